Context: an optimization exercise on an open-source flow, tuned for small area, a short achievable clock period and few clock cycles. The choices shown serve that exercise and are no tape-out recipe.
The RTL was checked by simulation tests, not by an equivalence proof against the original design.
Runs are listed by start time; runs that overlapped did not see each other's results, and the first one shown may already differ from the original design.
The series may have gaps, and a smaller design here may also do less where the tests do not look.

### flow/run.sh
#!/bin/bash
# synth_recipe.tcl (not shown) runs the flow's synth.tcl, then flattens the netlist and writes it again
# the make line also repeats each setting of config.mk as NAME=value (left out here)
make -C /OpenROAD-flow-scripts/flow DESIGN_CONFIG=/design/flow/config.mk WORK_HOME=/design/flow/orfs CLKGATE_MAP_FILE= SYNTH_SCRIPT=/design/flow/synth_recipe.tcl finish
### flow/config.mk
export PLATFORM = sky130hd
export DESIGN_NAME = matrix_calculator
export DESIGN_NICKNAME = matrix_calculator
export VERILOG_FILES = /design/flow/design.v
export SDC_FILE = /design/flow/constraint.sdc
export NUM_CORES = 4
export LEC_CHECK = 0
export CAP_MARGIN = 20
export CORE_MARGIN = 2
export CORE_UTILIZATION = 40
export SLEW_MARGIN = 20
### flow/constraint.sdc
create_clock -name core_clock -period 12.0 [get_ports {clk}]
set_input_delay 2.4000 -clock core_clock [delete_from_list [all_inputs] [get_ports {clk}]]
set_output_delay 2.4000 -clock core_clock [all_outputs]
set_load 0.01 [all_outputs]
### flow/design.v
`timescale 1ns / 1ps
module matrix_calculator (
    input           clk,           
    input           rst_n, 
    input           start,   
    input  [3:0]    operation_type, 
    input  [5:0]    matrix_a_dim,  
    input  [5:0]    matrix_b_dim,
    input  [7:0]    scalar_value, 
    input  [199:0]  matrix_a_data,
    input  [199:0]  matrix_b_data, 
    output reg [399:0] result_data, 
    output reg [5:0]   result_dim, 
    output reg         done,    
    output reg         error      
);
localparam IDLE        = 3'd0;  
localparam LOAD_DATA   = 3'd1;  
localparam CALCULATE   = 3'd2;  
localparam OUTPUT_RES  = 3'd3;  
reg [7:0]  mat_a [0:24];  
reg [7:0]  mat_b [0:24];  
reg [15:0] res_mat [0:24];
reg [2:0]  current_state;
reg [4:0]  row_cnt;       
reg [4:0]  col_cnt;       
reg [4:0]  k_cnt;         
reg [4:0]  idx;           
reg [15:0] mul_acc;       
wire [2:0] a_rows = matrix_a_dim[5:3];
wire [2:0] a_cols = matrix_a_dim[2:0];
wire [2:0] b_rows = matrix_b_dim[5:3];
wire [2:0] b_cols = matrix_b_dim[2:0];
wire [4:0] a_size = a_rows * a_cols;  
wire [4:0] b_size = b_rows * b_cols;  
integer i;
always @(posedge clk or negedge rst_n) begin
    if (!rst_n) begin
        current_state <= IDLE;
        done <= 1'b0;
        error <= 1'b0;
        row_cnt <= 5'd0;
        col_cnt <= 5'd0;
        k_cnt <= 5'd0;
        idx <= 5'd0;
        mul_acc <= 16'd0;
        result_dim <= 6'd0;
        result_data <= 400'd0;
        for (i = 0; i < 25; i = i + 1) begin
            mat_a[i] <= 8'd0;
            mat_b[i] <= 8'd0;
            res_mat[i] <= 16'd0;
        end
    end else begin
        case (current_state)
            IDLE: begin
                done <= 1'b0;
                error <= 1'b0;
                idx <= 5'd0;
                row_cnt <= 5'd0;
                col_cnt <= 5'd0;
                if (start) begin
                    if (operation_type > 3'd3) begin
                        error <= 1'b1;
                        done <= 1'b1;   
                        current_state <= IDLE;
                    end else begin
                        if (a_rows == 0 || a_cols == 0) begin
                            error <= 1'b1;
                            done <= 1'b1;   
                            current_state <= IDLE;
                        end else begin
                            current_state <= LOAD_DATA;
                        end
                    end
                end
            end
            LOAD_DATA: begin
                for (i = 0; i < 25; i = i + 1) begin
                    mat_a[i] <= matrix_a_data[i*8 +: 8];
                    mat_b[i] <= matrix_b_data[i*8 +: 8];
                end
                case (operation_type)
                    3'd0: begin
                        current_state <= CALCULATE;
                    end
                    3'd1: begin
                        if (matrix_a_dim != matrix_b_dim || b_rows == 0 || b_cols == 0) begin
                            error <= 1'b1;
                            done <= 1'b1;   
                            current_state <= IDLE;
                        end else begin
                            current_state <= CALCULATE;
                        end
                    end
                    3'd2: begin
                        current_state <= CALCULATE;
                    end
                    3'd3: begin
                        if (a_cols != b_rows || b_rows == 0 || b_cols == 0) begin
                            error <= 1'b1;
                            done <= 1'b1;   
                            current_state <= IDLE;
                        end else begin
                            current_state <= CALCULATE;
                        end
                    end
                endcase
            end
            CALCULATE: begin
                case (operation_type)
                    3'd0: begin
                        if (row_cnt < a_rows) begin
                            if (col_cnt < a_cols) begin
                                res_mat[col_cnt * a_rows + row_cnt] <= {8'd0, mat_a[row_cnt * a_cols + col_cnt]};
                                col_cnt <= col_cnt + 1'b1;
                            end else begin
                                col_cnt <= 5'd0;
                                row_cnt <= row_cnt + 1'b1;
                            end
                        end else begin
                            result_dim <= {a_cols, a_rows};
                            current_state <= OUTPUT_RES;
                        end
                    end
                    3'd1: begin
                        if (idx < a_size) begin
                            res_mat[idx] <= {8'd0, mat_a[idx]} + {8'd0, mat_b[idx]};
                            idx <= idx + 1'b1;
                        end else begin
                            result_dim <= matrix_a_dim;
                            current_state <= OUTPUT_RES;
                        end
                    end
                    3'd2: begin
                        if (idx < a_size) begin
                            res_mat[idx] <= mat_a[idx] * scalar_value;
                            idx <= idx + 1'b1;
                        end else begin
                            result_dim <= matrix_a_dim;
                            current_state <= OUTPUT_RES;
                        end
                    end
                    3'd3: begin
                        if (row_cnt < a_rows) begin
                            if (col_cnt < b_cols) begin
                                if (k_cnt < a_cols) begin
                                    mul_acc <= mul_acc + mat_a[row_cnt * a_cols + k_cnt] * mat_b[k_cnt * b_cols + col_cnt];
                                    k_cnt <= k_cnt + 1'b1;
                                end else begin
                                    res_mat[row_cnt * b_cols + col_cnt] <= mul_acc;
                                    mul_acc <= 16'd0;
                                    k_cnt <= 5'd0;
                                    col_cnt <= col_cnt + 1'b1;
                                end
                            end else begin
                                col_cnt <= 5'd0;
                                row_cnt <= row_cnt + 1'b1;
                            end
                        end else begin
                            result_dim <= {a_rows, b_cols};
                            current_state <= OUTPUT_RES;
                        end
                    end
                endcase
            end
            OUTPUT_RES: begin
                for (i = 0; i < 25; i = i + 1) begin
                    result_data[i*16 +: 16] <= res_mat[i];
                end
                done <= 1'b1;  
                current_state <= IDLE; 
            end
            default: current_state <= IDLE;
        endcase
    end
end
endmodule
==> impl_metrics.csv, run 1 <==
group,metric,value,unit
setup_path,cp_data_required_time,12670,ps
logic_synthesis,synthAdderAreaFrac,6.11,%
cts,cts_resized,0,
sta,hold_violations,0,
cts,cts-root-buf,"clkbuf_16",
grt,antenna_found_initial,31,
cts,htreeDepth,4,
logic_synthesis,synth_flop_cell,"dfrtp_1",
grt,grt_max_degree,166,
place,hpwl,211000,um
cts,cts_inserted_buffers,138,
drt,wl_met2,127000,um
logic_synthesis,synthSimpleGateAreaFrac,9.55,%
finish,layout_common_cells,"dfrtp_1 (1246), mux2_2 (931), clkdlybuf4s50_1 (833), nand2_1 (473), o21ai_0 (277)",
logic_synthesis,async_reset_ff_share,100,%
floorplanning,start_util,40.2,%
worst_hold_path,min_path_cells,2,
grt,overflow,0,
place,port-buffer-count,834,
logic_synthesis,synth.avg_cell_area,11.6,sq um
sta,worst_slew_pin_slew,1150,ps
cts,clk_pin_slew,60,ps
cts,ctsHoldBuffers,0,
grt,grt_pass1_vias,49750,
logic_synthesis,synth.distinct_cells,94,
logic_synthesis,syn_nets,6074,
worst_hold_path,worst_hold_path_type,"register to register",
sta,fin_tns_setup,0,ps
cts,postCtsSetupBuffers,0,
sta,setup_viol_count_final,0,
floorplanning,die_h,400,um
drt,wl_met3,22300,um
setup_path,regToRegStartpoint,"k_cnt[2]$_DFFE_PN0P_",
floorplanning,io_pins,835,
floorplanning,die_area,160000,sq um
setup_path,cp-start-kind,"input pin",
logic_synthesis,ys_seq_elements,1246,
drt,viasPerCell,5.96,
setup_path,crit_slowest_cell,"a2111oi_0",
grt,grt_pass1_wl,387000,um
sta,slew_headroom,23.4,%
drt,remaining_drc_errors,0,
setup_path,critPathMaxFanout,18,
drt,top_layer,"met5",
drt,routedWlPerCell,32.9,um
drt,vias,49972,
cts,insertion_delay,810,ps
sta,fin_crit_sh,91.0,%
place,gp_congestion,0.995,
run,maxCapViolations,0,
drt,ant_nets,0,
sta,hold_ws,471,ps
worst_hold_path,worstHoldStart,"res_mat[5][0]$_DFFE_PN0P_",
drt,dr.pass1.iters,7,
logic_synthesis,synth.area.mux_share,18.0,%
logic_synthesis,synth_compound_area_share,11.4,%
worst_hold_path,hold_end,"res_mat[5][0]$_DFFE_PN0P_",
logic_synthesis,synth_edf_count,0,
finish,final_nets,6877,
setup_path,r2r_end,"mul_acc[15]$_DFFE_PN0P_",
setup_path,path_class,"input pin to register",
finish,syn_to_final_growth,25.7,%
logic_synthesis,synth_top_cell_area_share,49.7,%
floorplanning,coreArea,156000,sq um
floorplanning,die_w,400,um
sta,fin_crit,10920,ps
finish,drive_gt1_share,23.3,%
logic_synthesis,synth_largest_area_cell,"dfrtp_1",
logic_synthesis,synth_xor_xnor_area_share,1.45,%
logic_synthesis,postSynthCellCount,5406,
grt,track_usage,34.2,%
sta,slew_viol_final,0,
logic_synthesis,synth_area,62700,sq um
sta,max_freq,91.6,MHz
setup_path,r2r_slack,2450,ps
outcome,status,"timing/DRC/antenna clean",
setup_path,ff2ff_path_depth,33,
drt,first_iter_violations,5282,
drt,wl_met1,112000,um
logic_synthesis,ys_warn_count,4,
drt,wl,276000,um
logic_synthesis,ys_seq_area_share,49.7,%
cts,clockBufferDepth,3,
cts,tritoncts,"built",
logic_synthesis,synthTopCellsByArea,"dfrtp_1 (50%), mux2_2 (17%), fa_1 (3.5%), nand2_1 (2.8%), ha_1 (2.6%)",
sta,rsz0062_at_grt,"false",
floorplanning,rows,145,
setup_path,crit_path_end_kind,"register",
sta,finClkSkew,64.5,ps
logic_synthesis,synth_top_family_by_area,"multiplexers",
cts,clock-sinks,1246,
finish,layout_commonest_cell,"dfrtp_1",
setup_path,worst_ep_arrival_time,11600,ps
setup_path,cpPeakStageDelay,820,ps
## worst max-delay path by stage
stage,from,endpoint,slack (ps),cells past startpoint
final,matrix_a_dim[1],mul_acc[15]$_DFFE_PN0P_,1080,35
after global routing,matrix_a_dim[1],mul_acc[15]$_DFFE_PN0P_,510,34
after CTS,matrix_a_dim[1],mul_acc[15]$_DFFE_PN0P_,1140,35
after detailed placement,matrix_a_dim[1],mul_acc[15]$_DFFE_PN0P_,310,35
after global placement,matrix_a_dim[1],mul_acc[15]$_DFFE_PN0P_,310,35
after floorplan,matrix_a_dim[1],mul_acc[15]$_DFFE_PN0P_,1760,37
## registers in the layout, indices dropped and copies added, names as in the netlist
signal         count
mat_a            200
error              1
row_cnt            5
mul_acc           16
res_mat          400
col_cnt            5
result_data      400
current_state      2
result_dim         6
mat_b            200
done               1
k_cnt              5
idx                5
## synthesized netlist by cell type (9+ instances only)
library cell	n
nand4_1	42
xor2_1	27
a31oi_1	37
mux2i_1	58
a22oi_1	126
o22a_1	9
a22o_1	66
or3_1	13
o31ai_1	31
and3_1	36
or4_1	28
clkbuf_1	294
ha_1	132
xnor2_1	37
nor3b_1	10
o21ai_1	38
dfrtp_1	1246
o21bai_1	10
nand2b_1	26
and2_1	93
nand4b_1	10
nand3_1	118
mux4_2	11
nor3_1	58
nand3b_1	11
mux2_2	931
nand2_1	474
a21oi_1	167
a21o_1	22
nor2_1	178
o21ai_0	279
buf_2	46
fa_1	109
nor4_2	17
inv_1	224
o22ai_1	11
o211ai_1	27
buf_1	12
a211oi_1	10
nor2b_1	26
a222oi_1	45
nor4_1	26
a221oi_1	67
## routing by layer
layer | vias up | global-route usage [%]
met2 | 2381 | 54.4
met4 | 32 | 14.9
met5 | - | 0
met1 | 25720 | 44.5
met3 | 660 | 8.18
li1 | 21179 | -
## per-stage QoR
step | instance area (sq um) | cells | setup WS (ps) | utilization, %
after global placement | 74000 | 8126 | 314 | 47.4
after CTS | 78800 | 8377 | 1140 | 50.5
after global routing | 78800 | 8378 | 511 | 50.5
after detailed placement | 74000 | 8126 | 310 | 47.4
final | 78800 | 8385 | 1080 | 50.5
after floorplan | 62700 | 5406 | 1760 | -
## worst max-delay path, delay by kind of cell
family          cells  cell delay (ps)
buf+inv             9             1440
mux                 1              250
simple gates        3              220
compound gates     10             2530
fa+ha+maj           9             3860
xor+xnor            3              900
## cells by family (layout without fill, tap and decap cells)
| logic type | count (synthesis) | after routing |
|---|---|---|
| other | 0 | 7 |
| adders and majority gates | 241 | 241 |
| xor gates and xnor gates | 79 | 79 |
| buffers and inverters | 586 | 1500 |
| muxes | 1000 | 1000 |
| AOI/OAI and AO/OA | 1053 | 1053 |
| DFF | 1246 | 1246 |
| and+or+nand+nor | 1201 | 1201 |
## cell type report
class                      instances  area [sq um]
clock inverter                    53           742
antenna                            7          17.5
fill                           13989         77200
tap                             2058          2570
clock buffer                     198          4020
multi-input combinational       3574         29600
sequential                      1246         31200
timing repair buffer            1025          9870
inverter                         224           841
Testbench counts, summed over its fixed seeds: cycles 85,737.
Power of run 1 is not shown: the default activity estimate is doubtful for this run.
==> run 2: changes to the inputs <==
==> flow/design.v (replaced) <==
module matrix_calculator (
    input           clk,
    input           rst_n,
    input           start,
    input  [3:0]    operation_type,
    input  [5:0]    matrix_a_dim,
    input  [5:0]    matrix_b_dim,
    input  [7:0]    scalar_value,
    input  [199:0]  matrix_a_data,
    input  [199:0]  matrix_b_data,
    output reg [399:0] result_data,
    output reg [5:0]   result_dim,
    output reg         done,
    output reg         error
);
wire [2:0] R  = matrix_a_dim[5:3];
wire [2:0] C  = matrix_a_dim[2:0];
wire [2:0] Rb = matrix_b_dim[5:3];
wire [2:0] Cb = matrix_b_dim[2:0];
wire [3:0] op = operation_type;
wire err = (op > 4'd3) || (R == 3'd0) || (C == 3'd0) ||
           ((op == 4'd1) && (matrix_b_dim != matrix_a_dim)) ||
           ((op == 4'd3) && ((Rb != C) || (Cb == 3'd0)));
wire is_mm = (op[1:0] == 2'd3);
wire is_sc = (op[1:0] == 2'd2);
wire c1    = (C == 3'd1);
wire dot   = is_mm & ~c1;          
wire m5    = is_mm & c1;           
reg        busy;
reg  [2:0] ri, ci;
reg        l1, l2;
reg  [2:0] btop;                   
always @* begin
    case ({is_mm, R, is_mm ? Cb : C})
        {1'b0, 3'd1, 3'd1}: btop = 3'd0;
        {1'b0, 3'd1, 3'd2}: btop = 3'd0;
        {1'b0, 3'd1, 3'd3}: btop = 3'd0;
        {1'b0, 3'd1, 3'd4}: btop = 3'd0;
        {1'b0, 3'd1, 3'd5}: btop = 3'd0;
        {1'b0, 3'd2, 3'd1}: btop = 3'd0;
        {1'b0, 3'd2, 3'd2}: btop = 3'd0;
        {1'b0, 3'd2, 3'd3}: btop = 3'd1;
        {1'b0, 3'd2, 3'd4}: btop = 3'd1;
        {1'b0, 3'd2, 3'd5}: btop = 3'd1;
        {1'b0, 3'd3, 3'd1}: btop = 3'd0;
        {1'b0, 3'd3, 3'd2}: btop = 3'd1;
        {1'b0, 3'd3, 3'd3}: btop = 3'd1;
        {1'b0, 3'd3, 3'd4}: btop = 3'd2;
        {1'b0, 3'd3, 3'd5}: btop = 3'd2;
        {1'b0, 3'd4, 3'd1}: btop = 3'd0;
        {1'b0, 3'd4, 3'd2}: btop = 3'd1;
        {1'b0, 3'd4, 3'd3}: btop = 3'd2;
        {1'b0, 3'd4, 3'd4}: btop = 3'd3;
        {1'b0, 3'd4, 3'd5}: btop = 3'd3;
        {1'b0, 3'd5, 3'd1}: btop = 3'd0;
        {1'b0, 3'd5, 3'd2}: btop = 3'd1;
        {1'b0, 3'd5, 3'd3}: btop = 3'd2;
        {1'b0, 3'd5, 3'd4}: btop = 3'd3;
        {1'b0, 3'd5, 3'd5}: btop = 3'd4;
        {1'b1, 3'd1, 3'd1}: btop = 3'd0;
        {1'b1, 3'd1, 3'd2}: btop = 3'd0;
        {1'b1, 3'd1, 3'd3}: btop = 3'd0;
        {1'b1, 3'd1, 3'd4}: btop = 3'd0;
        {1'b1, 3'd1, 3'd5}: btop = 3'd0;
        {1'b1, 3'd2, 3'd1}: btop = 3'd0;
        {1'b1, 3'd2, 3'd2}: btop = 3'd0;
        {1'b1, 3'd2, 3'd3}: btop = 3'd1;
        {1'b1, 3'd2, 3'd4}: btop = 3'd1;
        {1'b1, 3'd2, 3'd5}: btop = 3'd1;
        {1'b1, 3'd3, 3'd1}: btop = 3'd0;
        {1'b1, 3'd3, 3'd2}: btop = 3'd1;
        {1'b1, 3'd3, 3'd3}: btop = 3'd1;
        {1'b1, 3'd3, 3'd4}: btop = 3'd2;
        {1'b1, 3'd3, 3'd5}: btop = 3'd2;
        {1'b1, 3'd4, 3'd1}: btop = 3'd0;
        {1'b1, 3'd4, 3'd2}: btop = 3'd1;
        {1'b1, 3'd4, 3'd3}: btop = 3'd2;
        {1'b1, 3'd4, 3'd4}: btop = 3'd3;
        {1'b1, 3'd4, 3'd5}: btop = 3'd3;
        {1'b1, 3'd5, 3'd1}: btop = 3'd0;
        {1'b1, 3'd5, 3'd2}: btop = 3'd1;
        {1'b1, 3'd5, 3'd3}: btop = 3'd2;
        {1'b1, 3'd5, 3'd4}: btop = 3'd3;
        {1'b1, 3'd5, 3'd5}: btop = 3'd4;
        default: btop = 3'd0;
    endcase
end
wire row_end  = (ci == Cb - 3'd1);
wire last_sel = dot ? (row_end && ri == R - 3'd1) : (ri == btop);
wire feed = busy | (start & ~err & op[1]);
always @(posedge clk or negedge rst_n) begin
    if (!rst_n) begin
        busy  <= 1'b0;
        ri    <= 3'd0;
        ci    <= 3'd0;
        l1    <= 1'b0;
        l2    <= 1'b0;
        done  <= 1'b0;
        error <= 1'b0;
    end else begin
        error <= start & err;
        l1    <= feed & last_sel;
        l2    <= l1;
        done  <= l2 | (start & (err | ~op[1]));
        if (feed & ~last_sel) begin
            busy <= 1'b1;
            if (dot & ~row_end) begin
                ci <= ci + 3'd1;
            end else begin
                ci <= 3'd0;
                ri <= ri + 3'd1;
            end
        end else begin
            busy <= 1'b0;
            ri   <= 3'd0;
            ci   <= 3'd0;
        end
    end
end
always @(posedge clk) begin
    if (start) begin
        case (op[1:0])
            2'd0:    result_dim <= {C, R};
            2'd3:    result_dim <= {R, Cb};
            default: result_dim <= matrix_a_dim;
        endcase
    end
end
wire [7:0] A [0:24];
wire [7:0] B [0:24];
genvar g;
generate for (g = 0; g < 25; g = g + 1) begin : unpack
    assign A[g] = matrix_a_data[8*g +: 8];
    assign B[g] = matrix_b_data[8*g +: 8];
end endgenerate
wire [7:0] xs [0:4];
wire [7:0] ys [0:4];
assign xs[0] = ({8{(dot && R == 3'd1 && ri == 3'd0 && C == 3'd2) || (dot && R == 3'd1 && ri == 3'd0 && C == 3'd3) || (dot && R == 3'd1 && ri == 3'd0 && C == 3'd4) || (dot && R == 3'd1 && ri == 3'd0 && C == 3'd5) || (dot && R == 3'd2 && ri == 3'd1 && C == 3'd2) || (dot && R == 3'd2 && ri == 3'd1 && C == 3'd3) || (dot && R == 3'd2 && ri == 3'd1 && C == 3'd4) || (dot && R == 3'd2 && ri == 3'd1 && C == 3'd5) || (dot && R == 3'd3 && ri == 3'd2 && C == 3'd2) || (dot && R == 3'd3 && ri == 3'd2 && C == 3'd3) || (dot && R == 3'd3 && ri == 3'd2 && C == 3'd4) || (dot && R == 3'd3 && ri == 3'd2 && C == 3'd5) || (dot && R == 3'd4 && ri == 3'd3 && C == 3'd2) || (dot && R == 3'd4 && ri == 3'd3 && C == 3'd3) || (dot && R == 3'd4 && ri == 3'd3 && C == 3'd4) || (dot && R == 3'd4 && ri == 3'd3 && C == 3'd5) || (dot && R == 3'd5 && ri == 3'd4 && C == 3'd2) || (dot && R == 3'd5 && ri == 3'd4 && C == 3'd3) || (dot && R == 3'd5 && ri == 3'd4 && C == 3'd4) || (dot && R == 3'd5 && ri == 3'd4 && C == 3'd5) || (is_sc && R == 3'd1 && C == 3'd1 && ri == 3'd0) || (m5 && R == 3'd1 && Cb == 3'd1 && ri == 3'd0) || (is_sc && R == 3'd1 && C == 3'd2 && ri == 3'd0) || (m5 && R == 3'd1 && Cb == 3'd2 && ri == 3'd0) || (is_sc && R == 3'd1 && C == 3'd3 && ri == 3'd0) || (m5 && R == 3'd1 && Cb == 3'd3 && ri == 3'd0) || (is_sc && R == 3'd1 && C == 3'd4 && ri == 3'd0) || (m5 && R == 3'd1 && Cb == 3'd4 && ri == 3'd0) || (is_sc && R == 3'd1 && C == 3'd5 && ri == 3'd0) || (m5 && R == 3'd1 && Cb == 3'd5 && ri == 3'd0) || (is_sc && R == 3'd2 && C == 3'd1 && ri == 3'd0) || (m5 && R == 3'd2 && Cb == 3'd1 && ri == 3'd0) || (is_sc && R == 3'd2 && C == 3'd2 && ri == 3'd0) || (m5 && R == 3'd2 && Cb == 3'd2 && ri == 3'd0) || (is_sc && R == 3'd2 && C == 3'd3 && ri == 3'd1) || (m5 && R == 3'd2 && Cb == 3'd3 && ri == 3'd1) || (is_sc && R == 3'd2 && C == 3'd4 && ri == 3'd1) || (m5 && R == 3'd2 && Cb == 3'd4 && ri == 3'd1) || (is_sc && R == 3'd2 && C == 3'd5 && ri == 3'd1) || (m5 && R == 3'd2 && Cb == 3'd5 && ri == 3'd1) || (is_sc && R == 3'd3 && C == 3'd1 && ri == 3'd0) || (m5 && R == 3'd3 && Cb == 3'd1 && ri == 3'd0) || (is_sc && R == 3'd3 && C == 3'd2 && ri == 3'd1) || (m5 && R == 3'd3 && Cb == 3'd2 && ri == 3'd1) || (is_sc && R == 3'd3 && C == 3'd3 && ri == 3'd1) || (m5 && R == 3'd3 && Cb == 3'd3 && ri == 3'd1) || (is_sc && R == 3'd3 && C == 3'd4 && ri == 3'd2) || (m5 && R == 3'd3 && Cb == 3'd4 && ri == 3'd2) || (is_sc && R == 3'd3 && C == 3'd5 && ri == 3'd2) || (m5 && R == 3'd3 && Cb == 3'd5 && ri == 3'd2) || (is_sc && R == 3'd4 && C == 3'd1 && ri == 3'd0) || (m5 && R == 3'd4 && Cb == 3'd1 && ri == 3'd0) || (is_sc && R == 3'd4 && C == 3'd2 && ri == 3'd1) || (m5 && R == 3'd4 && Cb == 3'd2 && ri == 3'd1) || (is_sc && R == 3'd4 && C == 3'd3 && ri == 3'd2) || (m5 && R == 3'd4 && Cb == 3'd3 && ri == 3'd2) || (is_sc && R == 3'd4 && C == 3'd4 && ri == 3'd3) || (m5 && R == 3'd4 && Cb == 3'd4 && ri == 3'd3) || (is_sc && R == 3'd4 && C == 3'd5 && ri == 3'd3) || (m5 && R == 3'd4 && Cb == 3'd5 && ri == 3'd3) || (is_sc && R == 3'd5 && C == 3'd1 && ri == 3'd0) || (m5 && R == 3'd5 && Cb == 3'd1 && ri == 3'd0) || (is_sc && R == 3'd5 && C == 3'd2 && ri == 3'd1) || (m5 && R == 3'd5 && Cb == 3'd2 && ri == 3'd1) || (is_sc && R == 3'd5 && C == 3'd3 && ri == 3'd2) || (m5 && R == 3'd5 && Cb == 3'd3 && ri == 3'd2) || (is_sc && R == 3'd5 && C == 3'd4 && ri == 3'd3) || (m5 && R == 3'd5 && Cb == 3'd4 && ri == 3'd3) || (is_sc && R == 3'd5 && C == 3'd5 && ri == 3'd4) || (m5 && R == 3'd5 && Cb == 3'd5 && ri == 3'd4)}} & A[0]) |
    ({8{(m5 && R == 3'd2 && Cb == 3'd3 && ri == 3'd0) || (m5 && R == 3'd2 && Cb == 3'd4 && ri == 3'd0) || (m5 && R == 3'd2 && Cb == 3'd5 && ri == 3'd0) || (m5 && R == 3'd3 && Cb == 3'd3 && ri == 3'd0) || (m5 && R == 3'd3 && Cb == 3'd4 && ri == 3'd1) || (m5 && R == 3'd3 && Cb == 3'd5 && ri == 3'd1) || (m5 && R == 3'd4 && Cb == 3'd3 && ri == 3'd1) || (m5 && R == 3'd4 && Cb == 3'd4 && ri == 3'd2) || (m5 && R == 3'd4 && Cb == 3'd5 && ri == 3'd2) || (m5 && R == 3'd5 && Cb == 3'd3 && ri == 3'd1) || (m5 && R == 3'd5 && Cb == 3'd4 && ri == 3'd2) || (m5 && R == 3'd5 && Cb == 3'd5 && ri == 3'd3)}} & A[1]) |
    ({8{(dot && R == 3'd2 && ri == 3'd0 && C == 3'd2) || (dot && R == 3'd3 && ri == 3'd1 && C == 3'd2) || (dot && R == 3'd4 && ri == 3'd2 && C == 3'd2) || (dot && R == 3'd5 && ri == 3'd3 && C == 3'd2) || (m5 && R == 3'd3 && Cb == 3'd2 && ri == 3'd0) || (m5 && R == 3'd3 && Cb == 3'd4 && ri == 3'd0) || (m5 && R == 3'd3 && Cb == 3'd5 && ri == 3'd0) || (m5 && R == 3'd4 && Cb == 3'd2 && ri == 3'd0) || (m5 && R == 3'd4 && Cb == 3'd4 && ri == 3'd1) || (m5 && R == 3'd4 && Cb == 3'd5 && ri == 3'd1) || (m5 && R == 3'd5 && Cb == 3'd2 && ri == 3'd0) || (m5 && R == 3'd5 && Cb == 3'd4 && ri == 3'd1) || (m5 && R == 3'd5 && Cb == 3'd5 && ri == 3'd2)}} & A[2]) |
    ({8{(dot && R == 3'd2 && ri == 3'd0 && C == 3'd3) || (dot && R == 3'd3 && ri == 3'd1 && C == 3'd3) || (dot && R == 3'd4 && ri == 3'd2 && C == 3'd3) || (dot && R == 3'd5 && ri == 3'd3 && C == 3'd3) || (m5 && R == 3'd4 && Cb == 3'd3 && ri == 3'd0) || (m5 && R == 3'd4 && Cb == 3'd4 && ri == 3'd0) || (m5 && R == 3'd4 && Cb == 3'd5 && ri == 3'd0) || (m5 && R == 3'd5 && Cb == 3'd3 && ri == 3'd0) || (m5 && R == 3'd5 && Cb == 3'd4 && ri == 3'd0) || (m5 && R == 3'd5 && Cb == 3'd5 && ri == 3'd1)}} & A[3]) |
    ({8{(dot && R == 3'd2 && ri == 3'd0 && C == 3'd4) || (dot && R == 3'd3 && ri == 3'd1 && C == 3'd4) || (dot && R == 3'd3 && ri == 3'd0 && C == 3'd2) || (dot && R == 3'd4 && ri == 3'd2 && C == 3'd4) || (dot && R == 3'd4 && ri == 3'd1 && C == 3'd2) || (dot && R == 3'd5 && ri == 3'd3 && C == 3'd4) || (dot && R == 3'd5 && ri == 3'd2 && C == 3'd2) || (m5 && R == 3'd5 && Cb == 3'd5 && ri == 3'd0)}} & A[4]) |
    ({8{(dot && R == 3'd2 && ri == 3'd0 && C == 3'd5) || (dot && R == 3'd3 && ri == 3'd1 && C == 3'd5) || (dot && R == 3'd4 && ri == 3'd2 && C == 3'd5) || (dot && R == 3'd5 && ri == 3'd3 && C == 3'd5) || (is_sc && R == 3'd2 && C == 3'd3 && ri == 3'd0) || (is_sc && R == 3'd2 && C == 3'd4 && ri == 3'd0) || (is_sc && R == 3'd2 && C == 3'd5 && ri == 3'd0) || (is_sc && R == 3'd3 && C == 3'd2 && ri == 3'd0) || (is_sc && R == 3'd3 && C == 3'd3 && ri == 3'd0) || (is_sc && R == 3'd3 && C == 3'd4 && ri == 3'd1) || (is_sc && R == 3'd3 && C == 3'd5 && ri == 3'd1) || (is_sc && R == 3'd4 && C == 3'd2 && ri == 3'd0) || (is_sc && R == 3'd4 && C == 3'd3 && ri == 3'd1) || (is_sc && R == 3'd4 && C == 3'd4 && ri == 3'd2) || (is_sc && R == 3'd4 && C == 3'd5 && ri == 3'd2) || (is_sc && R == 3'd5 && C == 3'd2 && ri == 3'd0) || (is_sc && R == 3'd5 && C == 3'd3 && ri == 3'd1) || (is_sc && R == 3'd5 && C == 3'd4 && ri == 3'd2) || (is_sc && R == 3'd5 && C == 3'd5 && ri == 3'd3)}} & A[5]) |
    ({8{(dot && R == 3'd3 && ri == 3'd0 && C == 3'd3) || (dot && R == 3'd4 && ri == 3'd1 && C == 3'd3) || (dot && R == 3'd4 && ri == 3'd0 && C == 3'd2) || (dot && R == 3'd5 && ri == 3'd2 && C == 3'd3) || (dot && R == 3'd5 && ri == 3'd1 && C == 3'd2)}} & A[6]) |
    ({8{(dot && R == 3'd3 && ri == 3'd0 && C == 3'd4) || (dot && R == 3'd4 && ri == 3'd1 && C == 3'd4) || (dot && R == 3'd5 && ri == 3'd2 && C == 3'd4) || (dot && R == 3'd5 && ri == 3'd0 && C == 3'd2)}} & A[8]) |
    ({8{(dot && R == 3'd4 && ri == 3'd0 && C == 3'd3) || (dot && R == 3'd5 && ri == 3'd1 && C == 3'd3)}} & A[9]) |
    ({8{(dot && R == 3'd3 && ri == 3'd0 && C == 3'd5) || (dot && R == 3'd4 && ri == 3'd1 && C == 3'd5) || (dot && R == 3'd5 && ri == 3'd2 && C == 3'd5) || (is_sc && R == 3'd3 && C == 3'd4 && ri == 3'd0) || (is_sc && R == 3'd3 && C == 3'd5 && ri == 3'd0) || (is_sc && R == 3'd4 && C == 3'd3 && ri == 3'd0) || (is_sc && R == 3'd4 && C == 3'd4 && ri == 3'd1) || (is_sc && R == 3'd4 && C == 3'd5 && ri == 3'd1) || (is_sc && R == 3'd5 && C == 3'd3 && ri == 3'd0) || (is_sc && R == 3'd5 && C == 3'd4 && ri == 3'd1) || (is_sc && R == 3'd5 && C == 3'd5 && ri == 3'd2)}} & A[10]) |
    ({8{(dot && R == 3'd4 && ri == 3'd0 && C == 3'd4) || (dot && R == 3'd5 && ri == 3'd1 && C == 3'd4) || (dot && R == 3'd5 && ri == 3'd0 && C == 3'd3)}} & A[12]) |
    ({8{(dot && R == 3'd4 && ri == 3'd0 && C == 3'd5) || (dot && R == 3'd5 && ri == 3'd1 && C == 3'd5) || (is_sc && R == 3'd4 && C == 3'd4 && ri == 3'd0) || (is_sc && R == 3'd4 && C == 3'd5 && ri == 3'd0) || (is_sc && R == 3'd5 && C == 3'd4 && ri == 3'd0) || (is_sc && R == 3'd5 && C == 3'd5 && ri == 3'd1)}} & A[15]) |
    ({8{(dot && R == 3'd5 && ri == 3'd0 && C == 3'd4)}} & A[16]) |
    ({8{(dot && R == 3'd5 && ri == 3'd0 && C == 3'd5) || (is_sc && R == 3'd5 && C == 3'd5 && ri == 3'd0)}} & A[20]);
assign ys[0] = ({8{is_sc}} & scalar_value) |
    ({8{(dot && Cb == 3'd1 && ci == 3'd0) || (dot && Cb == 3'd2 && ci == 3'd1) || (dot && Cb == 3'd3 && ci == 3'd2) || (dot && Cb == 3'd4 && ci == 3'd3) || (dot && Cb == 3'd5 && ci == 3'd4) || (m5 && R == 3'd1 && Cb == 3'd1 && ri == 3'd0) || (m5 && R == 3'd1 && Cb == 3'd2 && ri == 3'd0) || (m5 && R == 3'd1 && Cb == 3'd3 && ri == 3'd0) || (m5 && R == 3'd1 && Cb == 3'd4 && ri == 3'd0) || (m5 && R == 3'd1 && Cb == 3'd5 && ri == 3'd0) || (m5 && R == 3'd2 && Cb == 3'd1 && ri == 3'd0) || (m5 && R == 3'd2 && Cb == 3'd2 && ri == 3'd0) || (m5 && R == 3'd2 && Cb == 3'd3 && ri == 3'd1) || (m5 && R == 3'd2 && Cb == 3'd4 && ri == 3'd1) || (m5 && R == 3'd2 && Cb == 3'd5 && ri == 3'd1) || (m5 && R == 3'd2 && Cb == 3'd5 && ri == 3'd0) || (m5 && R == 3'd3 && Cb == 3'd1 && ri == 3'd0) || (m5 && R == 3'd3 && Cb == 3'd2 && ri == 3'd1) || (m5 && R == 3'd3 && Cb == 3'd3 && ri == 3'd1) || (m5 && R == 3'd3 && Cb == 3'd4 && ri == 3'd2) || (m5 && R == 3'd3 && Cb == 3'd5 && ri == 3'd2) || (m5 && R == 3'd3 && Cb == 3'd5 && ri == 3'd1) || (m5 && R == 3'd3 && Cb == 3'd5 && ri == 3'd0) || (m5 && R == 3'd4 && Cb == 3'd1 && ri == 3'd0) || (m5 && R == 3'd4 && Cb == 3'd2 && ri == 3'd1) || (m5 && R == 3'd4 && Cb == 3'd3 && ri == 3'd2) || (m5 && R == 3'd4 && Cb == 3'd4 && ri == 3'd3) || (m5 && R == 3'd4 && Cb == 3'd5 && ri == 3'd3) || (m5 && R == 3'd4 && Cb == 3'd5 && ri == 3'd2) || (m5 && R == 3'd4 && Cb == 3'd5 && ri == 3'd1) || (m5 && R == 3'd4 && Cb == 3'd5 && ri == 3'd0) || (m5 && R == 3'd5 && Cb == 3'd1 && ri == 3'd0) || (m5 && R == 3'd5 && Cb == 3'd2 && ri == 3'd1) || (m5 && R == 3'd5 && Cb == 3'd3 && ri == 3'd2) || (m5 && R == 3'd5 && Cb == 3'd4 && ri == 3'd3) || (m5 && R == 3'd5 && Cb == 3'd5 && ri == 3'd4) || (m5 && R == 3'd5 && Cb == 3'd5 && ri == 3'd3) || (m5 && R == 3'd5 && Cb == 3'd5 && ri == 3'd2) || (m5 && R == 3'd5 && Cb == 3'd5 && ri == 3'd1) || (m5 && R == 3'd5 && Cb == 3'd5 && ri == 3'd0)}} & B[0]) |
    ({8{(dot && Cb == 3'd2 && ci == 3'd0) || (dot && Cb == 3'd3 && ci == 3'd1) || (dot && Cb == 3'd4 && ci == 3'd2) || (dot && Cb == 3'd5 && ci == 3'd3) || (m5 && R == 3'd2 && Cb == 3'd4 && ri == 3'd0) || (m5 && R == 3'd3 && Cb == 3'd2 && ri == 3'd0) || (m5 && R == 3'd3 && Cb == 3'd4 && ri == 3'd1) || (m5 && R == 3'd4 && Cb == 3'd2 && ri == 3'd0) || (m5 && R == 3'd4 && Cb == 3'd3 && ri == 3'd0) || (m5 && R == 3'd4 && Cb == 3'd4 && ri == 3'd2) || (m5 && R == 3'd5 && Cb == 3'd2 && ri == 3'd0) || (m5 && R == 3'd5 && Cb == 3'd3 && ri == 3'd0) || (m5 && R == 3'd5 && Cb == 3'd4 && ri == 3'd2)}} & B[1]) |
    ({8{(dot && Cb == 3'd3 && ci == 3'd0) || (dot && Cb == 3'd4 && ci == 3'd1) || (dot && Cb == 3'd5 && ci == 3'd2) || (m5 && R == 3'd2 && Cb == 3'd3 && ri == 3'd0) || (m5 && R == 3'd3 && Cb == 3'd3 && ri == 3'd0) || (m5 && R == 3'd3 && Cb == 3'd4 && ri == 3'd0) || (m5 && R == 3'd4 && Cb == 3'd3 && ri == 3'd1) || (m5 && R == 3'd4 && Cb == 3'd4 && ri == 3'd1) || (m5 && R == 3'd5 && Cb == 3'd3 && ri == 3'd1) || (m5 && R == 3'd5 && Cb == 3'd4 && ri == 3'd1)}} & B[2]) |
    ({8{(dot && Cb == 3'd4 && ci == 3'd0) || (dot && Cb == 3'd5 && ci == 3'd1) || (m5 && R == 3'd4 && Cb == 3'd4 && ri == 3'd0) || (m5 && R == 3'd5 && Cb == 3'd4 && ri == 3'd0)}} & B[3]) |
    ({8{(dot && Cb == 3'd5 && ci == 3'd0)}} & B[4]);
assign xs[1] = ({8{(m5 && R == 3'd1 && Cb == 3'd2 && ri == 3'd0) || (m5 && R == 3'd1 && Cb == 3'd3 && ri == 3'd0) || (m5 && R == 3'd1 && Cb == 3'd4 && ri == 3'd0) || (m5 && R == 3'd1 && Cb == 3'd5 && ri == 3'd0) || (m5 && R == 3'd2 && Cb == 3'd2 && ri == 3'd0) || (m5 && R == 3'd2 && Cb == 3'd3 && ri == 3'd1) || (m5 && R == 3'd2 && Cb == 3'd4 && ri == 3'd1) || (m5 && R == 3'd2 && Cb == 3'd5 && ri == 3'd1) || (m5 && R == 3'd3 && Cb == 3'd2 && ri == 3'd1) || (m5 && R == 3'd3 && Cb == 3'd3 && ri == 3'd1) || (m5 && R == 3'd3 && Cb == 3'd4 && ri == 3'd2) || (m5 && R == 3'd3 && Cb == 3'd5 && ri == 3'd2) || (m5 && R == 3'd4 && Cb == 3'd2 && ri == 3'd1) || (m5 && R == 3'd4 && Cb == 3'd3 && ri == 3'd2) || (m5 && R == 3'd4 && Cb == 3'd4 && ri == 3'd3) || (m5 && R == 3'd4 && Cb == 3'd5 && ri == 3'd3) || (m5 && R == 3'd5 && Cb == 3'd2 && ri == 3'd1) || (m5 && R == 3'd5 && Cb == 3'd3 && ri == 3'd2) || (m5 && R == 3'd5 && Cb == 3'd4 && ri == 3'd3) || (m5 && R == 3'd5 && Cb == 3'd5 && ri == 3'd4)}} & A[0]) |
    ({8{(dot && R == 3'd1 && ri == 3'd0 && C == 3'd2) || (dot && R == 3'd1 && ri == 3'd0 && C == 3'd3) || (dot && R == 3'd1 && ri == 3'd0 && C == 3'd4) || (dot && R == 3'd1 && ri == 3'd0 && C == 3'd5) || (dot && R == 3'd2 && ri == 3'd1 && C == 3'd2) || (dot && R == 3'd2 && ri == 3'd1 && C == 3'd3) || (dot && R == 3'd2 && ri == 3'd1 && C == 3'd4) || (dot && R == 3'd2 && ri == 3'd1 && C == 3'd5) || (dot && R == 3'd3 && ri == 3'd2 && C == 3'd2) || (dot && R == 3'd3 && ri == 3'd2 && C == 3'd3) || (dot && R == 3'd3 && ri == 3'd2 && C == 3'd4) || (dot && R == 3'd3 && ri == 3'd2 && C == 3'd5) || (dot && R == 3'd4 && ri == 3'd3 && C == 3'd2) || (dot && R == 3'd4 && ri == 3'd3 && C == 3'd3) || (dot && R == 3'd4 && ri == 3'd3 && C == 3'd4) || (dot && R == 3'd4 && ri == 3'd3 && C == 3'd5) || (dot && R == 3'd5 && ri == 3'd4 && C == 3'd2) || (dot && R == 3'd5 && ri == 3'd4 && C == 3'd3) || (dot && R == 3'd5 && ri == 3'd4 && C == 3'd4) || (dot && R == 3'd5 && ri == 3'd4 && C == 3'd5) || (is_sc && R == 3'd1 && C == 3'd2 && ri == 3'd0) || (is_sc && R == 3'd1 && C == 3'd3 && ri == 3'd0) || (is_sc && R == 3'd1 && C == 3'd4 && ri == 3'd0) || (is_sc && R == 3'd1 && C == 3'd5 && ri == 3'd0) || (is_sc && R == 3'd2 && C == 3'd1 && ri == 3'd0) || (m5 && R == 3'd2 && Cb == 3'd1 && ri == 3'd0) || (is_sc && R == 3'd2 && C == 3'd2 && ri == 3'd0) || (is_sc && R == 3'd2 && C == 3'd3 && ri == 3'd1) || (is_sc && R == 3'd2 && C == 3'd4 && ri == 3'd1) || (m5 && R == 3'd2 && Cb == 3'd4 && ri == 3'd0) || (is_sc && R == 3'd2 && C == 3'd5 && ri == 3'd1) || (m5 && R == 3'd2 && Cb == 3'd5 && ri == 3'd0) || (is_sc && R == 3'd3 && C == 3'd1 && ri == 3'd0) || (m5 && R == 3'd3 && Cb == 3'd1 && ri == 3'd0) || (is_sc && R == 3'd3 && C == 3'd2 && ri == 3'd1) || (is_sc && R == 3'd3 && C == 3'd3 && ri == 3'd1) || (is_sc && R == 3'd3 && C == 3'd4 && ri == 3'd2) || (m5 && R == 3'd3 && Cb == 3'd4 && ri == 3'd1) || (is_sc && R == 3'd3 && C == 3'd5 && ri == 3'd2) || (m5 && R == 3'd3 && Cb == 3'd5 && ri == 3'd1) || (is_sc && R == 3'd4 && C == 3'd1 && ri == 3'd0) || (m5 && R == 3'd4 && Cb == 3'd1 && ri == 3'd0) || (is_sc && R == 3'd4 && C == 3'd2 && ri == 3'd1) || (is_sc && R == 3'd4 && C == 3'd3 && ri == 3'd2) || (is_sc && R == 3'd4 && C == 3'd4 && ri == 3'd3) || (m5 && R == 3'd4 && Cb == 3'd4 && ri == 3'd2) || (is_sc && R == 3'd4 && C == 3'd5 && ri == 3'd3) || (m5 && R == 3'd4 && Cb == 3'd5 && ri == 3'd2) || (is_sc && R == 3'd5 && C == 3'd1 && ri == 3'd0) || (m5 && R == 3'd5 && Cb == 3'd1 && ri == 3'd0) || (is_sc && R == 3'd5 && C == 3'd2 && ri == 3'd1) || (is_sc && R == 3'd5 && C == 3'd3 && ri == 3'd2) || (is_sc && R == 3'd5 && C == 3'd4 && ri == 3'd3) || (m5 && R == 3'd5 && Cb == 3'd4 && ri == 3'd2) || (is_sc && R == 3'd5 && C == 3'd5 && ri == 3'd4) || (m5 && R == 3'd5 && Cb == 3'd5 && ri == 3'd3)}} & A[1]) |
    ({8{(m5 && R == 3'd3 && Cb == 3'd3 && ri == 3'd0) || (m5 && R == 3'd3 && Cb == 3'd4 && ri == 3'd0) || (m5 && R == 3'd3 && Cb == 3'd5 && ri == 3'd0) || (m5 && R == 3'd4 && Cb == 3'd3 && ri == 3'd1) || (m5 && R == 3'd4 && Cb == 3'd4 && ri == 3'd1) || (m5 && R == 3'd4 && Cb == 3'd5 && ri == 3'd1) || (m5 && R == 3'd5 && Cb == 3'd3 && ri == 3'd1) || (m5 && R == 3'd5 && Cb == 3'd4 && ri == 3'd1) || (m5 && R == 3'd5 && Cb == 3'd5 && ri == 3'd2)}} & A[2]) |
    ({8{(dot && R == 3'd2 && ri == 3'd0 && C == 3'd2) || (dot && R == 3'd3 && ri == 3'd1 && C == 3'd2) || (dot && R == 3'd4 && ri == 3'd2 && C == 3'd2) || (dot && R == 3'd5 && ri == 3'd3 && C == 3'd2) || (m5 && R == 3'd4 && Cb == 3'd2 && ri == 3'd0) || (m5 && R == 3'd4 && Cb == 3'd3 && ri == 3'd0) || (m5 && R == 3'd4 && Cb == 3'd5 && ri == 3'd0) || (m5 && R == 3'd5 && Cb == 3'd2 && ri == 3'd0) || (m5 && R == 3'd5 && Cb == 3'd3 && ri == 3'd0) || (m5 && R == 3'd5 && Cb == 3'd5 && ri == 3'd1)}} & A[3]) |
    ({8{(dot && R == 3'd2 && ri == 3'd0 && C == 3'd3) || (dot && R == 3'd3 && ri == 3'd1 && C == 3'd3) || (dot && R == 3'd4 && ri == 3'd2 && C == 3'd3) || (dot && R == 3'd5 && ri == 3'd3 && C == 3'd3) || (m5 && R == 3'd5 && Cb == 3'd4 && ri == 3'd0) || (m5 && R == 3'd5 && Cb == 3'd5 && ri == 3'd0)}} & A[4]) |
    ({8{(dot && R == 3'd2 && ri == 3'd0 && C == 3'd4) || (dot && R == 3'd3 && ri == 3'd1 && C == 3'd4) || (dot && R == 3'd3 && ri == 3'd0 && C == 3'd2) || (dot && R == 3'd4 && ri == 3'd2 && C == 3'd4) || (dot && R == 3'd4 && ri == 3'd1 && C == 3'd2) || (dot && R == 3'd5 && ri == 3'd3 && C == 3'd4) || (dot && R == 3'd5 && ri == 3'd2 && C == 3'd2)}} & A[5]) |
    ({8{(dot && R == 3'd2 && ri == 3'd0 && C == 3'd5) || (dot && R == 3'd3 && ri == 3'd1 && C == 3'd5) || (dot && R == 3'd4 && ri == 3'd2 && C == 3'd5) || (dot && R == 3'd5 && ri == 3'd3 && C == 3'd5) || (is_sc && R == 3'd2 && C == 3'd4 && ri == 3'd0) || (is_sc && R == 3'd2 && C == 3'd5 && ri == 3'd0) || (is_sc && R == 3'd3 && C == 3'd3 && ri == 3'd0) || (is_sc && R == 3'd3 && C == 3'd4 && ri == 3'd1) || (is_sc && R == 3'd3 && C == 3'd5 && ri == 3'd1) || (is_sc && R == 3'd4 && C == 3'd2 && ri == 3'd0) || (is_sc && R == 3'd4 && C == 3'd3 && ri == 3'd1) || (is_sc && R == 3'd4 && C == 3'd4 && ri == 3'd2) || (is_sc && R == 3'd4 && C == 3'd5 && ri == 3'd2) || (is_sc && R == 3'd5 && C == 3'd2 && ri == 3'd0) || (is_sc && R == 3'd5 && C == 3'd3 && ri == 3'd1) || (is_sc && R == 3'd5 && C == 3'd4 && ri == 3'd2) || (is_sc && R == 3'd5 && C == 3'd5 && ri == 3'd3)}} & A[6]) |
    ({8{(dot && R == 3'd3 && ri == 3'd0 && C == 3'd3) || (dot && R == 3'd4 && ri == 3'd1 && C == 3'd3) || (dot && R == 3'd4 && ri == 3'd0 && C == 3'd2) || (dot && R == 3'd5 && ri == 3'd2 && C == 3'd3) || (dot && R == 3'd5 && ri == 3'd1 && C == 3'd2)}} & A[7]) |
    ({8{(dot && R == 3'd3 && ri == 3'd0 && C == 3'd4) || (dot && R == 3'd4 && ri == 3'd1 && C == 3'd4) || (dot && R == 3'd5 && ri == 3'd2 && C == 3'd4) || (dot && R == 3'd5 && ri == 3'd0 && C == 3'd2)}} & A[9]) |
    ({8{(dot && R == 3'd4 && ri == 3'd0 && C == 3'd3) || (dot && R == 3'd5 && ri == 3'd1 && C == 3'd3)}} & A[10]) |
    ({8{(dot && R == 3'd3 && ri == 3'd0 && C == 3'd5) || (dot && R == 3'd4 && ri == 3'd1 && C == 3'd5) || (dot && R == 3'd5 && ri == 3'd2 && C == 3'd5) || (is_sc && R == 3'd3 && C == 3'd4 && ri == 3'd0) || (is_sc && R == 3'd3 && C == 3'd5 && ri == 3'd0) || (is_sc && R == 3'd4 && C == 3'd3 && ri == 3'd0) || (is_sc && R == 3'd4 && C == 3'd4 && ri == 3'd1) || (is_sc && R == 3'd4 && C == 3'd5 && ri == 3'd1) || (is_sc && R == 3'd5 && C == 3'd3 && ri == 3'd0) || (is_sc && R == 3'd5 && C == 3'd4 && ri == 3'd1) || (is_sc && R == 3'd5 && C == 3'd5 && ri == 3'd2)}} & A[11]) |
    ({8{(dot && R == 3'd4 && ri == 3'd0 && C == 3'd4) || (dot && R == 3'd5 && ri == 3'd1 && C == 3'd4) || (dot && R == 3'd5 && ri == 3'd0 && C == 3'd3)}} & A[13]) |
    ({8{(dot && R == 3'd4 && ri == 3'd0 && C == 3'd5) || (dot && R == 3'd5 && ri == 3'd1 && C == 3'd5) || (is_sc && R == 3'd4 && C == 3'd5 && ri == 3'd0) || (is_sc && R == 3'd5 && C == 3'd4 && ri == 3'd0) || (is_sc && R == 3'd5 && C == 3'd5 && ri == 3'd1)}} & A[16]) |
    ({8{(dot && R == 3'd5 && ri == 3'd0 && C == 3'd4)}} & A[17]) |
    ({8{(dot && R == 3'd5 && ri == 3'd0 && C == 3'd5) || (is_sc && R == 3'd5 && C == 3'd5 && ri == 3'd0)}} & A[21]);
assign ys[1] = ({8{is_sc}} & scalar_value) |
    ({8{(m5 && R == 3'd2 && Cb == 3'd1 && ri == 3'd0) || (m5 && R == 3'd3 && Cb == 3'd1 && ri == 3'd0) || (m5 && R == 3'd3 && Cb == 3'd3 && ri == 3'd0) || (m5 && R == 3'd4 && Cb == 3'd1 && ri == 3'd0) || (m5 && R == 3'd4 && Cb == 3'd2 && ri == 3'd0) || (m5 && R == 3'd4 && Cb == 3'd3 && ri == 3'd1) || (m5 && R == 3'd5 && Cb == 3'd1 && ri == 3'd0) || (m5 && R == 3'd5 && Cb == 3'd2 && ri == 3'd0) || (m5 && R == 3'd5 && Cb == 3'd3 && ri == 3'd1) || (m5 && R == 3'd5 && Cb == 3'd4 && ri == 3'd0)}} & B[0]) |
    ({8{(dot && Cb == 3'd1 && ci == 3'd0) || (m5 && R == 3'd1 && Cb == 3'd2 && ri == 3'd0) || (m5 && R == 3'd1 && Cb == 3'd3 && ri == 3'd0) || (m5 && R == 3'd1 && Cb == 3'd4 && ri == 3'd0) || (m5 && R == 3'd1 && Cb == 3'd5 && ri == 3'd0) || (m5 && R == 3'd2 && Cb == 3'd2 && ri == 3'd0) || (m5 && R == 3'd2 && Cb == 3'd3 && ri == 3'd1) || (m5 && R == 3'd2 && Cb == 3'd4 && ri == 3'd1) || (m5 && R == 3'd2 && Cb == 3'd5 && ri == 3'd1) || (m5 && R == 3'd2 && Cb == 3'd5 && ri == 3'd0) || (m5 && R == 3'd3 && Cb == 3'd2 && ri == 3'd1) || (m5 && R == 3'd3 && Cb == 3'd3 && ri == 3'd1) || (m5 && R == 3'd3 && Cb == 3'd4 && ri == 3'd2) || (m5 && R == 3'd3 && Cb == 3'd5 && ri == 3'd2) || (m5 && R == 3'd3 && Cb == 3'd5 && ri == 3'd1) || (m5 && R == 3'd3 && Cb == 3'd5 && ri == 3'd0) || (m5 && R == 3'd4 && Cb == 3'd2 && ri == 3'd1) || (m5 && R == 3'd4 && Cb == 3'd3 && ri == 3'd2) || (m5 && R == 3'd4 && Cb == 3'd4 && ri == 3'd3) || (m5 && R == 3'd4 && Cb == 3'd5 && ri == 3'd3) || (m5 && R == 3'd4 && Cb == 3'd5 && ri == 3'd2) || (m5 && R == 3'd4 && Cb == 3'd5 && ri == 3'd1) || (m5 && R == 3'd4 && Cb == 3'd5 && ri == 3'd0) || (m5 && R == 3'd5 && Cb == 3'd2 && ri == 3'd1) || (m5 && R == 3'd5 && Cb == 3'd3 && ri == 3'd2) || (m5 && R == 3'd5 && Cb == 3'd4 && ri == 3'd3) || (m5 && R == 3'd5 && Cb == 3'd5 && ri == 3'd4) || (m5 && R == 3'd5 && Cb == 3'd5 && ri == 3'd3) || (m5 && R == 3'd5 && Cb == 3'd5 && ri == 3'd2) || (m5 && R == 3'd5 && Cb == 3'd5 && ri == 3'd1) || (m5 && R == 3'd5 && Cb == 3'd5 && ri == 3'd0)}} & B[1]) |
    ({8{(dot && Cb == 3'd2 && ci == 3'd1) || (m5 && R == 3'd2 && Cb == 3'd4 && ri == 3'd0) || (m5 && R == 3'd3 && Cb == 3'd4 && ri == 3'd1) || (m5 && R == 3'd4 && Cb == 3'd3 && ri == 3'd0) || (m5 && R == 3'd4 && Cb == 3'd4 && ri == 3'd2) || (m5 && R == 3'd5 && Cb == 3'd3 && ri == 3'd0) || (m5 && R == 3'd5 && Cb == 3'd4 && ri == 3'd2)}} & B[2]) |
    ({8{(dot && Cb == 3'd2 && ci == 3'd0) || (dot && Cb == 3'd3 && ci == 3'd2) || (m5 && R == 3'd3 && Cb == 3'd4 && ri == 3'd0) || (m5 && R == 3'd4 && Cb == 3'd4 && ri == 3'd1) || (m5 && R == 3'd5 && Cb == 3'd4 && ri == 3'd1)}} & B[3]) |
    ({8{(dot && Cb == 3'd3 && ci == 3'd1) || (dot && Cb == 3'd4 && ci == 3'd3)}} & B[4]) |
    ({8{(dot && Cb == 3'd3 && ci == 3'd0) || (dot && Cb == 3'd4 && ci == 3'd2) || (dot && Cb == 3'd5 && ci == 3'd4)}} & B[5]) |
    ({8{(dot && Cb == 3'd4 && ci == 3'd1) || (dot && Cb == 3'd5 && ci == 3'd3)}} & B[6]) |
    ({8{(dot && Cb == 3'd4 && ci == 3'd0) || (dot && Cb == 3'd5 && ci == 3'd2)}} & B[7]) |
    ({8{(dot && Cb == 3'd5 && ci == 3'd1)}} & B[8]) |
    ({8{(dot && Cb == 3'd5 && ci == 3'd0)}} & B[9]);
assign xs[2] = ({8{(m5 && R == 3'd1 && Cb == 3'd3 && ri == 3'd0) || (m5 && R == 3'd1 && Cb == 3'd4 && ri == 3'd0) || (m5 && R == 3'd1 && Cb == 3'd5 && ri == 3'd0) || (m5 && R == 3'd2 && Cb == 3'd3 && ri == 3'd1) || (m5 && R == 3'd2 && Cb == 3'd4 && ri == 3'd1) || (m5 && R == 3'd2 && Cb == 3'd5 && ri == 3'd1) || (m5 && R == 3'd3 && Cb == 3'd3 && ri == 3'd1) || (m5 && R == 3'd3 && Cb == 3'd4 && ri == 3'd2) || (m5 && R == 3'd3 && Cb == 3'd5 && ri == 3'd2) || (m5 && R == 3'd4 && Cb == 3'd3 && ri == 3'd2) || (m5 && R == 3'd4 && Cb == 3'd4 && ri == 3'd3) || (m5 && R == 3'd4 && Cb == 3'd5 && ri == 3'd3) || (m5 && R == 3'd5 && Cb == 3'd3 && ri == 3'd2) || (m5 && R == 3'd5 && Cb == 3'd4 && ri == 3'd3) || (m5 && R == 3'd5 && Cb == 3'd5 && ri == 3'd4)}} & A[0]) |
    ({8{(m5 && R == 3'd2 && Cb == 3'd2 && ri == 3'd0) || (m5 && R == 3'd2 && Cb == 3'd4 && ri == 3'd0) || (m5 && R == 3'd2 && Cb == 3'd5 && ri == 3'd0) || (m5 && R == 3'd3 && Cb == 3'd2 && ri == 3'd1) || (m5 && R == 3'd3 && Cb == 3'd4 && ri == 3'd1) || (m5 && R == 3'd3 && Cb == 3'd5 && ri == 3'd1) || (m5 && R == 3'd4 && Cb == 3'd2 && ri == 3'd1) || (m5 && R == 3'd4 && Cb == 3'd4 && ri == 3'd2) || (m5 && R == 3'd4 && Cb == 3'd5 && ri == 3'd2) || (m5 && R == 3'd5 && Cb == 3'd2 && ri == 3'd1) || (m5 && R == 3'd5 && Cb == 3'd4 && ri == 3'd2) || (m5 && R == 3'd5 && Cb == 3'd5 && ri == 3'd3)}} & A[1]) |
    ({8{(dot && R == 3'd1 && ri == 3'd0 && C == 3'd3) || (dot && R == 3'd1 && ri == 3'd0 && C == 3'd4) || (dot && R == 3'd1 && ri == 3'd0 && C == 3'd5) || (dot && R == 3'd2 && ri == 3'd1 && C == 3'd3) || (dot && R == 3'd2 && ri == 3'd1 && C == 3'd4) || (dot && R == 3'd2 && ri == 3'd1 && C == 3'd5) || (dot && R == 3'd3 && ri == 3'd2 && C == 3'd3) || (dot && R == 3'd3 && ri == 3'd2 && C == 3'd4) || (dot && R == 3'd3 && ri == 3'd2 && C == 3'd5) || (dot && R == 3'd4 && ri == 3'd3 && C == 3'd3) || (dot && R == 3'd4 && ri == 3'd3 && C == 3'd4) || (dot && R == 3'd4 && ri == 3'd3 && C == 3'd5) || (dot && R == 3'd5 && ri == 3'd4 && C == 3'd3) || (dot && R == 3'd5 && ri == 3'd4 && C == 3'd4) || (dot && R == 3'd5 && ri == 3'd4 && C == 3'd5) || (is_sc && R == 3'd1 && C == 3'd3 && ri == 3'd0) || (is_sc && R == 3'd1 && C == 3'd4 && ri == 3'd0) || (is_sc && R == 3'd1 && C == 3'd5 && ri == 3'd0) || (is_sc && R == 3'd2 && C == 3'd2 && ri == 3'd0) || (is_sc && R == 3'd2 && C == 3'd3 && ri == 3'd1) || (is_sc && R == 3'd2 && C == 3'd4 && ri == 3'd1) || (is_sc && R == 3'd2 && C == 3'd5 && ri == 3'd1) || (is_sc && R == 3'd3 && C == 3'd1 && ri == 3'd0) || (m5 && R == 3'd3 && Cb == 3'd1 && ri == 3'd0) || (is_sc && R == 3'd3 && C == 3'd2 && ri == 3'd1) || (is_sc && R == 3'd3 && C == 3'd3 && ri == 3'd1) || (m5 && R == 3'd3 && Cb == 3'd3 && ri == 3'd0) || (is_sc && R == 3'd3 && C == 3'd4 && ri == 3'd2) || (is_sc && R == 3'd3 && C == 3'd5 && ri == 3'd2) || (m5 && R == 3'd3 && Cb == 3'd5 && ri == 3'd0) || (is_sc && R == 3'd4 && C == 3'd1 && ri == 3'd0) || (m5 && R == 3'd4 && Cb == 3'd1 && ri == 3'd0) || (is_sc && R == 3'd4 && C == 3'd2 && ri == 3'd1) || (is_sc && R == 3'd4 && C == 3'd3 && ri == 3'd2) || (m5 && R == 3'd4 && Cb == 3'd3 && ri == 3'd1) || (is_sc && R == 3'd4 && C == 3'd4 && ri == 3'd3) || (is_sc && R == 3'd4 && C == 3'd5 && ri == 3'd3) || (m5 && R == 3'd4 && Cb == 3'd5 && ri == 3'd1) || (is_sc && R == 3'd5 && C == 3'd1 && ri == 3'd0) || (m5 && R == 3'd5 && Cb == 3'd1 && ri == 3'd0) || (is_sc && R == 3'd5 && C == 3'd2 && ri == 3'd1) || (is_sc && R == 3'd5 && C == 3'd3 && ri == 3'd2) || (m5 && R == 3'd5 && Cb == 3'd3 && ri == 3'd1) || (is_sc && R == 3'd5 && C == 3'd4 && ri == 3'd3) || (is_sc && R == 3'd5 && C == 3'd5 && ri == 3'd4) || (m5 && R == 3'd5 && Cb == 3'd5 && ri == 3'd2)}} & A[2]) |
    ({8{(m5 && R == 3'd4 && Cb == 3'd2 && ri == 3'd0) || (m5 && R == 3'd4 && Cb == 3'd4 && ri == 3'd1) || (m5 && R == 3'd4 && Cb == 3'd5 && ri == 3'd0) || (m5 && R == 3'd5 && Cb == 3'd2 && ri == 3'd0) || (m5 && R == 3'd5 && Cb == 3'd4 && ri == 3'd1) || (m5 && R == 3'd5 && Cb == 3'd5 && ri == 3'd1)}} & A[3]) |
    ({8{(m5 && R == 3'd5 && Cb == 3'd3 && ri == 3'd0) || (m5 && R == 3'd5 && Cb == 3'd4 && ri == 3'd0) || (m5 && R == 3'd5 && Cb == 3'd5 && ri == 3'd0)}} & A[4]) |
    ({8{(dot && R == 3'd2 && ri == 3'd0 && C == 3'd3) || (dot && R == 3'd3 && ri == 3'd1 && C == 3'd3) || (dot && R == 3'd4 && ri == 3'd2 && C == 3'd3) || (dot && R == 3'd5 && ri == 3'd3 && C == 3'd3)}} & A[5]) |
    ({8{(dot && R == 3'd2 && ri == 3'd0 && C == 3'd4) || (dot && R == 3'd3 && ri == 3'd1 && C == 3'd4) || (dot && R == 3'd4 && ri == 3'd2 && C == 3'd4) || (dot && R == 3'd5 && ri == 3'd3 && C == 3'd4)}} & A[6]) |
    ({8{(dot && R == 3'd2 && ri == 3'd0 && C == 3'd5) || (dot && R == 3'd3 && ri == 3'd1 && C == 3'd5) || (dot && R == 3'd4 && ri == 3'd2 && C == 3'd5) || (dot && R == 3'd5 && ri == 3'd3 && C == 3'd5) || (is_sc && R == 3'd2 && C == 3'd4 && ri == 3'd0) || (is_sc && R == 3'd2 && C == 3'd5 && ri == 3'd0) || (is_sc && R == 3'd3 && C == 3'd3 && ri == 3'd0) || (is_sc && R == 3'd3 && C == 3'd4 && ri == 3'd1) || (is_sc && R == 3'd3 && C == 3'd5 && ri == 3'd1) || (is_sc && R == 3'd4 && C == 3'd2 && ri == 3'd0) || (is_sc && R == 3'd4 && C == 3'd3 && ri == 3'd1) || (is_sc && R == 3'd4 && C == 3'd4 && ri == 3'd2) || (is_sc && R == 3'd4 && C == 3'd5 && ri == 3'd2) || (is_sc && R == 3'd5 && C == 3'd2 && ri == 3'd0) || (is_sc && R == 3'd5 && C == 3'd3 && ri == 3'd1) || (is_sc && R == 3'd5 && C == 3'd4 && ri == 3'd2) || (is_sc && R == 3'd5 && C == 3'd5 && ri == 3'd3)}} & A[7]) |
    ({8{(dot && R == 3'd3 && ri == 3'd0 && C == 3'd3) || (dot && R == 3'd4 && ri == 3'd1 && C == 3'd3) || (dot && R == 3'd5 && ri == 3'd2 && C == 3'd3)}} & A[8]) |
    ({8{(dot && R == 3'd3 && ri == 3'd0 && C == 3'd4) || (dot && R == 3'd4 && ri == 3'd1 && C == 3'd4) || (dot && R == 3'd5 && ri == 3'd2 && C == 3'd4)}} & A[10]) |
    ({8{(dot && R == 3'd4 && ri == 3'd0 && C == 3'd3) || (dot && R == 3'd5 && ri == 3'd1 && C == 3'd3)}} & A[11]) |
    ({8{(dot && R == 3'd3 && ri == 3'd0 && C == 3'd5) || (dot && R == 3'd4 && ri == 3'd1 && C == 3'd5) || (dot && R == 3'd5 && ri == 3'd2 && C == 3'd5) || (is_sc && R == 3'd3 && C == 3'd5 && ri == 3'd0) || (is_sc && R == 3'd4 && C == 3'd4 && ri == 3'd1) || (is_sc && R == 3'd4 && C == 3'd5 && ri == 3'd1) || (is_sc && R == 3'd5 && C == 3'd3 && ri == 3'd0) || (is_sc && R == 3'd5 && C == 3'd4 && ri == 3'd1) || (is_sc && R == 3'd5 && C == 3'd5 && ri == 3'd2)}} & A[12]) |
    ({8{(dot && R == 3'd4 && ri == 3'd0 && C == 3'd4) || (dot && R == 3'd5 && ri == 3'd1 && C == 3'd4) || (dot && R == 3'd5 && ri == 3'd0 && C == 3'd3)}} & A[14]) |
    ({8{(dot && R == 3'd4 && ri == 3'd0 && C == 3'd5) || (dot && R == 3'd5 && ri == 3'd1 && C == 3'd5) || (is_sc && R == 3'd4 && C == 3'd5 && ri == 3'd0) || (is_sc && R == 3'd5 && C == 3'd4 && ri == 3'd0) || (is_sc && R == 3'd5 && C == 3'd5 && ri == 3'd1)}} & A[17]) |
    ({8{(dot && R == 3'd5 && ri == 3'd0 && C == 3'd4)}} & A[18]) |
    ({8{(dot && R == 3'd5 && ri == 3'd0 && C == 3'd5) || (is_sc && R == 3'd5 && C == 3'd5 && ri == 3'd0)}} & A[22]);
assign ys[2] = ({8{is_sc}} & scalar_value) |
    ({8{(m5 && R == 3'd2 && Cb == 3'd2 && ri == 3'd0) || (m5 && R == 3'd3 && Cb == 3'd1 && ri == 3'd0) || (m5 && R == 3'd3 && Cb == 3'd2 && ri == 3'd1) || (m5 && R == 3'd4 && Cb == 3'd1 && ri == 3'd0) || (m5 && R == 3'd4 && Cb == 3'd2 && ri == 3'd1) || (m5 && R == 3'd4 && Cb == 3'd4 && ri == 3'd1) || (m5 && R == 3'd5 && Cb == 3'd1 && ri == 3'd0) || (m5 && R == 3'd5 && Cb == 3'd2 && ri == 3'd1) || (m5 && R == 3'd5 && Cb == 3'd3 && ri == 3'd0) || (m5 && R == 3'd5 && Cb == 3'd4 && ri == 3'd1)}} & B[0]) |
    ({8{(m5 && R == 3'd3 && Cb == 3'd3 && ri == 3'd0) || (m5 && R == 3'd4 && Cb == 3'd2 && ri == 3'd0) || (m5 && R == 3'd4 && Cb == 3'd3 && ri == 3'd1) || (m5 && R == 3'd5 && Cb == 3'd2 && ri == 3'd0) || (m5 && R == 3'd5 && Cb == 3'd3 && ri == 3'd1) || (m5 && R == 3'd5 && Cb == 3'd4 && ri == 3'd0)}} & B[1]) |
    ({8{(dot && Cb == 3'd1 && ci == 3'd0) || (m5 && R == 3'd1 && Cb == 3'd3 && ri == 3'd0) || (m5 && R == 3'd1 && Cb == 3'd4 && ri == 3'd0) || (m5 && R == 3'd1 && Cb == 3'd5 && ri == 3'd0) || (m5 && R == 3'd2 && Cb == 3'd3 && ri == 3'd1) || (m5 && R == 3'd2 && Cb == 3'd4 && ri == 3'd1) || (m5 && R == 3'd2 && Cb == 3'd5 && ri == 3'd1) || (m5 && R == 3'd2 && Cb == 3'd5 && ri == 3'd0) || (m5 && R == 3'd3 && Cb == 3'd3 && ri == 3'd1) || (m5 && R == 3'd3 && Cb == 3'd4 && ri == 3'd2) || (m5 && R == 3'd3 && Cb == 3'd5 && ri == 3'd2) || (m5 && R == 3'd3 && Cb == 3'd5 && ri == 3'd1) || (m5 && R == 3'd3 && Cb == 3'd5 && ri == 3'd0) || (m5 && R == 3'd4 && Cb == 3'd3 && ri == 3'd2) || (m5 && R == 3'd4 && Cb == 3'd4 && ri == 3'd3) || (m5 && R == 3'd4 && Cb == 3'd5 && ri == 3'd3) || (m5 && R == 3'd4 && Cb == 3'd5 && ri == 3'd2) || (m5 && R == 3'd4 && Cb == 3'd5 && ri == 3'd1) || (m5 && R == 3'd4 && Cb == 3'd5 && ri == 3'd0) || (m5 && R == 3'd5 && Cb == 3'd3 && ri == 3'd2) || (m5 && R == 3'd5 && Cb == 3'd4 && ri == 3'd3) || (m5 && R == 3'd5 && Cb == 3'd5 && ri == 3'd4) || (m5 && R == 3'd5 && Cb == 3'd5 && ri == 3'd3) || (m5 && R == 3'd5 && Cb == 3'd5 && ri == 3'd2) || (m5 && R == 3'd5 && Cb == 3'd5 && ri == 3'd1) || (m5 && R == 3'd5 && Cb == 3'd5 && ri == 3'd0)}} & B[2]) |
    ({8{(m5 && R == 3'd2 && Cb == 3'd4 && ri == 3'd0) || (m5 && R == 3'd3 && Cb == 3'd4 && ri == 3'd1) || (m5 && R == 3'd4 && Cb == 3'd4 && ri == 3'd2) || (m5 && R == 3'd5 && Cb == 3'd4 && ri == 3'd2)}} & B[3]) |
    ({8{(dot && Cb == 3'd2 && ci == 3'd1)}} & B[4]) |
    ({8{(dot && Cb == 3'd2 && ci == 3'd0)}} & B[5]) |
    ({8{(dot && Cb == 3'd3 && ci == 3'd2)}} & B[6]) |
    ({8{(dot && Cb == 3'd3 && ci == 3'd1)}} & B[7]) |
    ({8{(dot && Cb == 3'd3 && ci == 3'd0) || (dot && Cb == 3'd4 && ci == 3'd3)}} & B[8]) |
    ({8{(dot && Cb == 3'd4 && ci == 3'd2)}} & B[9]) |
    ({8{(dot && Cb == 3'd4 && ci == 3'd1) || (dot && Cb == 3'd5 && ci == 3'd4)}} & B[10]) |
    ({8{(dot && Cb == 3'd4 && ci == 3'd0) || (dot && Cb == 3'd5 && ci == 3'd3)}} & B[11]) |
    ({8{(dot && Cb == 3'd5 && ci == 3'd2)}} & B[12]) |
    ({8{(dot && Cb == 3'd5 && ci == 3'd1)}} & B[13]) |
    ({8{(dot && Cb == 3'd5 && ci == 3'd0)}} & B[14]);
assign xs[3] = ({8{(m5 && R == 3'd1 && Cb == 3'd4 && ri == 3'd0) || (m5 && R == 3'd1 && Cb == 3'd5 && ri == 3'd0) || (m5 && R == 3'd2 && Cb == 3'd4 && ri == 3'd1) || (m5 && R == 3'd2 && Cb == 3'd5 && ri == 3'd1) || (m5 && R == 3'd3 && Cb == 3'd4 && ri == 3'd2) || (m5 && R == 3'd3 && Cb == 3'd5 && ri == 3'd2) || (m5 && R == 3'd4 && Cb == 3'd4 && ri == 3'd3) || (m5 && R == 3'd4 && Cb == 3'd5 && ri == 3'd3) || (m5 && R == 3'd5 && Cb == 3'd4 && ri == 3'd3) || (m5 && R == 3'd5 && Cb == 3'd5 && ri == 3'd4)}} & A[0]) |
    ({8{(m5 && R == 3'd2 && Cb == 3'd2 && ri == 3'd0) || (m5 && R == 3'd2 && Cb == 3'd3 && ri == 3'd1) || (m5 && R == 3'd2 && Cb == 3'd5 && ri == 3'd0) || (m5 && R == 3'd3 && Cb == 3'd2 && ri == 3'd1) || (m5 && R == 3'd3 && Cb == 3'd3 && ri == 3'd1) || (m5 && R == 3'd3 && Cb == 3'd5 && ri == 3'd1) || (m5 && R == 3'd4 && Cb == 3'd2 && ri == 3'd1) || (m5 && R == 3'd4 && Cb == 3'd3 && ri == 3'd2) || (m5 && R == 3'd4 && Cb == 3'd5 && ri == 3'd2) || (m5 && R == 3'd5 && Cb == 3'd2 && ri == 3'd1) || (m5 && R == 3'd5 && Cb == 3'd3 && ri == 3'd2) || (m5 && R == 3'd5 && Cb == 3'd5 && ri == 3'd3)}} & A[1]) |
    ({8{(m5 && R == 3'd3 && Cb == 3'd3 && ri == 3'd0) || (m5 && R == 3'd3 && Cb == 3'd4 && ri == 3'd1) || (m5 && R == 3'd3 && Cb == 3'd5 && ri == 3'd0) || (m5 && R == 3'd4 && Cb == 3'd3 && ri == 3'd1) || (m5 && R == 3'd4 && Cb == 3'd4 && ri == 3'd2) || (m5 && R == 3'd4 && Cb == 3'd5 && ri == 3'd1) || (m5 && R == 3'd5 && Cb == 3'd3 && ri == 3'd1) || (m5 && R == 3'd5 && Cb == 3'd4 && ri == 3'd2) || (m5 && R == 3'd5 && Cb == 3'd5 && ri == 3'd2)}} & A[2]) |
    ({8{(dot && R == 3'd1 && ri == 3'd0 && C == 3'd4) || (dot && R == 3'd1 && ri == 3'd0 && C == 3'd5) || (dot && R == 3'd2 && ri == 3'd1 && C == 3'd4) || (dot && R == 3'd2 && ri == 3'd1 && C == 3'd5) || (dot && R == 3'd3 && ri == 3'd2 && C == 3'd4) || (dot && R == 3'd3 && ri == 3'd2 && C == 3'd5) || (dot && R == 3'd4 && ri == 3'd3 && C == 3'd4) || (dot && R == 3'd4 && ri == 3'd3 && C == 3'd5) || (dot && R == 3'd5 && ri == 3'd4 && C == 3'd4) || (dot && R == 3'd5 && ri == 3'd4 && C == 3'd5) || (is_sc && R == 3'd1 && C == 3'd4 && ri == 3'd0) || (is_sc && R == 3'd1 && C == 3'd5 && ri == 3'd0) || (is_sc && R == 3'd2 && C == 3'd2 && ri == 3'd0) || (is_sc && R == 3'd2 && C == 3'd3 && ri == 3'd1) || (is_sc && R == 3'd2 && C == 3'd4 && ri == 3'd1) || (is_sc && R == 3'd2 && C == 3'd5 && ri == 3'd1) || (is_sc && R == 3'd3 && C == 3'd2 && ri == 3'd1) || (is_sc && R == 3'd3 && C == 3'd3 && ri == 3'd1) || (is_sc && R == 3'd3 && C == 3'd4 && ri == 3'd2) || (is_sc && R == 3'd3 && C == 3'd5 && ri == 3'd2) || (is_sc && R == 3'd4 && C == 3'd1 && ri == 3'd0) || (m5 && R == 3'd4 && Cb == 3'd1 && ri == 3'd0) || (is_sc && R == 3'd4 && C == 3'd2 && ri == 3'd1) || (is_sc && R == 3'd4 && C == 3'd3 && ri == 3'd2) || (is_sc && R == 3'd4 && C == 3'd4 && ri == 3'd3) || (m5 && R == 3'd4 && Cb == 3'd4 && ri == 3'd1) || (is_sc && R == 3'd4 && C == 3'd5 && ri == 3'd3) || (m5 && R == 3'd4 && Cb == 3'd5 && ri == 3'd0) || (is_sc && R == 3'd5 && C == 3'd1 && ri == 3'd0) || (m5 && R == 3'd5 && Cb == 3'd1 && ri == 3'd0) || (is_sc && R == 3'd5 && C == 3'd2 && ri == 3'd1) || (is_sc && R == 3'd5 && C == 3'd3 && ri == 3'd2) || (is_sc && R == 3'd5 && C == 3'd4 && ri == 3'd3) || (m5 && R == 3'd5 && Cb == 3'd4 && ri == 3'd1) || (is_sc && R == 3'd5 && C == 3'd5 && ri == 3'd4) || (m5 && R == 3'd5 && Cb == 3'd5 && ri == 3'd1)}} & A[3]) |
    ({8{(m5 && R == 3'd5 && Cb == 3'd2 && ri == 3'd0) || (m5 && R == 3'd5 && Cb == 3'd3 && ri == 3'd0) || (m5 && R == 3'd5 && Cb == 3'd4 && ri == 3'd0) || (m5 && R == 3'd5 && Cb == 3'd5 && ri == 3'd0)}} & A[4]) |
    ({8{(dot && R == 3'd2 && ri == 3'd0 && C == 3'd4) || (dot && R == 3'd3 && ri == 3'd1 && C == 3'd4) || (dot && R == 3'd4 && ri == 3'd2 && C == 3'd4) || (dot && R == 3'd5 && ri == 3'd3 && C == 3'd4)}} & A[7]) |
    ({8{(dot && R == 3'd2 && ri == 3'd0 && C == 3'd5) || (dot && R == 3'd3 && ri == 3'd1 && C == 3'd5) || (dot && R == 3'd4 && ri == 3'd2 && C == 3'd5) || (dot && R == 3'd5 && ri == 3'd3 && C == 3'd5) || (is_sc && R == 3'd2 && C == 3'd5 && ri == 3'd0) || (is_sc && R == 3'd3 && C == 3'd3 && ri == 3'd0) || (is_sc && R == 3'd3 && C == 3'd4 && ri == 3'd1) || (is_sc && R == 3'd3 && C == 3'd5 && ri == 3'd1) || (is_sc && R == 3'd4 && C == 3'd3 && ri == 3'd1) || (is_sc && R == 3'd4 && C == 3'd4 && ri == 3'd2) || (is_sc && R == 3'd4 && C == 3'd5 && ri == 3'd2) || (is_sc && R == 3'd5 && C == 3'd2 && ri == 3'd0) || (is_sc && R == 3'd5 && C == 3'd3 && ri == 3'd1) || (is_sc && R == 3'd5 && C == 3'd4 && ri == 3'd2) || (is_sc && R == 3'd5 && C == 3'd5 && ri == 3'd3)}} & A[8]) |
    ({8{(dot && R == 3'd3 && ri == 3'd0 && C == 3'd4) || (dot && R == 3'd4 && ri == 3'd1 && C == 3'd4) || (dot && R == 3'd5 && ri == 3'd2 && C == 3'd4)}} & A[11]) |
    ({8{(dot && R == 3'd3 && ri == 3'd0 && C == 3'd5) || (dot && R == 3'd4 && ri == 3'd1 && C == 3'd5) || (dot && R == 3'd5 && ri == 3'd2 && C == 3'd5) || (is_sc && R == 3'd3 && C == 3'd5 && ri == 3'd0) || (is_sc && R == 3'd4 && C == 3'd4 && ri == 3'd1) || (is_sc && R == 3'd4 && C == 3'd5 && ri == 3'd1) || (is_sc && R == 3'd5 && C == 3'd3 && ri == 3'd0) || (is_sc && R == 3'd5 && C == 3'd4 && ri == 3'd1) || (is_sc && R == 3'd5 && C == 3'd5 && ri == 3'd2)}} & A[13]) |
    ({8{(dot && R == 3'd4 && ri == 3'd0 && C == 3'd4) || (dot && R == 3'd5 && ri == 3'd1 && C == 3'd4)}} & A[15]) |
    ({8{(dot && R == 3'd4 && ri == 3'd0 && C == 3'd5) || (dot && R == 3'd5 && ri == 3'd1 && C == 3'd5) || (is_sc && R == 3'd4 && C == 3'd5 && ri == 3'd0) || (is_sc && R == 3'd5 && C == 3'd4 && ri == 3'd0) || (is_sc && R == 3'd5 && C == 3'd5 && ri == 3'd1)}} & A[18]) |
    ({8{(dot && R == 3'd5 && ri == 3'd0 && C == 3'd4)}} & A[19]) |
    ({8{(dot && R == 3'd5 && ri == 3'd0 && C == 3'd5) || (is_sc && R == 3'd5 && C == 3'd5 && ri == 3'd0)}} & A[23]);
assign ys[3] = ({8{is_sc}} & scalar_value) |
    ({8{(m5 && R == 3'd2 && Cb == 3'd3 && ri == 3'd1) || (m5 && R == 3'd3 && Cb == 3'd3 && ri == 3'd1) || (m5 && R == 3'd3 && Cb == 3'd4 && ri == 3'd1) || (m5 && R == 3'd4 && Cb == 3'd1 && ri == 3'd0) || (m5 && R == 3'd4 && Cb == 3'd3 && ri == 3'd2) || (m5 && R == 3'd4 && Cb == 3'd4 && ri == 3'd2) || (m5 && R == 3'd5 && Cb == 3'd1 && ri == 3'd0) || (m5 && R == 3'd5 && Cb == 3'd2 && ri == 3'd0) || (m5 && R == 3'd5 && Cb == 3'd3 && ri == 3'd2) || (m5 && R == 3'd5 && Cb == 3'd4 && ri == 3'd2)}} & B[0]) |
    ({8{(m5 && R == 3'd2 && Cb == 3'd2 && ri == 3'd0) || (m5 && R == 3'd3 && Cb == 3'd2 && ri == 3'd1) || (m5 && R == 3'd4 && Cb == 3'd2 && ri == 3'd1) || (m5 && R == 3'd4 && Cb == 3'd4 && ri == 3'd1) || (m5 && R == 3'd5 && Cb == 3'd2 && ri == 3'd1) || (m5 && R == 3'd5 && Cb == 3'd3 && ri == 3'd0) || (m5 && R == 3'd5 && Cb == 3'd4 && ri == 3'd1)}} & B[1]) |
    ({8{(m5 && R == 3'd3 && Cb == 3'd3 && ri == 3'd0) || (m5 && R == 3'd4 && Cb == 3'd3 && ri == 3'd1) || (m5 && R == 3'd5 && Cb == 3'd3 && ri == 3'd1) || (m5 && R == 3'd5 && Cb == 3'd4 && ri == 3'd0)}} & B[2]) |
    ({8{(dot && Cb == 3'd1 && ci == 3'd0) || (m5 && R == 3'd1 && Cb == 3'd4 && ri == 3'd0) || (m5 && R == 3'd1 && Cb == 3'd5 && ri == 3'd0) || (m5 && R == 3'd2 && Cb == 3'd4 && ri == 3'd1) || (m5 && R == 3'd2 && Cb == 3'd5 && ri == 3'd1) || (m5 && R == 3'd2 && Cb == 3'd5 && ri == 3'd0) || (m5 && R == 3'd3 && Cb == 3'd4 && ri == 3'd2) || (m5 && R == 3'd3 && Cb == 3'd5 && ri == 3'd2) || (m5 && R == 3'd3 && Cb == 3'd5 && ri == 3'd1) || (m5 && R == 3'd3 && Cb == 3'd5 && ri == 3'd0) || (m5 && R == 3'd4 && Cb == 3'd4 && ri == 3'd3) || (m5 && R == 3'd4 && Cb == 3'd5 && ri == 3'd3) || (m5 && R == 3'd4 && Cb == 3'd5 && ri == 3'd2) || (m5 && R == 3'd4 && Cb == 3'd5 && ri == 3'd1) || (m5 && R == 3'd4 && Cb == 3'd5 && ri == 3'd0) || (m5 && R == 3'd5 && Cb == 3'd4 && ri == 3'd3) || (m5 && R == 3'd5 && Cb == 3'd5 && ri == 3'd4) || (m5 && R == 3'd5 && Cb == 3'd5 && ri == 3'd3) || (m5 && R == 3'd5 && Cb == 3'd5 && ri == 3'd2) || (m5 && R == 3'd5 && Cb == 3'd5 && ri == 3'd1) || (m5 && R == 3'd5 && Cb == 3'd5 && ri == 3'd0)}} & B[3]) |
    ({8{(dot && Cb == 3'd2 && ci == 3'd1)}} & B[6]) |
    ({8{(dot && Cb == 3'd2 && ci == 3'd0)}} & B[7]) |
    ({8{(dot && Cb == 3'd3 && ci == 3'd2)}} & B[9]) |
    ({8{(dot && Cb == 3'd3 && ci == 3'd1)}} & B[10]) |
    ({8{(dot && Cb == 3'd3 && ci == 3'd0)}} & B[11]) |
    ({8{(dot && Cb == 3'd4 && ci == 3'd3)}} & B[12]) |
    ({8{(dot && Cb == 3'd4 && ci == 3'd2)}} & B[13]) |
    ({8{(dot && Cb == 3'd4 && ci == 3'd1)}} & B[14]) |
    ({8{(dot && Cb == 3'd4 && ci == 3'd0) || (dot && Cb == 3'd5 && ci == 3'd4)}} & B[15]) |
    ({8{(dot && Cb == 3'd5 && ci == 3'd3)}} & B[16]) |
    ({8{(dot && Cb == 3'd5 && ci == 3'd2)}} & B[17]) |
    ({8{(dot && Cb == 3'd5 && ci == 3'd1)}} & B[18]) |
    ({8{(dot && Cb == 3'd5 && ci == 3'd0)}} & B[19]);
assign xs[4] = ({8{(m5 && R == 3'd1 && Cb == 3'd5 && ri == 3'd0) || (m5 && R == 3'd2 && Cb == 3'd5 && ri == 3'd1) || (m5 && R == 3'd3 && Cb == 3'd5 && ri == 3'd2) || (m5 && R == 3'd4 && Cb == 3'd5 && ri == 3'd3) || (m5 && R == 3'd5 && Cb == 3'd5 && ri == 3'd4)}} & A[0]) |
    ({8{(m5 && R == 3'd2 && Cb == 3'd3 && ri == 3'd1) || (m5 && R == 3'd2 && Cb == 3'd4 && ri == 3'd1) || (m5 && R == 3'd2 && Cb == 3'd5 && ri == 3'd0) || (m5 && R == 3'd3 && Cb == 3'd3 && ri == 3'd1) || (m5 && R == 3'd3 && Cb == 3'd4 && ri == 3'd2) || (m5 && R == 3'd3 && Cb == 3'd5 && ri == 3'd1) || (m5 && R == 3'd4 && Cb == 3'd3 && ri == 3'd2) || (m5 && R == 3'd4 && Cb == 3'd4 && ri == 3'd3) || (m5 && R == 3'd4 && Cb == 3'd5 && ri == 3'd2) || (m5 && R == 3'd5 && Cb == 3'd3 && ri == 3'd2) || (m5 && R == 3'd5 && Cb == 3'd4 && ri == 3'd3) || (m5 && R == 3'd5 && Cb == 3'd5 && ri == 3'd3)}} & A[1]) |
    ({8{(m5 && R == 3'd3 && Cb == 3'd2 && ri == 3'd1) || (m5 && R == 3'd3 && Cb == 3'd4 && ri == 3'd1) || (m5 && R == 3'd3 && Cb == 3'd5 && ri == 3'd0) || (m5 && R == 3'd4 && Cb == 3'd2 && ri == 3'd1) || (m5 && R == 3'd4 && Cb == 3'd4 && ri == 3'd2) || (m5 && R == 3'd4 && Cb == 3'd5 && ri == 3'd1) || (m5 && R == 3'd5 && Cb == 3'd2 && ri == 3'd1) || (m5 && R == 3'd5 && Cb == 3'd4 && ri == 3'd2) || (m5 && R == 3'd5 && Cb == 3'd5 && ri == 3'd2)}} & A[2]) |
    ({8{(m5 && R == 3'd4 && Cb == 3'd3 && ri == 3'd1) || (m5 && R == 3'd4 && Cb == 3'd4 && ri == 3'd1) || (m5 && R == 3'd4 && Cb == 3'd5 && ri == 3'd0) || (m5 && R == 3'd5 && Cb == 3'd3 && ri == 3'd1) || (m5 && R == 3'd5 && Cb == 3'd4 && ri == 3'd1) || (m5 && R == 3'd5 && Cb == 3'd5 && ri == 3'd1)}} & A[3]) |
    ({8{(dot && R == 3'd1 && ri == 3'd0 && C == 3'd5) || (dot && R == 3'd2 && ri == 3'd1 && C == 3'd5) || (dot && R == 3'd3 && ri == 3'd2 && C == 3'd5) || (dot && R == 3'd4 && ri == 3'd3 && C == 3'd5) || (dot && R == 3'd5 && ri == 3'd4 && C == 3'd5) || (is_sc && R == 3'd1 && C == 3'd5 && ri == 3'd0) || (is_sc && R == 3'd2 && C == 3'd3 && ri == 3'd1) || (is_sc && R == 3'd2 && C == 3'd4 && ri == 3'd1) || (is_sc && R == 3'd2 && C == 3'd5 && ri == 3'd1) || (is_sc && R == 3'd3 && C == 3'd2 && ri == 3'd1) || (is_sc && R == 3'd3 && C == 3'd3 && ri == 3'd1) || (is_sc && R == 3'd3 && C == 3'd4 && ri == 3'd2) || (is_sc && R == 3'd3 && C == 3'd5 && ri == 3'd2) || (is_sc && R == 3'd4 && C == 3'd2 && ri == 3'd1) || (is_sc && R == 3'd4 && C == 3'd3 && ri == 3'd2) || (is_sc && R == 3'd4 && C == 3'd4 && ri == 3'd3) || (is_sc && R == 3'd4 && C == 3'd5 && ri == 3'd3) || (is_sc && R == 3'd5 && C == 3'd1 && ri == 3'd0) || (m5 && R == 3'd5 && Cb == 3'd1 && ri == 3'd0) || (is_sc && R == 3'd5 && C == 3'd2 && ri == 3'd1) || (m5 && R == 3'd5 && Cb == 3'd2 && ri == 3'd0) || (is_sc && R == 3'd5 && C == 3'd3 && ri == 3'd2) || (m5 && R == 3'd5 && Cb == 3'd3 && ri == 3'd0) || (is_sc && R == 3'd5 && C == 3'd4 && ri == 3'd3) || (m5 && R == 3'd5 && Cb == 3'd4 && ri == 3'd0) || (is_sc && R == 3'd5 && C == 3'd5 && ri == 3'd4) || (m5 && R == 3'd5 && Cb == 3'd5 && ri == 3'd0)}} & A[4]) |
    ({8{(dot && R == 3'd2 && ri == 3'd0 && C == 3'd5) || (dot && R == 3'd3 && ri == 3'd1 && C == 3'd5) || (dot && R == 3'd4 && ri == 3'd2 && C == 3'd5) || (dot && R == 3'd5 && ri == 3'd3 && C == 3'd5) || (is_sc && R == 3'd2 && C == 3'd5 && ri == 3'd0) || (is_sc && R == 3'd3 && C == 3'd4 && ri == 3'd1) || (is_sc && R == 3'd3 && C == 3'd5 && ri == 3'd1) || (is_sc && R == 3'd4 && C == 3'd3 && ri == 3'd1) || (is_sc && R == 3'd4 && C == 3'd4 && ri == 3'd2) || (is_sc && R == 3'd4 && C == 3'd5 && ri == 3'd2) || (is_sc && R == 3'd5 && C == 3'd2 && ri == 3'd0) || (is_sc && R == 3'd5 && C == 3'd3 && ri == 3'd1) || (is_sc && R == 3'd5 && C == 3'd4 && ri == 3'd2) || (is_sc && R == 3'd5 && C == 3'd5 && ri == 3'd3)}} & A[9]) |
    ({8{(dot && R == 3'd3 && ri == 3'd0 && C == 3'd5) || (dot && R == 3'd4 && ri == 3'd1 && C == 3'd5) || (dot && R == 3'd5 && ri == 3'd2 && C == 3'd5) || (is_sc && R == 3'd3 && C == 3'd5 && ri == 3'd0) || (is_sc && R == 3'd4 && C == 3'd4 && ri == 3'd1) || (is_sc && R == 3'd4 && C == 3'd5 && ri == 3'd1) || (is_sc && R == 3'd5 && C == 3'd3 && ri == 3'd0) || (is_sc && R == 3'd5 && C == 3'd4 && ri == 3'd1) || (is_sc && R == 3'd5 && C == 3'd5 && ri == 3'd2)}} & A[14]) |
    ({8{(dot && R == 3'd4 && ri == 3'd0 && C == 3'd5) || (dot && R == 3'd5 && ri == 3'd1 && C == 3'd5) || (is_sc && R == 3'd4 && C == 3'd5 && ri == 3'd0) || (is_sc && R == 3'd5 && C == 3'd4 && ri == 3'd0) || (is_sc && R == 3'd5 && C == 3'd5 && ri == 3'd1)}} & A[19]) |
    ({8{(dot && R == 3'd5 && ri == 3'd0 && C == 3'd5) || (is_sc && R == 3'd5 && C == 3'd5 && ri == 3'd0)}} & A[24]);
assign ys[4] = ({8{is_sc}} & scalar_value) |
    ({8{(m5 && R == 3'd2 && Cb == 3'd4 && ri == 3'd1) || (m5 && R == 3'd3 && Cb == 3'd2 && ri == 3'd1) || (m5 && R == 3'd3 && Cb == 3'd4 && ri == 3'd2) || (m5 && R == 3'd4 && Cb == 3'd2 && ri == 3'd1) || (m5 && R == 3'd4 && Cb == 3'd3 && ri == 3'd1) || (m5 && R == 3'd4 && Cb == 3'd4 && ri == 3'd3) || (m5 && R == 3'd5 && Cb == 3'd1 && ri == 3'd0) || (m5 && R == 3'd5 && Cb == 3'd2 && ri == 3'd1) || (m5 && R == 3'd5 && Cb == 3'd3 && ri == 3'd1) || (m5 && R == 3'd5 && Cb == 3'd4 && ri == 3'd3)}} & B[0]) |
    ({8{(m5 && R == 3'd2 && Cb == 3'd3 && ri == 3'd1) || (m5 && R == 3'd3 && Cb == 3'd3 && ri == 3'd1) || (m5 && R == 3'd3 && Cb == 3'd4 && ri == 3'd1) || (m5 && R == 3'd4 && Cb == 3'd3 && ri == 3'd2) || (m5 && R == 3'd4 && Cb == 3'd4 && ri == 3'd2) || (m5 && R == 3'd5 && Cb == 3'd2 && ri == 3'd0) || (m5 && R == 3'd5 && Cb == 3'd3 && ri == 3'd2) || (m5 && R == 3'd5 && Cb == 3'd4 && ri == 3'd2)}} & B[1]) |
    ({8{(m5 && R == 3'd4 && Cb == 3'd4 && ri == 3'd1) || (m5 && R == 3'd5 && Cb == 3'd3 && ri == 3'd0) || (m5 && R == 3'd5 && Cb == 3'd4 && ri == 3'd1)}} & B[2]) |
    ({8{(m5 && R == 3'd5 && Cb == 3'd4 && ri == 3'd0)}} & B[3]) |
    ({8{(dot && Cb == 3'd1 && ci == 3'd0) || (m5 && R == 3'd1 && Cb == 3'd5 && ri == 3'd0) || (m5 && R == 3'd2 && Cb == 3'd5 && ri == 3'd1) || (m5 && R == 3'd2 && Cb == 3'd5 && ri == 3'd0) || (m5 && R == 3'd3 && Cb == 3'd5 && ri == 3'd2) || (m5 && R == 3'd3 && Cb == 3'd5 && ri == 3'd1) || (m5 && R == 3'd3 && Cb == 3'd5 && ri == 3'd0) || (m5 && R == 3'd4 && Cb == 3'd5 && ri == 3'd3) || (m5 && R == 3'd4 && Cb == 3'd5 && ri == 3'd2) || (m5 && R == 3'd4 && Cb == 3'd5 && ri == 3'd1) || (m5 && R == 3'd4 && Cb == 3'd5 && ri == 3'd0) || (m5 && R == 3'd5 && Cb == 3'd5 && ri == 3'd4) || (m5 && R == 3'd5 && Cb == 3'd5 && ri == 3'd3) || (m5 && R == 3'd5 && Cb == 3'd5 && ri == 3'd2) || (m5 && R == 3'd5 && Cb == 3'd5 && ri == 3'd1) || (m5 && R == 3'd5 && Cb == 3'd5 && ri == 3'd0)}} & B[4]) |
    ({8{(dot && Cb == 3'd2 && ci == 3'd1)}} & B[8]) |
    ({8{(dot && Cb == 3'd2 && ci == 3'd0)}} & B[9]) |
    ({8{(dot && Cb == 3'd3 && ci == 3'd2)}} & B[12]) |
    ({8{(dot && Cb == 3'd3 && ci == 3'd1)}} & B[13]) |
    ({8{(dot && Cb == 3'd3 && ci == 3'd0)}} & B[14]) |
    ({8{(dot && Cb == 3'd4 && ci == 3'd3)}} & B[16]) |
    ({8{(dot && Cb == 3'd4 && ci == 3'd2)}} & B[17]) |
    ({8{(dot && Cb == 3'd4 && ci == 3'd1)}} & B[18]) |
    ({8{(dot && Cb == 3'd4 && ci == 3'd0)}} & B[19]) |
    ({8{(dot && Cb == 3'd5 && ci == 3'd4)}} & B[20]) |
    ({8{(dot && Cb == 3'd5 && ci == 3'd3)}} & B[21]) |
    ({8{(dot && Cb == 3'd5 && ci == 3'd2)}} & B[22]) |
    ({8{(dot && Cb == 3'd5 && ci == 3'd1)}} & B[23]) |
    ({8{(dot && Cb == 3'd5 && ci == 3'd0)}} & B[24]);
reg [7:0]  x [0:4];
reg [7:0]  y [0:4];
reg [15:0] p [0:4];
integer i;
always @(posedge clk) begin
    for (i = 0; i < 5; i = i + 1) begin
        x[i] <= xs[i];
        y[i] <= ys[i];
        p[i] <= x[i] * y[i];         
    end
end
wire [15:0] sum = p[0] + p[1] + p[2] + p[3] + p[4];
wire [7:0] t [0:24];
assign t[0] = ({8{(R == 3'd1 && C == 3'd1) || (R == 3'd1 && C == 3'd2) || (R == 3'd1 && C == 3'd3) || (R == 3'd1 && C == 3'd4) || (R == 3'd1 && C == 3'd5) || (R == 3'd2 && C == 3'd1) || (R == 3'd2 && C == 3'd2) || (R == 3'd2 && C == 3'd3) || (R == 3'd2 && C == 3'd4) || (R == 3'd2 && C == 3'd5) || (R == 3'd3 && C == 3'd1) || (R == 3'd3 && C == 3'd2) || (R == 3'd3 && C == 3'd3) || (R == 3'd3 && C == 3'd4) || (R == 3'd3 && C == 3'd5) || (R == 3'd4 && C == 3'd1) || (R == 3'd4 && C == 3'd2) || (R == 3'd4 && C == 3'd3) || (R == 3'd4 && C == 3'd4) || (R == 3'd4 && C == 3'd5) || (R == 3'd5 && C == 3'd1) || (R == 3'd5 && C == 3'd2) || (R == 3'd5 && C == 3'd3) || (R == 3'd5 && C == 3'd4) || (R == 3'd5 && C == 3'd5)}} & A[0]);
assign t[1] = ({8{(R == 3'd1 && C == 3'd2) || (R == 3'd1 && C == 3'd3) || (R == 3'd1 && C == 3'd4) || (R == 3'd1 && C == 3'd5) || (R == 3'd2 && C == 3'd1) || (R == 3'd3 && C == 3'd1) || (R == 3'd4 && C == 3'd1) || (R == 3'd5 && C == 3'd1)}} & A[1]) |
    ({8{(R == 3'd2 && C == 3'd2) || (R == 3'd3 && C == 3'd2) || (R == 3'd4 && C == 3'd2) || (R == 3'd5 && C == 3'd2)}} & A[2]) |
    ({8{(R == 3'd2 && C == 3'd3) || (R == 3'd3 && C == 3'd3) || (R == 3'd4 && C == 3'd3) || (R == 3'd5 && C == 3'd3)}} & A[3]) |
    ({8{(R == 3'd2 && C == 3'd4) || (R == 3'd3 && C == 3'd4) || (R == 3'd4 && C == 3'd4) || (R == 3'd5 && C == 3'd4)}} & A[4]) |
    ({8{(R == 3'd2 && C == 3'd5) || (R == 3'd3 && C == 3'd5) || (R == 3'd4 && C == 3'd5) || (R == 3'd5 && C == 3'd5)}} & A[5]);
assign t[2] = ({8{(R == 3'd2 && C == 3'd2) || (R == 3'd2 && C == 3'd3) || (R == 3'd2 && C == 3'd4) || (R == 3'd2 && C == 3'd5)}} & A[1]) |
    ({8{(R == 3'd1 && C == 3'd3) || (R == 3'd1 && C == 3'd4) || (R == 3'd1 && C == 3'd5) || (R == 3'd3 && C == 3'd1) || (R == 3'd4 && C == 3'd1) || (R == 3'd5 && C == 3'd1)}} & A[2]) |
    ({8{(R == 3'd3 && C == 3'd2) || (R == 3'd4 && C == 3'd2) || (R == 3'd5 && C == 3'd2)}} & A[4]) |
    ({8{(R == 3'd3 && C == 3'd3) || (R == 3'd4 && C == 3'd3) || (R == 3'd5 && C == 3'd3)}} & A[6]) |
    ({8{(R == 3'd3 && C == 3'd4) || (R == 3'd4 && C == 3'd4) || (R == 3'd5 && C == 3'd4)}} & A[8]) |
    ({8{(R == 3'd3 && C == 3'd5) || (R == 3'd4 && C == 3'd5) || (R == 3'd5 && C == 3'd5)}} & A[10]);
assign t[3] = ({8{(R == 3'd3 && C == 3'd2) || (R == 3'd3 && C == 3'd3) || (R == 3'd3 && C == 3'd4) || (R == 3'd3 && C == 3'd5)}} & A[1]) |
    ({8{(R == 3'd1 && C == 3'd4) || (R == 3'd1 && C == 3'd5) || (R == 3'd2 && C == 3'd2) || (R == 3'd4 && C == 3'd1) || (R == 3'd5 && C == 3'd1)}} & A[3]) |
    ({8{(R == 3'd2 && C == 3'd3)}} & A[4]) |
    ({8{(R == 3'd2 && C == 3'd4)}} & A[5]) |
    ({8{(R == 3'd2 && C == 3'd5) || (R == 3'd4 && C == 3'd2) || (R == 3'd5 && C == 3'd2)}} & A[6]) |
    ({8{(R == 3'd4 && C == 3'd3) || (R == 3'd5 && C == 3'd3)}} & A[9]) |
    ({8{(R == 3'd4 && C == 3'd4) || (R == 3'd5 && C == 3'd4)}} & A[12]) |
    ({8{(R == 3'd4 && C == 3'd5) || (R == 3'd5 && C == 3'd5)}} & A[15]);
assign t[4] = ({8{(R == 3'd4 && C == 3'd2) || (R == 3'd4 && C == 3'd3) || (R == 3'd4 && C == 3'd4) || (R == 3'd4 && C == 3'd5)}} & A[1]) |
    ({8{(R == 3'd2 && C == 3'd3) || (R == 3'd2 && C == 3'd4) || (R == 3'd2 && C == 3'd5)}} & A[2]) |
    ({8{(R == 3'd3 && C == 3'd2)}} & A[3]) |
    ({8{(R == 3'd1 && C == 3'd5) || (R == 3'd3 && C == 3'd3) || (R == 3'd5 && C == 3'd1)}} & A[4]) |
    ({8{(R == 3'd3 && C == 3'd4)}} & A[5]) |
    ({8{(R == 3'd3 && C == 3'd5)}} & A[6]) |
    ({8{(R == 3'd5 && C == 3'd2)}} & A[8]) |
    ({8{(R == 3'd5 && C == 3'd3)}} & A[12]) |
    ({8{(R == 3'd5 && C == 3'd4)}} & A[16]) |
    ({8{(R == 3'd5 && C == 3'd5)}} & A[20]);
assign t[5] = ({8{(R == 3'd5 && C == 3'd2) || (R == 3'd5 && C == 3'd3) || (R == 3'd5 && C == 3'd4) || (R == 3'd5 && C == 3'd5)}} & A[1]) |
    ({8{(R == 3'd4 && C == 3'd2)}} & A[3]) |
    ({8{(R == 3'd4 && C == 3'd3)}} & A[4]) |
    ({8{(R == 3'd2 && C == 3'd3) || (R == 3'd3 && C == 3'd2) || (R == 3'd4 && C == 3'd4)}} & A[5]) |
    ({8{(R == 3'd2 && C == 3'd4) || (R == 3'd4 && C == 3'd5)}} & A[6]) |
    ({8{(R == 3'd2 && C == 3'd5) || (R == 3'd3 && C == 3'd3)}} & A[7]) |
    ({8{(R == 3'd3 && C == 3'd4)}} & A[9]) |
    ({8{(R == 3'd3 && C == 3'd5)}} & A[11]);
assign t[6] = ({8{(R == 3'd3 && C == 3'd3) || (R == 3'd3 && C == 3'd4) || (R == 3'd3 && C == 3'd5)}} & A[2]) |
    ({8{(R == 3'd2 && C == 3'd4) || (R == 3'd2 && C == 3'd5) || (R == 3'd5 && C == 3'd2)}} & A[3]) |
    ({8{(R == 3'd5 && C == 3'd3)}} & A[4]) |
    ({8{(R == 3'd4 && C == 3'd2) || (R == 3'd5 && C == 3'd4)}} & A[5]) |
    ({8{(R == 3'd5 && C == 3'd5)}} & A[6]) |
    ({8{(R == 3'd4 && C == 3'd3)}} & A[7]) |
    ({8{(R == 3'd4 && C == 3'd4)}} & A[9]) |
    ({8{(R == 3'd4 && C == 3'd5)}} & A[11]);
assign t[7] = ({8{(R == 3'd3 && C == 3'd3) || (R == 3'd5 && C == 3'd2)}} & A[5]) |
    ({8{(R == 3'd3 && C == 3'd4)}} & A[6]) |
    ({8{(R == 3'd2 && C == 3'd4) || (R == 3'd3 && C == 3'd5) || (R == 3'd4 && C == 3'd2) || (R == 3'd5 && C == 3'd3)}} & A[7]) |
    ({8{(R == 3'd2 && C == 3'd5)}} & A[8]) |
    ({8{(R == 3'd5 && C == 3'd4)}} & A[9]) |
    ({8{(R == 3'd4 && C == 3'd3)}} & A[10]) |
    ({8{(R == 3'd5 && C == 3'd5)}} & A[11]) |
    ({8{(R == 3'd4 && C == 3'd4)}} & A[13]) |
    ({8{(R == 3'd4 && C == 3'd5)}} & A[16]);
assign t[8] = ({8{(R == 3'd4 && C == 3'd3) || (R == 3'd4 && C == 3'd4) || (R == 3'd4 && C == 3'd5)}} & A[2]) |
    ({8{(R == 3'd2 && C == 3'd5)}} & A[4]) |
    ({8{(R == 3'd5 && C == 3'd2)}} & A[7]) |
    ({8{(R == 3'd3 && C == 3'd3)}} & A[8]) |
    ({8{(R == 3'd3 && C == 3'd4) || (R == 3'd5 && C == 3'd3)}} & A[10]) |
    ({8{(R == 3'd3 && C == 3'd5)}} & A[12]) |
    ({8{(R == 3'd5 && C == 3'd4)}} & A[13]) |
    ({8{(R == 3'd5 && C == 3'd5)}} & A[16]);
assign t[9] = ({8{(R == 3'd3 && C == 3'd4) || (R == 3'd3 && C == 3'd5)}} & A[3]) |
    ({8{(R == 3'd4 && C == 3'd3)}} & A[5]) |
    ({8{(R == 3'd4 && C == 3'd4)}} & A[6]) |
    ({8{(R == 3'd4 && C == 3'd5)}} & A[7]) |
    ({8{(R == 3'd2 && C == 3'd5) || (R == 3'd5 && C == 3'd2)}} & A[9]) |
    ({8{(R == 3'd5 && C == 3'd3)}} & A[13]) |
    ({8{(R == 3'd5 && C == 3'd4)}} & A[17]) |
    ({8{(R == 3'd5 && C == 3'd5)}} & A[21]);
assign t[10] = ({8{(R == 3'd5 && C == 3'd3) || (R == 3'd5 && C == 3'd4) || (R == 3'd5 && C == 3'd5)}} & A[2]) |
    ({8{(R == 3'd3 && C == 3'd4)}} & A[7]) |
    ({8{(R == 3'd3 && C == 3'd5) || (R == 3'd4 && C == 3'd3)}} & A[8]) |
    ({8{(R == 3'd4 && C == 3'd4)}} & A[10]) |
    ({8{(R == 3'd4 && C == 3'd5)}} & A[12]);
assign t[11] = ({8{(R == 3'd5 && C == 3'd3)}} & A[5]) |
    ({8{(R == 3'd5 && C == 3'd4)}} & A[6]) |
    ({8{(R == 3'd5 && C == 3'd5)}} & A[7]) |
    ({8{(R == 3'd3 && C == 3'd4) || (R == 3'd4 && C == 3'd3)}} & A[11]) |
    ({8{(R == 3'd3 && C == 3'd5)}} & A[13]) |
    ({8{(R == 3'd4 && C == 3'd4)}} & A[14]) |
    ({8{(R == 3'd4 && C == 3'd5)}} & A[17]);
assign t[12] = ({8{(R == 3'd4 && C == 3'd4) || (R == 3'd4 && C == 3'd5)}} & A[3]) |
    ({8{(R == 3'd3 && C == 3'd5)}} & A[4]) |
    ({8{(R == 3'd5 && C == 3'd3)}} & A[8]) |
    ({8{(R == 3'd5 && C == 3'd4)}} & A[10]) |
    ({8{(R == 3'd5 && C == 3'd5)}} & A[12]);
assign t[13] = ({8{(R == 3'd4 && C == 3'd4)}} & A[7]) |
    ({8{(R == 3'd4 && C == 3'd5)}} & A[8]) |
    ({8{(R == 3'd3 && C == 3'd5)}} & A[9]) |
    ({8{(R == 3'd5 && C == 3'd3)}} & A[11]) |
    ({8{(R == 3'd5 && C == 3'd4)}} & A[14]) |
    ({8{(R == 3'd5 && C == 3'd5)}} & A[17]);
assign t[14] = ({8{(R == 3'd4 && C == 3'd4)}} & A[11]) |
    ({8{(R == 3'd4 && C == 3'd5)}} & A[13]) |
    ({8{(R == 3'd3 && C == 3'd5) || (R == 3'd5 && C == 3'd3)}} & A[14]) |
    ({8{(R == 3'd5 && C == 3'd4)}} & A[18]) |
    ({8{(R == 3'd5 && C == 3'd5)}} & A[22]);
assign t[15] = ({8{(R == 3'd5 && C == 3'd4) || (R == 3'd5 && C == 3'd5)}} & A[3]) |
    ({8{(R == 3'd4 && C == 3'd4)}} & A[15]) |
    ({8{(R == 3'd4 && C == 3'd5)}} & A[18]);
assign t[16] = ({8{(R == 3'd4 && C == 3'd5)}} & A[4]) |
    ({8{(R == 3'd5 && C == 3'd4)}} & A[7]) |
    ({8{(R == 3'd5 && C == 3'd5)}} & A[8]);
assign t[17] = ({8{(R == 3'd4 && C == 3'd5)}} & A[9]) |
    ({8{(R == 3'd5 && C == 3'd4)}} & A[11]) |
    ({8{(R == 3'd5 && C == 3'd5)}} & A[13]);
assign t[18] = ({8{(R == 3'd4 && C == 3'd5)}} & A[14]) |
    ({8{(R == 3'd5 && C == 3'd4)}} & A[15]) |
    ({8{(R == 3'd5 && C == 3'd5)}} & A[18]);
assign t[19] = ({8{(R == 3'd4 && C == 3'd5) || (R == 3'd5 && C == 3'd4)}} & A[19]) |
    ({8{(R == 3'd5 && C == 3'd5)}} & A[23]);
assign t[20] = ({8{(R == 3'd5 && C == 3'd5)}} & A[4]);
assign t[21] = ({8{(R == 3'd5 && C == 3'd5)}} & A[9]);
assign t[22] = ({8{(R == 3'd5 && C == 3'd5)}} & A[14]);
assign t[23] = ({8{(R == 3'd5 && C == 3'd5)}} & A[19]);
assign t[24] = ({8{(R == 3'd5 && C == 3'd5)}} & A[24]);
wire ld_tr  = start & (op[1:0] == 2'd0);
wire ld_add = start & (op[1:0] == 2'd1);
always @(posedge clk) begin
    result_data[0 +: 16] <= ld_tr ? {8'd0, t[0]} : ld_add ? ({8'd0, A[0]} + {8'd0, B[0]}) : dot ? sum : p[0];
    result_data[16 +: 16] <= ld_tr ? {8'd0, t[1]} : ld_add ? ({8'd0, A[1]} + {8'd0, B[1]}) : dot ? result_data[0 +: 16] : p[1];
    result_data[32 +: 16] <= ld_tr ? {8'd0, t[2]} : ld_add ? ({8'd0, A[2]} + {8'd0, B[2]}) : dot ? result_data[16 +: 16] : p[2];
    result_data[48 +: 16] <= ld_tr ? {8'd0, t[3]} : ld_add ? ({8'd0, A[3]} + {8'd0, B[3]}) : dot ? result_data[32 +: 16] : p[3];
    result_data[64 +: 16] <= ld_tr ? {8'd0, t[4]} : ld_add ? ({8'd0, A[4]} + {8'd0, B[4]}) : dot ? result_data[48 +: 16] : p[4];
    result_data[80 +: 16] <= ld_tr ? {8'd0, t[5]} : ld_add ? ({8'd0, A[5]} + {8'd0, B[5]}) : dot ? result_data[64 +: 16] : result_data[0 +: 16];
    result_data[96 +: 16] <= ld_tr ? {8'd0, t[6]} : ld_add ? ({8'd0, A[6]} + {8'd0, B[6]}) : dot ? result_data[80 +: 16] : result_data[16 +: 16];
    result_data[112 +: 16] <= ld_tr ? {8'd0, t[7]} : ld_add ? ({8'd0, A[7]} + {8'd0, B[7]}) : dot ? result_data[96 +: 16] : result_data[32 +: 16];
    result_data[128 +: 16] <= ld_tr ? {8'd0, t[8]} : ld_add ? ({8'd0, A[8]} + {8'd0, B[8]}) : dot ? result_data[112 +: 16] : result_data[48 +: 16];
    result_data[144 +: 16] <= ld_tr ? {8'd0, t[9]} : ld_add ? ({8'd0, A[9]} + {8'd0, B[9]}) : dot ? result_data[128 +: 16] : result_data[64 +: 16];
    result_data[160 +: 16] <= ld_tr ? {8'd0, t[10]} : ld_add ? ({8'd0, A[10]} + {8'd0, B[10]}) : dot ? result_data[144 +: 16] : result_data[80 +: 16];
    result_data[176 +: 16] <= ld_tr ? {8'd0, t[11]} : ld_add ? ({8'd0, A[11]} + {8'd0, B[11]}) : dot ? result_data[160 +: 16] : result_data[96 +: 16];
    result_data[192 +: 16] <= ld_tr ? {8'd0, t[12]} : ld_add ? ({8'd0, A[12]} + {8'd0, B[12]}) : dot ? result_data[176 +: 16] : result_data[112 +: 16];
    result_data[208 +: 16] <= ld_tr ? {8'd0, t[13]} : ld_add ? ({8'd0, A[13]} + {8'd0, B[13]}) : dot ? result_data[192 +: 16] : result_data[128 +: 16];
    result_data[224 +: 16] <= ld_tr ? {8'd0, t[14]} : ld_add ? ({8'd0, A[14]} + {8'd0, B[14]}) : dot ? result_data[208 +: 16] : result_data[144 +: 16];
    result_data[240 +: 16] <= ld_tr ? {8'd0, t[15]} : ld_add ? ({8'd0, A[15]} + {8'd0, B[15]}) : dot ? result_data[224 +: 16] : result_data[160 +: 16];
    result_data[256 +: 16] <= ld_tr ? {8'd0, t[16]} : ld_add ? ({8'd0, A[16]} + {8'd0, B[16]}) : dot ? result_data[240 +: 16] : result_data[176 +: 16];
    result_data[272 +: 16] <= ld_tr ? {8'd0, t[17]} : ld_add ? ({8'd0, A[17]} + {8'd0, B[17]}) : dot ? result_data[256 +: 16] : result_data[192 +: 16];
    result_data[288 +: 16] <= ld_tr ? {8'd0, t[18]} : ld_add ? ({8'd0, A[18]} + {8'd0, B[18]}) : dot ? result_data[272 +: 16] : result_data[208 +: 16];
    result_data[304 +: 16] <= ld_tr ? {8'd0, t[19]} : ld_add ? ({8'd0, A[19]} + {8'd0, B[19]}) : dot ? result_data[288 +: 16] : result_data[224 +: 16];
    result_data[320 +: 16] <= ld_tr ? {8'd0, t[20]} : ld_add ? ({8'd0, A[20]} + {8'd0, B[20]}) : dot ? result_data[304 +: 16] : result_data[240 +: 16];
    result_data[336 +: 16] <= ld_tr ? {8'd0, t[21]} : ld_add ? ({8'd0, A[21]} + {8'd0, B[21]}) : dot ? result_data[320 +: 16] : result_data[256 +: 16];
    result_data[352 +: 16] <= ld_tr ? {8'd0, t[22]} : ld_add ? ({8'd0, A[22]} + {8'd0, B[22]}) : dot ? result_data[336 +: 16] : result_data[272 +: 16];
    result_data[368 +: 16] <= ld_tr ? {8'd0, t[23]} : ld_add ? ({8'd0, A[23]} + {8'd0, B[23]}) : dot ? result_data[352 +: 16] : result_data[288 +: 16];
    result_data[384 +: 16] <= ld_tr ? {8'd0, t[24]} : ld_add ? ({8'd0, A[24]} + {8'd0, B[24]}) : dot ? result_data[368 +: 16] : result_data[304 +: 16];
end
endmodule
--- a/flow/config.mk
+++ b/flow/config.mk
@@ -8,4 +8,5 @@
 export CAP_MARGIN = 20
 export CORE_MARGIN = 2
 export CORE_UTILIZATION = 40
+export SETUP_SLACK_MARGIN = 5
 export SLEW_MARGIN = 20
==> run 2 against run 1 <==
  * Wire length increased by 42%
  * Register-to-register slack gained 4000 ps
  * Still clean
  * Hold slack got worse by 110 ps
  * Via count is 31% higher
  * Area after synthesis down 17%
  * Non-clock buffer count down 38
  * Highest routed layer unchanged
  * Sequential share of layout area fell by 22 points
  * Die area decreased by 17%
==> impl_metrics.csv, run 2 <==
group,metric,value,unit
outcome,status,"timing/DRC/antenna clean",
grt,grt_pass1_vias,59193,
cts,cts_inserted_buffers,73,
logic_synthesis,synthTopCellsByCount,"nand2_1 (1082), a21oi_1 (653), dfxtp_1 (560)",
setup_path,critPathMaxFanout,13,
setup_path,worstSetupStartpoint,"matrix_a_dim[3]",
sta,setup_viol_count_final,0,
setup_path,crit_path_end_kind,"register",
finish,layout_common_cells,"nand2_1 (1077), clkdlybuf4s50_1 (833), a21oi_1 (652), dfxtp_1 (560), ha_1 (419)",
floorplanning,die_area,133000,sq um
place,dp_cells,8694,
setup_path,critPathCapture,"y[4][6]$_DFF_P_",
cts,cts_resized,0,
floorplanning,io_pins,835,
logic_synthesis,synth_top_cell_area_share,21.5,%
sta,worst_slack,5390,ps
sta,max_freq,151,MHz
sta,rsz0062_at_grt,"false",
logic_synthesis,synthTopCellsByArea,"dfxtp_1 (22%), ha_1 (10%), fa_1 (9.6%), nand2_1 (7.8%), a21oi_1 (6.3%)",
floorplanning,start_util,40.2,%
finish,largest_reg_flops,400,
cts,postCtsSetupBuffers,0,
drt,vias,65332,
setup_path,worst_ep_arrival_time,7160,ps
logic_synthesis,syn_nets,7544,
setup_path,path_class,"input pin to register",
cts,ctsHoldBuffers,0,
drt,first_iter_violations,14375,
finish,syn_to_final_growth,24.6,%
floorplanning,die_w,365,um
logic_synthesis,async_reset_ff_share,1.91,%
drt,remaining_drc_errors,0,
run,maxCapViolations,0,
setup_path,ff2ff_path_depth,15,
grt,overflow,0,
floorplanning,rows,132,
place,port-buffer-count,834,
drt,viasPerCell,7.32,
cts,clk_pin_slew,60,ps
place,hpwl,309000,um
finish,top_register,"result_data",
logic_synthesis,synth.avg_cell_area,8.07,sq um
sta,fin_crit_sh,55.1,%
cts,clock-sinks,577,
logic_synthesis,postSynthCellCount,6448,
cts,tritoncts,"built",
cts,htreeDepth,3,
finish,stdcell_count,8931,
logic_synthesis,ys_seq_area_share,22.4,%
finish,drive_gt1_share,5.22,%
finish,fillers,12406,
logic_synthesis,ys_warn_count,4,
floorplanning,die_h,365,um
place,gp_congestion,1.16,
sta,slew_headroom,6.86,%
cts,insertion_delay,750,ps
grt,grt_max_degree,184,
logic_synthesis,synth_area,52000,sq um
drt,routedWlPerCell,44.0,um
finish,reg_top3,"result_data: 400 flops, p: 80 flops",
setup_path,crit_chain,"clkdlybuf4s50_1, inv_1, ha_1, nand3b_4, a21oi_4, nand2_1, a21o_1, nand3_1, nand2_1, nand4_1, a221o_1",
setup_path,r2r_slack,6470,ps
setup_path,crit_slowest_cell,"ha_1",
sta,slew_viol_final,0,
setup_path,cpPeakStageDelay,780,ps
drt,dr.pass1.iters,20,
finish,final_nets,8124,
sta,worst_slew_pin_slew,1390,ps
sta,hold_violations,0,
cts,cts-root-buf,"clkbuf_16",
logic_synthesis,synth_most_common_cell,"nand2_1",
drt,wl,393000,um
finish,layout_commonest_cell,"nand2_1",
setup_path,r2r_end,"p[0][15]$_DFF_P_",
logic_synthesis,synth.distinct_cells,96,
setup_path,cp_data_required_time,12560,ps
logic_synthesis,ys_seq_elements,577,
setup_path,regToRegStartpoint,"x[0][5]$_DFF_P_",
worst_hold_path,worst_hold_path_type,"register to register",
floorplanning,coreArea,129000,sq um
logic_synthesis,synth_edf_count,6,
logic_synthesis,synth_flop_cell,"dfxtp_1",
sta,fin_tns_setup,0,ps
setup_path,crit_top_cell,"nand2_1",
sta,finClkSkew,46.8,ps
drt,ant_nets,0,
grt,grt_pass1_wl,514000,um
worst_hold_path,worstHoldStart,"l1$_DFF_PN0_",
cts,clockBufferDepth,3,
grt,antenna_found_initial,106,
grt,track_usage,56.6,%
logic_synthesis,synth_largest_area_cell,"dfxtp_1",
setup_path,cp-start-kind,"input pin",
sta,fin_crit,6610,ps
place,place_ws,5020,ps
[run 2: changes by cell type after synthesis, moves of 136 or more]
cell,previous run,this run
a21oi_1,167,653
a222oi_1,45,234
a22oi_1,126,262
dfrtp_1,1246,11
dfxtp_1,0,560
fa_1,109,249
ha_1,132,420
inv_1,224,415
mux2_2,931,2
nand2_1,474,1082
xnor2_1,37,173
[run 2: layer usage]
metal	vias to the layer above	share of wire [%]	routed length (um)	GRT usage [%]
met1	31423	34	135000	63.2
met5	-	0.35	1380	5.34
met2	6852	38	149000	75.9
met4	90	9.6	37800	43.8
met3	2049	18	69100	35.1
li1	24918	-	-	-
[run 2: critical path: cells and delay by family]
family	cells	cell delay (ps)
and+or+nand+nor	5	1770
AOI/OAI and AO/OA	3	1300
buffers and inverters	2	890
adders and majority gates	1	780
[run 2: metrics by stage]
step	utilization [%]	instance area [sq um]	hold slack, ps
6_report	50.1	64900	357
4_1_cts	49.9	64500	359
3_3_place_gp	47.9	62000	342
5_1_grt	50.0	64600	364
3_5_place_dp	47.9	62000	346
2_1_floorplan	-	52000	331
[run 2: final cells by class]
| class | count | area [sq um] | share of cell area (%) |
|---|---|---|---|
| timing repair buffer | 987 | 9540 | 14.7 |
| antenna | 102 | 255 | 0.394 |
| sequential | 577 | 11700 | 18.0 |
| inverter | 416 | 1560 | 2.41 |
| multi-input combinational | 4973 | 37100 | 57.3 |
| clock inverter | 30 | 430 | 0.664 |
| tap | 1742 | 2180 | 3.36 |
| clock buffer | 104 | 2090 | 3.23 |
[run 2: cell families (layout without fill, tap and decap cells)]
kind of cell	count (synthesis)	after routing	share of synthesized area (%)
xor gates and xnor gates	244	244	4.11
DFF	577	577	22.4
buffers and inverters	898	1537	6.75
other	0	102	0
AOI/OAI and AO/OA	2112	2112	28.9
muxes	85	85	1.64
adders and majority gates	669	669	19.7
and+or+nand+nor	1863	1863	16.5
[run 2: how the worst min path moves through the flow]
stage / endpoint / slack [ps] / cells past startpoint
3_5_place_dp: l2$_DFF_PN0_ / 350 / 0
2_1_floorplan: l2$_DFF_PN0_ / 330 / 0
3_3_place_gp: l2$_DFF_PN0_ / 340 / 0
6_report: l2$_DFF_PN0_ / 360 / 0
4_1_cts: l2$_DFF_PN0_ / 360 / 0
5_1_grt: l2$_DFF_PN0_ / 360 / 0
Testbench counts for the RTL of run 2, summed over its fixed seeds: cycles 16,076.
Power of run 2 is not shown: the default activity estimate is doubtful for this run.
==> run 3: changes to the inputs <==
--- a/flow/design.v
+++ b/flow/design.v
@@ -100,8 +100,8 @@
     end else begin
         error <= start & err;
         l1    <= feed & last_sel;
-        l2    <= l1;
-        done  <= l2 | (start & (err | ~op[1]));
+        l2    <= l1 & dot;
+        done  <= l2 | (l1 & ~dot) | (start & (err | ~op[1]));
         if (feed & ~last_sel) begin
             busy <= 1'b1;
             if (dot & ~row_end) begin
@@ -407,11 +407,11 @@
 wire ld_tr  = start & (op[1:0] == 2'd0);
 wire ld_add = start & (op[1:0] == 2'd1);
 always @(posedge clk) begin
-    result_data[0 +: 16] <= ld_tr ? {8'd0, t[0]} : ld_add ? ({8'd0, A[0]} + {8'd0, B[0]}) : dot ? sum : p[0];
-    result_data[16 +: 16] <= ld_tr ? {8'd0, t[1]} : ld_add ? ({8'd0, A[1]} + {8'd0, B[1]}) : dot ? result_data[0 +: 16] : p[1];
-    result_data[32 +: 16] <= ld_tr ? {8'd0, t[2]} : ld_add ? ({8'd0, A[2]} + {8'd0, B[2]}) : dot ? result_data[16 +: 16] : p[2];
-    result_data[48 +: 16] <= ld_tr ? {8'd0, t[3]} : ld_add ? ({8'd0, A[3]} + {8'd0, B[3]}) : dot ? result_data[32 +: 16] : p[3];
-    result_data[64 +: 16] <= ld_tr ? {8'd0, t[4]} : ld_add ? ({8'd0, A[4]} + {8'd0, B[4]}) : dot ? result_data[48 +: 16] : p[4];
+    result_data[0 +: 16] <= ld_tr ? {8'd0, t[0]} : ld_add ? ({8'd0, A[0]} + {8'd0, B[0]}) : dot ? sum : (x[0] * y[0]);
+    result_data[16 +: 16] <= ld_tr ? {8'd0, t[1]} : ld_add ? ({8'd0, A[1]} + {8'd0, B[1]}) : dot ? result_data[0 +: 16] : (x[1] * y[1]);
+    result_data[32 +: 16] <= ld_tr ? {8'd0, t[2]} : ld_add ? ({8'd0, A[2]} + {8'd0, B[2]}) : dot ? result_data[16 +: 16] : (x[2] * y[2]);
+    result_data[48 +: 16] <= ld_tr ? {8'd0, t[3]} : ld_add ? ({8'd0, A[3]} + {8'd0, B[3]}) : dot ? result_data[32 +: 16] : (x[3] * y[3]);
+    result_data[64 +: 16] <= ld_tr ? {8'd0, t[4]} : ld_add ? ({8'd0, A[4]} + {8'd0, B[4]}) : dot ? result_data[48 +: 16] : (x[4] * y[4]);
     result_data[80 +: 16] <= ld_tr ? {8'd0, t[5]} : ld_add ? ({8'd0, A[5]} + {8'd0, B[5]}) : dot ? result_data[64 +: 16] : result_data[0 +: 16];
     result_data[96 +: 16] <= ld_tr ? {8'd0, t[6]} : ld_add ? ({8'd0, A[6]} + {8'd0, B[6]}) : dot ? result_data[80 +: 16] : result_data[16 +: 16];
     result_data[112 +: 16] <= ld_tr ? {8'd0, t[7]} : ld_add ? ({8'd0, A[7]} + {8'd0, B[7]}) : dot ? result_data[96 +: 16] : result_data[32 +: 16];
==> flow/flow/run.sh (new file) <==
#!/bin/bash
set -euo pipefail
MARGIN=$(cat flow/margin.txt)
bash standard.sh SETUP_SLACK_MARGIN=$MARGIN finish > make_finish.log 2>&1
==> flow/flow/margin.txt (new file) <==
8.5
==> flow/standard.sh (new file) <==
#!/bin/bash
# synth_recipe.tcl (not shown) runs the flow's synth.tcl, then flattens the netlist and writes it again
# the make line also repeats each setting of config.mk as NAME=value (left out here)
make -C /OpenROAD-flow-scripts/flow DESIGN_CONFIG=/design/flow/config.mk WORK_HOME=/design/flow/orfs CLKGATE_MAP_FILE= SYNTH_SCRIPT=/design/flow/synth_recipe.tcl "${@:-finish}"
--- a/flow/config.mk
+++ b/flow/config.mk
@@ -8,5 +8,5 @@
 export CAP_MARGIN = 20
 export CORE_MARGIN = 2
 export CORE_UTILIZATION = 40
-export SETUP_SLACK_MARGIN = 5
+export PLACE_DENSITY = 0.5
 export SLEW_MARGIN = 20
removed: flow/run.sh
==> run 3 against run 2 <==
  * The flow now stops in global routing (5_1_grt)
  * Area after synthesis grew 1.3%
  * Synthesized cell count increased by 4.3%
==> impl_metrics.csv, run 3 <==
group,metric,value,unit
outcome,status,"stopped before the end",
outcome,haltStage,"global routing (5_1_grt)",
outcome,stop_error,"[ERROR GRT-0116] Global routing finished with congestion. Check the congestion regions in the DRC Viewer.",
cts,cts_inserted_buffers,75,
place,port-buffer-count,834,
logic_synthesis,ys_warn_count,4,
cts,ctsHoldBuffers,0,
grt,track_usage,72.8,%
logic_synthesis,synth_flop_cell,"dfxtp_1",
logic_synthesis,postSynthCellCount,6724,
grt,grt_pass1_vias,78649,
logic_synthesis,synth.avg_cell_area,7.84,sq um
place,gp_congestion,1.15,
floorplanning,io_pins,835,
grt,overflow,2,
logic_synthesis,synth_top_cell_area_share,21.3,%
cts,cts-root-buf,"clkbuf_16",
logic_synthesis,synthTopCellsByCount,"nand2_1 (1133), a21oi_1 (653), dfxtp_1 (560)",
place,hpwl,297000,um
logic_synthesis,ys_seq_elements,577,
logic_synthesis,synth_area,52700,sq um
floorplanning,start_util,40.2,%
logic_synthesis,synth.distinct_cells,99,
cts,clockBufferDepth,3,
logic_synthesis,synthTopCellsByArea,"dfxtp_1 (21%), ha_1 (10%), fa_1 (9.5%), nand2_1 (8.1%), a21oi_1 (6.2%)",
floorplanning,rows,133,
logic_synthesis,async_reset_ff_share,1.91,%
logic_synthesis,ys_seq_area_share,22.1,%
floorplanning,die_h,367,um
grt,grt_pass1_wl,683000,um
cts,clock-sinks,577,
cts,htreeDepth,3,
grt,grt_max_degree,91,
logic_synthesis,synth_edf_count,6,
logic_synthesis,synth_largest_area_cell,"dfxtp_1",
floorplanning,die_w,367,um
place,place_ws,5280,ps
logic_synthesis,syn_nets,7820,
logic_synthesis,synth_most_common_cell,"nand2_1",
-- run 3: changes by cell type after synthesis, sizes merged, moves of 21 or more --
| cell | change |
|---|---|
| a222oi | -67 |
| o21ai | +92 |
| o21a | +28 |
| nor3 | +47 |
| xor2 | -42 |
| nor2 | +99 |
| o21bai | -29 |
| a221oi | +38 |
| a21o | -57 |
| and3 | -21 |
| a21boi | +21 |
| inv | +34 |
| mux2i | -26 |
| nand2 | +51 |
-- run 3: what timing repair did --
item / CTS
setup buffers: 886
pin swaps: 773
gates resized for setup: 5567
endpoints found under the setup margin: 951
gates cloned: 137
-- run 3: worst min path at each step --
stage | startpoint | to | slack [ps] | depth (start not counted)
4_1_cts | result_data[345]$_SDFF_PP0_ | result_data[361]$_SDFF_PP0_ | 460 | 2
2_1_floorplan | l2$_DFF_PN0_ | done$_DFF_PN0_ | 420 | 1
3_3_place_gp | result_data[345]$_SDFF_PP0_ | result_data[361]$_SDFF_PP0_ | 440 | 2
3_5_place_dp | result_data[347]$_SDFF_PP0_ | result_data[363]$_SDFF_PP0_ | 450 | 2
-- run 3: cells by family after synthesis --
group | Yosys count | synth area share (%)
fa+ha+maj | 669 | 19.4
compound gates | 2155 | 28.4
flops | 577 | 22.1
xor+xnor | 207 | 3.44
buf+inv | 938 | 6.95
mux | 60 | 1.15
simple gates | 2118 | 18.5
-- run 3: stage by stage --
step,std cells,cell area (sq um)
3_3_place_gp,9012,65000
2_1_floorplan,6724,56400
4_1_cts,10174,88100
3_5_place_dp,9015,65100
-- run 3: routing by layer --
| metal | track usage, % | overflow |
|---|---|---|
| met1 | 73.6 | 0 |
| met2 | 89.3 | 0 |
| met3 | 56.8 | 1 |
| met4 | 69.8 | 1 |
| met5 | 33.4 | 0 |
Testbench counts for the RTL of run 3, summed over its fixed seeds: cycles 14,862.
==> run 4: changes to the inputs <==
==> flow/run.sh (new file) <==
#!/bin/bash
# synth_recipe.tcl (not shown) runs the flow's synth.tcl, then flattens the netlist and writes it again
# the make line also repeats each setting of config.mk as NAME=value (left out here)
make -C /OpenROAD-flow-scripts/flow DESIGN_CONFIG=/design/flow/config.mk WORK_HOME=/design/flow/orfs CLKGATE_MAP_FILE= SYNTH_SCRIPT=/design/flow/synth_recipe.tcl finish
--- a/flow/config.mk
+++ b/flow/config.mk
@@ -9,4 +9,5 @@
 export CORE_MARGIN = 2
 export CORE_UTILIZATION = 40
 export PLACE_DENSITY = 0.5
+export SETUP_SLACK_MARGIN = 5
 export SLEW_MARGIN = 20
removed: flow/flow/run.sh
removed: flow/flow/margin.txt
removed: flow/standard.sh
==> run 4 against run 3 <==
  * Now clean on timing, DRC and antenna
  * Synthesized cell count stayed put
  * Area after synthesis did not move
==> impl_metrics.csv, run 4 <==
group,metric,value,unit
floorplanning,rows,133,
place,hpwl,297000,um
drt,vias,66045,
worst_hold_path,worst_hold_path_type,"register to register",
finish,stdcell_count,9198,
drt,remaining_drc_errors,0,
sta,finClkSkew,95.8,ps
setup_path,critPathMaxFanout,19,
logic_synthesis,synthTopCellsByCount,"nand2_1 (1133), a21oi_1 (653), dfxtp_1 (560)",
drt,dr.pass1.iters,17,
finish,largest_reg_flops,400,
cts,ctsHoldBuffers,0,
logic_synthesis,ys_seq_elements,577,
cts,cts_inserted_buffers,75,
logic_synthesis,async_reset_ff_share,1.91,%
logic_synthesis,synthTopCellsByArea,"dfxtp_1 (21%), ha_1 (10%), fa_1 (9.5%), nand2_1 (8.1%), a21oi_1 (6.2%)",
sta,slew_headroom,10.5,%
logic_synthesis,postSynthCellCount,6724,
finish,stdcell_area,65800,sq um
logic_synthesis,synth_area,52700,sq um
place,dpl_cell_area,63100,sq um
setup_path,cp-start-kind,"input pin",
logic_synthesis,synth_edf_count,6,
floorplanning,start_util,40.2,%
sta,hold_ws,450,ps
cts,cts-root-buf,"clkbuf_16",
cts,postCtsSetupBuffers,0,
grt,track_usage,55.5,%
logic_synthesis,ys_warn_count,4,
setup_path,cp_data_required_time,12630,ps
setup_path,crit_path_end_kind,"register",
sta,setup_viol_count_final,0,
logic_synthesis,syn_nets,7820,
logic_synthesis,ys_seq_area_share,22.1,%
cts,cts_resized,0,
logic_synthesis,synth_most_common_cell,"nand2_1",
finish,layout_common_cells,"nand2_1 (1129), clkdlybuf4s50_1 (830), a21oi_1 (651), dfxtp_1 (560), inv_1 (449)",
logic_synthesis,synth_flop_cell,"dfxtp_1",
logic_synthesis,synth.avg_cell_area,7.84,sq um
cts,clock-sinks,577,
place,gp_congestion,1.14,
drt,viasPerCell,7.18,
grt,grt_pass1_wl,522000,um
floorplanning,io_pins,835,
finish,top_register,"result_data",
sta,slew_viol_final,0,
finish,syn_to_final_growth,25.0,%
finish,fillers,12876,
run,maxCapViolations,0,
cts,insertion_delay,770,ps
finish,reg_top3,"result_data: 400 flops, p: 80 flops",
cts,htreeDepth,3,
place,dp_cells,9019,
sta,fin_tns_setup,0,ps
floorplanning,coreArea,131000,sq um
floorplanning,die_area,135000,sq um
finish,layout_commonest_cell,"nand2_1",
floorplanning,die_h,367,um
cts,clockBufferDepth,3,
cts,clk_pin_slew,60,ps
cts,tritoncts,"built",
drt,routedWlPerCell,42.4,um
logic_synthesis,synth.distinct_cells,99,
floorplanning,die_w,367,um
grt,grt_pass1_vias,61842,
grt,overflow,0,
sta,max_freq,147,MHz
setup_path,worst_ep_arrival_time,7440,ps
sta,fin_crit_sh,56.8,%
finish,regArea,11700,sq um
grt,grt_max_degree,194,
logic_synthesis,synth_largest_area_cell,"dfxtp_1",
grt,antenna_found_initial,73,
finish,drive_gt1_share,5.98,%
sta,fin_crit,6810,ps
finish,final_nets,8441,
drt,ant_nets,0,
sta,hold_violations,0,
drt,wl,390000,um
finish,multiInputGateArea,37700,sq um
sta,rsz0062_at_grt,"false",
outcome,status,"timing/DRC/antenna clean",
logic_synthesis,synth_top_cell_area_share,21.3,%
drt,first_iter_violations,13267,
setup_path,path_class,"input pin to register",
place,port-buffer-count,834,
sta,worst_slew_pin_slew,1340,ps
==> run 4: metrics by stage <==
step | util, % | setup WS, ps
4_1_cts | 50.1 | 5480
3_5_place_dp | 48.1 | 4740
5_1_grt | 50.1 | 5250
3_3_place_gp | 48.0 | 4560
2_1_floorplan | - | 7010
6_report | 50.2 | 5190
==> run 4: area by class of cell <==
type,count,share of cell area [%]
Sequential cell,577,17.7
Antenna cell,40,0.152
Timing Repair Buffer,1031,14.9
Clock buffer,96,3.20
Tap cell,1755,3.34
Clock inverter,39,0.800
Inverter,451,2.57
Multi-Input combinational cell,5209,57.3
==> run 4: cell families (layout without fill, tap and decap cells) <==
group                      after synthesis  after routing  share of synthesized area [%]
adders and majority gates              669            669                           19.4
xor gates and xnor gates               207            207                           3.44
AOI/OAI and AO/OA                     2155           2155                           28.4
other                                    0             40                              0
DFF                                    577            577                           22.1
buffers and inverters                  938           1617                           6.95
muxes                                   60             60                           1.15
and+or+nand+nor                       2118           2118                           18.5
==> run 4: per-layer routing <==
| layer | up-vias | track usage, % | routed length, um |
|---|---|---|---|
| met5 | - | 3.10 | 967 |
| met4 | 68 | 47.3 | 44100 |
| met3 | 2389 | 28.2 | 60300 |
| met2 | 6294 | 77.1 | 151000 |
| met1 | 31594 | 62.4 | 134000 |
| li1 | 25700 | - | - |
==> run 4: path summary, 6_finish.rpt <==
kind	from	to	slack, ps	depth (start not counted)
min	result_data[377]$_SDFF_PP0_	result_data[393]$_SDFF_PP0_	450	2
min in group asynchronous	rst_n	ci[2]$_DFF_PN0_	2020	1
min reg2reg	result_data[377]$_SDFF_PP0_	result_data[393]$_SDFF_PP0_	450	2
max reg2reg	x[1][3]$_DFF_P_	result_data[31]$_SDFF_PP0_	6630	15
max	matrix_a_dim[3]	y[0][1]$_DFF_P_	5190	11
max in group asynchronous	rst_n	ri[0]$_DFFE_PN0P_	9580	1
==> run 4: critical path: stages <==
cell and delay, ps:
clkdlybuf4s50_1 780, inv_1 170, ha_1 520, nor2b_1 270
o21ai_1 820, nor2_1 220, o21ai_0 730, o21ai_2 460
a221oi_1 530, o21ai_0 230, a221o_1 300
Power of run 4 is not shown: the default activity estimate is doubtful for this run.

==> afterwards: timing with drivers on the ports <==
No port has a modelled driver above. Below, the same layouts with a new extraction and two added sets of constraints. Step 1 sets driving cells, clkbuf_16 on the clock port and buf_2 on the other inputs (assumed; they add their load-dependent delay and slew). Step 2 times the ports against the registers' clock, not the clock port: input delays grow and output delays shrink by t, the midpoint of the rising clock arrivals with the driver on. Slacks: ideal / step 1 / step 2; pairs: ideal / step 1.
run	t, ns	setup slack, ns	hold slack, ns	clock arrival spread, ns	pins driven straight from the clock port
run 1	0.867	1.078 / 1.013 / 0.145	0.471 / 0.471 / 0.471	0.085 / 0.085	1
run 2	0.813	5.393 / 5.456 / 4.643	0.357 / 0.357 / 0.357	0.047 / 0.048	1
run 4	0.817	5.187 / 5.247 / 4.430	0.450 / 0.450 / 0.450	0.103 / 0.103	1
After both steps every run listed still meets setup and hold. For run 1, which loses most, drivers alone change the setup slack by -0.065 ns; drivers and shift together by -0.933 ns.
